What follows belongs to an exercise in optimizing a design on an open flow for small area; a production flow would make more cautious choices.
RTL that was checked went through simulation tests only; none was proved equivalent to the original.
The runs stand in the order in which they began. Some may have run side by side, so a run need not build on the results above it, and the first need not be the original design.
Not every run is shown, and edits may drop behaviour that the tests do not exercise.
Only the layout flow was run in runs 3 and 4; the RTL was not checked for function there.

===== flow/design.v =====
module fifo
#(
    parameter DATA_WIDTH = 20,
    parameter FIFO_DEPTH = 16,
    parameter ADDR_WIDTH = 4
)
(
    input  wire                  clk,
    input  wire                  rst,
    input  wire                  wr_en,
    input  wire                  rd_en,
    input  wire [DATA_WIDTH-1:0] wr_data,
    output wire [DATA_WIDTH-1:0] rd_data,
    output wire                  full,
    output wire                  empty
);
    reg [DATA_WIDTH-1:0] fifo_mem [0:FIFO_DEPTH-1];
    reg [ADDR_WIDTH:0]   wr_ptr;
    reg [ADDR_WIDTH:0]   rd_ptr;
    wire push = wr_en && !full;
    wire pop  = rd_en && !empty;
    always @(posedge clk) begin
        if (push)
            fifo_mem[wr_ptr[ADDR_WIDTH-1:0]] <= wr_data;
    end
    always @(posedge clk or posedge rst) begin
        if (rst) begin
            wr_ptr <= 0;
            rd_ptr <= 0;
        end else begin
            if (push) wr_ptr <= wr_ptr + 1'b1;
            if (pop)  rd_ptr <= rd_ptr + 1'b1;
        end
    end
    reg [DATA_WIDTH-1:0] rd_mux;
    integer k;
    always @(*) begin
        rd_mux = {DATA_WIDTH{1'b0}};
        for (k = 0; k < FIFO_DEPTH; k = k + 1)
            rd_mux = rd_mux | (fifo_mem[k] & {DATA_WIDTH{rd_ptr[ADDR_WIDTH-1:0] == k}});
    end
    assign rd_data = rd_mux;
    assign empty = (wr_ptr == rd_ptr);
    assign full  = (wr_ptr == {~rd_ptr[ADDR_WIDTH], rd_ptr[ADDR_WIDTH-1:0]});
endmodule
module LIF_neuron
(
    input  wire       clk,
    input  wire       rst,
    input  wire       fire,       
    input  wire       load,       
    input  wire [6:0] load_val,
    output wire       ge_thr,     
    output reg  [6:0] pot_lo
);
    assign ge_thr = (pot_lo >= 7'd100);
    always @(posedge clk or posedge rst) begin
        if (rst)
            pot_lo <= 7'd0;
        else if (fire)
            pot_lo <= 7'd0;
        else if (load)
            pot_lo <= load_val;
        else if (pot_lo != 7'd0)
            pot_lo <= pot_lo - 7'd1;
    end
endmodule
module snn_core
#(
    parameter N_NEURONS  = 16,
    parameter ID_WIDTH   = 4,
    parameter DATA_WIDTH = 16,
    parameter FIFO_DEPTH = 16,
    parameter FIFO_AW    = 4
)
(
    input  wire                               clk,
    input  wire                               rst,
    input  wire                               ev_valid,
    input  wire [ID_WIDTH+DATA_WIDTH-1:0]     ev_data,
    input  wire                               run,
    output wire                               full,
    output wire                               empty,
    output wire [N_NEURONS-1:0]               spike_out,
    output wire [N_NEURONS*DATA_WIDTH-1:0]    potential
);
    wire [ID_WIDTH+DATA_WIDTH-1:0] head;
    fifo #(
        .DATA_WIDTH (ID_WIDTH+DATA_WIDTH),
        .FIFO_DEPTH (FIFO_DEPTH),
        .ADDR_WIDTH (FIFO_AW)
    ) u_queue (
        .clk     (clk),
        .rst     (rst),
        .wr_en   (ev_valid),
        .rd_en   (run),
        .wr_data (ev_data),
        .rd_data (head),
        .full    (full),
        .empty   (empty)
    );
    wire                  deliver = run && !empty;
    wire [ID_WIDTH-1:0]   head_id = head[ID_WIDTH+DATA_WIDTH-1:DATA_WIDTH];
    wire [DATA_WIDTH-1:0] head_w  = head[DATA_WIDTH-1:0];
    reg  [ID_WIDTH-1:0]   last_id;
    reg  [8:0]            hi;
    reg  [ID_WIDTH-1:0]   spk_id;
    reg                   spk_v;
    wire                  hi_nz = |hi;
    wire [6:0]            lo     [0:N_NEURONS-1];
    wire [N_NEURONS-1:0]  ge_thr;
    wire [N_NEURONS-1:0]  fire;
    wire [N_NEURONS-1:0]  addr;
    reg  [6:0]            sel_lo;
    integer k;
    always @(*) begin
        sel_lo = 7'd0;
        for (k = 0; k < N_NEURONS; k = k + 1)
            sel_lo = sel_lo | (lo[k] & {7{addr[k]}});
    end
    wire [DATA_WIDTH-1:0] y_raw = {9'd0, sel_lo} + head_w - 1'b1;
    wire [DATA_WIDTH-1:0] y     = (&y_raw) ? {DATA_WIDTH{1'b0}} : y_raw;
    wire fire_tgt = |(addr & fire);
    wire load_hi  = deliver && !fire_tgt;
    genvar i;
    generate
        for (i = 0; i < N_NEURONS; i = i + 1) begin : g_neuron
            assign addr[i] = deliver && (head_id == i);
            assign fire[i] = ge_thr[i] || (hi_nz && (last_id == i));
            LIF_neuron u_neuron (
                .clk      (clk),
                .rst      (rst),
                .fire     (fire[i]),
                .load     (addr[i]),
                .load_val (y[6:0]),
                .ge_thr   (ge_thr[i]),
                .pot_lo   (lo[i])
            );
            assign potential[i*DATA_WIDTH +: 7] = lo[i];
            assign potential[i*DATA_WIDTH+7 +: 9] = (last_id == i) ? hi : 9'd0;
            assign spike_out[i] = spk_v && (spk_id == i);
        end
    endgenerate
    always @(posedge clk or posedge rst) begin
        if (rst) begin
            last_id <= 0;
            hi      <= 9'd0;
            spk_id  <= 0;
            spk_v   <= 1'b0;
        end else begin
            if (deliver) last_id <= head_id;
            hi     <= load_hi ? y[15:7] : 9'd0;
            spk_id <= last_id;
            spk_v  <= |fire;
        end
    end
endmodule

===== flow/run.sh =====
#!/bin/bash
# synth_recipe.tcl (not shown) runs the flow's synth.tcl, then flattens the netlist and writes it again
# the make line also repeats each setting of config.mk as NAME=value (left out here)
make -C /OpenROAD-flow-scripts/flow DESIGN_CONFIG=/design/flow/config.mk WORK_HOME=/design/flow/orfs CLKGATE_MAP_FILE= SYNTH_SCRIPT=/design/flow/synth_recipe.tcl finish

===== flow/config.mk =====
export PLATFORM = sky130hd
export DESIGN_NAME = snn_core
export DESIGN_NICKNAME = snn_core
export VERILOG_FILES = /design/flow/design.v
export SDC_FILE = /design/flow/constraint.sdc
export NUM_CORES = 4
export LEC_CHECK = 0
export CAP_MARGIN = 20
export CORE_MARGIN = 2
export CORE_UTILIZATION = 40
export PLACE_DENSITY = 0.6
export SLEW_MARGIN = 20

===== flow/constraint.sdc =====
create_clock -name core_clock -period 10.0 [get_ports {clk}]
set_input_delay 2.0000 -clock core_clock [delete_from_list [all_inputs] [get_ports {clk}]]
set_output_delay 2.0000 -clock core_clock [all_outputs]
set_load 0.01 [all_outputs]

==> summary.md, run 1 <==
| Metric | Value |
|---|---|
| Cell Count, Final, Fillers Out | 3085 |
| Clock skew | 35.0 ps |
| Most common cell in the netlist | edfxtp_1 |
| Routed len/inst | 26.7 um |
| TNS Setup | 0 ps |
| Chip height | 245 um |
| Ratio of cells with drive above 1 in the final layout | between 8 and 9% |
| Setup CP Type | reg2reg |
| Clk slew on worst S/H paths | 60 ps |
| Clk Latency, worst-skew pair | slightly above 600 ps |
| Max Cap Viol | 0 |
| I/O Buffers | 297 |
| Drt via density | 6.02 |
| Final wirelength | 82400 um |
| Top post-synthesis cells by count | edfxtp_1 (320), nand2_1 (168), and2_1 (148) |
| Hold Buf Count CTS | 0 |
| Full die area | 0.0600 mm^2 |
| Yosys warnings | 3 |
| HP Start | u_queue.wr_ptr[4] |
| Die Wd | roughly 240 um |
| Design area | 0.0289 mm^2 |
| Gate Count Post-Synth | 2000 |
| Post-synth top area share | 41.4% |
| Overflow after GRT | 0 |
| Final min period | 7960 ps |
| CTS tree | built |
| Core area | 0.0576 mm^2 |
| Setup crit end kind | register |
| Yosys cell types | 82 |
| Starting DRT DRC Count | 2128 |
| Crit path DAT | 8410 ps |
| Post-DP HPWL | 54500 um |
| CTS H-Tree Depth | 2 |
| Final Cycle Share | 79.6% |
| Number of global-route vias before repair | roughly 18000 |
| Mapped cell area | between 0.02 and 0.025 mm^2 |
| Post-route DRC | 0 |
| Slew margin rel. | between 20% and 30% |
| Synthesis-stage register bit count | 460 |
| First-pass GRT wire length | 120000 um |
| # rows | 88 |
| Detail Route Antenna Nets | 0 |
| Synth-to-Final Area Change | 24.3% |
| Vias post-DR | 18600 |
| PostCTS Resize Cnt | 0 |
| Critical Path Source Type | register |
| Seq/Total Area, Yosys | 56.5% |
| Fraction of registers with async set/reset | 30.4% |
| Area contributors post-synth | edfxtp_1 (41%), dfrtp_1 (15%), a22oi_1 (4.2%), and2_1 (4.0%), ha_1 (3.3%) |
| Root Buffer | clkbuf_16 |
| Area occupied by multi-input gates | 0.00949 mm^2 |
| Final hold violation count | 0 |
| Routability cong. | just under 1 |
| Syn_area_per_cell | 11.6 um^2 |
| Hold Path Class | reg2reg |
| Drt first pass iters | 7 |
| Crit Path Max Fanout | 72 |
| Antenna violations before repair | 1 |
| Area after DPL | 0.0272 mm^2 |
| Initial core utilization | around 40% |
| Slew Viols, Final | 0 |
| Register Area | 0.0131 mm^2 |
| Post-CTS setup buffers | 0 |
| Worst reg2reg path startpoint | u_queue.rd_ptr[0] |
| Layout fillers | roughly 5000 |
| Cts bufs inserted | 48 |
| WP data required | approximately 10000 ps |
| DP Cell Count | 2994 |
| Post-synth EDFFs | 320 |
| Yosys top cell by area | edfxtp_1 |
| Fmax achieved | approximately 130 MHz |
| RSZ-0062 raised after global routing | no |
| Sink Count | 460 |
| Largest net degree at the start of global routing | 73 |
| Least-Margin Pin Slew | 1140 ps |
| Clock Path Buffers | 3 |
| I/O pins | 298 |
| Status | no timing/DRC/antenna violations |
| Worst Setup SP | u_queue.rd_ptr[0] |
| # nets final | 2365 |
| Main synth FF type | edfxtp_1 |
| Final setup fails | 0 |
| Syn Nets | about 2100 |
| GR Util All Layers | between 20% and 30% |
==> cell usage in the layout, fill, tap and decap left out, drive strengths merged, types with 64 or more instances in the layout <==
cell           netlist  routed
edfxtp             320     320
clkdlybuf4s50        0     297
nand2              168     168
and2               154     154
dfrtp              140     140
a22oi              131     131
nor2               115     115
inv                 76      77
xnor2               70      70
nor3                64      64
==> area by class of cell <==
type	instances	share of cell area, %
antenna	2	0.0173
clock buffer	55	4.32
clock inverter	34	1.45
inverter	77	1.02
multi-input combinational	1346	32.9
sequential	460	45.4
tap	765	3.32
timing repair buffer	346	11.6
==> sequential cells by signal, summed over array words and instances (netlist names) <==
register / flops
u_queue.wr_ptr: 5
hi: 9
spk_id: 4
u_queue.fifo_mem: 320
g_neuron.u_neuron.pot_lo: 112
last_id: 4
u_queue.rd_ptr: 5
spk_v: 1
==> worst paths after layout <==
check / end / slack [ps] / cells past startpoint
max in group asynchronous: g_neuron[5].u_neuron.pot_lo[5] / 6750 / 3
setup / recovery: g_neuron[15].u_neuron.pot_lo[2] / 2040 / 22
hold / removal: u_queue.wr_ptr[4] / 490 / 1
min in group asynchronous: g_neuron[12].u_neuron.pot_lo[1] / 1860 / 2
setup reg to reg: g_neuron[15].u_neuron.pot_lo[2] / 2040 / 22
hold reg to reg: u_queue.wr_ptr[4] / 490 / 1
==> kinds of logic (layout without fill, tap and decap cells) <==
family	Yosys count	after routing	share of synthesized area [%]
simple gates	699	699	15.8
buf+inv	194	512	3.56
other cells	0	2	0
compound gates	453	453	15.5
xor+xnor	108	108	4.07
flops	460	460	56.5
fa+ha+maj	62	62	3.37
mux	24	24	1.22
==> stage by stage <==
stage / hold slack [ps] / setup slack (ps) / util, %
4_1_cts: 499 / 2060 / 50.1
2_1_floorplan: 460 / 3670 / -
3_5_place_dp: 484 / 1840 / 47.2
6_report: 491 / 2040 / 50.1
3_3_place_gp: 478 / 1900 / 47.2
5_1_grt: 508 / 1540 / 50.1
==> routing by layer <==
metal	wire [um]	part of all wire [%]	track usage (%)
met2	39100	47	44.6
met3	6230	7.6	4.18
met1	33500	41	34.9
met4	3530	4.3	11.8
met5	0	0	0
==> critical path, stage by stage (launching register included) <==
cell       delay (ps)
dfrtp_1           440
inv_1             150
ha_1              760
and2_1            230
buf_4             320
nand2_1           200
nand3_1           710
nor3_1            340
buf_4             260
a222oi_1          520
nand3_1           150
nor4_1            350
ha_1              330
fa_1              430
xor2_2            160
or4_1             420
nor4bb_1          270
o21ai_0           130
nor4_1            290
o2111ai_1         230
nor2_4            140
buf_4             630
o32ai_1           210
Power of run 1 is not shown: default switching activity piles up to over one toggle a cycle in this logic, so the estimate is an artifact.
==> run 2: changes to the inputs <==
==> flow/flow/run.sh (new file) <==
#!/bin/bash
set -euo pipefail
echo 'export BUFFER_PORTS_ARGS = -buffer_cell sky130_fd_sc_hd__buf_1' >> config.mk
bash standard.sh > standard_flow.log 2>&1
==> flow/standard.sh (new file) <==
#!/bin/bash
# synth_recipe.tcl (not shown) runs the flow's synth.tcl, then flattens the netlist and writes it again
# the make line also repeats each setting of config.mk as NAME=value (left out here)
make -C /OpenROAD-flow-scripts/flow DESIGN_CONFIG=/design/flow/config.mk WORK_HOME=/design/flow/orfs CLKGATE_MAP_FILE= SYNTH_SCRIPT=/design/flow/synth_recipe.tcl "${@:-finish}"
--- a/flow/config.mk
+++ b/flow/config.mk
@@ -8,5 +8,7 @@
 export CAP_MARGIN = 20
 export CORE_MARGIN = 2
 export CORE_UTILIZATION = 40
+export CTS_BUF_LIST = sky130_fd_sc_hd__clkbuf_8
 export PLACE_DENSITY = 0.6
 export SLEW_MARGIN = 20
+export BUFFER_PORTS_ARGS = -buffer_cell sky130_fd_sc_hd__buf_1
removed: flow/run.sh
==> summary.md, run 2 <==
| Metric | Value |
|---|---|
| Status | no timing/DRC/antenna violations |
| Synthesis-stage register bit count | 460 (unchanged) |
| Post-layout util | 46.6% (-3.6 points) |
| Routability cong. | 0.990 (+0.35%) |
| Max Cap Viol | 0 (unchanged) |
| CTS H-Tree Depth | 3 (+1) |
| Tightest hold margin | 483 ps (-8.17 ps) |
| Slew margin rel. | 19.2% (-4.8 points) |
| Full die area | 0.0600 mm^2 (unchanged) |
| Number of global-route vias before repair | 17900 (+1.7%) |
| Post-synth top area share | 41.4% (unchanged) |
| Hold Buf Count CTS | 0 (unchanged) |
| TNS Setup | 0 ps (unchanged) |
| Ratio of cells with drive above 1 in the final layout | 9.21% (+0.89 points) |
| I/O pins | 298 (unchanged) |
| Register Area | 0.0131 mm^2 (unchanged) |
| RSZ-0062 raised after global routing | no |
| Crit Path Max Fanout | 74 (+2.8%) |
| First-pass GRT wire length | 120000 um (+0.35%) |
| GR Util All Layers | 27.1% (+0.24 points) |
| Post-synth EDFFs | 320 (unchanged) |
| Final wirelength | 82400 um (about the same) |
| Initial core utilization | 40.3% (unchanged) |
| Crit path DAT | 8820 ps (+410 ps) |
| Main synth FF type | edfxtp_1 |
| # rows | 88 (unchanged) |
| Top post-synthesis cells by count | edfxtp_1 (320), nand2_1 (168), and2_1 (148) |
| Starting DRT DRC Count | 2099 (-1.4%) |
| Setup CP Type | reg2reg |
| Cell Count, Final, Fillers Out | 3134 (+1.6%) |
| Post-synthesis mux area share | 1.22% (unchanged) |
| Clk Latency, worst-skew pair | 710 ps (+90 ps) |
| Slew Viols, Final | 0 (unchanged) |
| Clk slew on worst S/H paths | 60 ps (about the same) |
| Synth-to-Final Area Change | 15.5% |
| Yosys top cell by area | edfxtp_1 |
| Routed len/inst | 26.3 um (-1.5%) |
| Hold Path Class | reg2reg |
| WP data required | 10500 ps (+60 ps) |
| Drt via density | 5.95 (-1.1%) |
| Yosys cell types | 82 (unchanged) |
| Final min period | 8320 ps (+354 ps) |
| Clock skew | 45.3 ps (+10.3 ps) |
| Vias post-DR | 18700 (+0.45%) |
| Sink Count | 460 (unchanged) |
| Synth Area in Simple Gates | 15.8% (unchanged) |
| Largest family of logic cells by synthesized area | simple AND/OR/NAND/NOR gates |
| Cts bufs inserted | 78 (+63%) |
| Overflow after GRT | 0 (unchanged) |
| Adder-Cell Fraction of Synth Area | 3.37% (unchanged) |
| Chip height | 245 um (unchanged) |
| Drt first pass iters | 6 (-1) |
| Post-Synth XOR/XNOR Area | 4.07% (unchanged) |
| Post-route DRC | 0 (unchanged) |
| Syn Nets | 2086 (unchanged) |
| Final Cycle Share | 83.2% (+3.5 points) |
| PostCTS Resize Cnt | 0 (unchanged) |
| Commonest non-fill, non-tap cells in the layout | edfxtp_1 (320), buf_1 (297), nand2_1 (168), and2_1 (148), dfrtp_1 (140) |
| Antenna violations before repair | 4 (+3) |
| Least-Margin Pin Slew | 1210 ps (+73.7 ps) |
| Leading cell type in the layout, fill and taps excluded | edfxtp_1 |
| Setup crit end kind | register |
| Final hold violation count | 0 (unchanged) |
| Post-DP HPWL | 54700 um (+0.44%) |
| Fraction of registers with async set/reset | 30.4% (unchanged) |
| Critical Path Source Type | register |
| Layout fillers | 5383 (+7.9%) |
| Fmax achieved | 120 MHz (-4.3%) |
| Largest net degree at the start of global routing | 77 (+5.5%) |
| Mapped cell area | 0.0232 mm^2 (unchanged) |
| Syn_area_per_cell | 11.6 um^2 (unchanged) |
| Yosys warnings | 3 (unchanged) |
| CTS tree | built |
| Area contributors post-synth | edfxtp_1 (41%), dfrtp_1 (15%), a22oi_1 (4.2%), and2_1 (4.0%), ha_1 (3.3%) |
| Clock Path Buffers | 3 (unchanged) |
| Compound-Gate Fraction of Synth Area | 15.5% (unchanged) |
| Core area | 0.0576 mm^2 (unchanged) |
| Gate Count Post-Synth | 2000 (unchanged) |
| Die Wd | 245 um (unchanged) |
| Detail Route Antenna Nets | 0 (unchanged) |
| I/O Buffers | 297 (unchanged) |
| Most common cell in the netlist | edfxtp_1 |
| Seq/Total Area, Yosys | 56.5% (unchanged) |
| Post-CTS setup buffers | 0 (unchanged) |
| Root Buffer | clkbuf_8 |
| DP Cell Count | 3001 (+0.23%) |
| Area occupied by multi-input gates | 0.00946 mm^2 (-0.32%) |
| # nets final | 2402 (+1.6%) |
| Max FFs per register | 320 (unchanged) |
| Final setup fails | 0 (unchanged) |
## run 2: cell types whose count changed in the layout (fill, tap and decap cells not counted), moves of 4 or more
cell	delta
buf_1	+297
buf_4	+9
bufinv_16	-5
clkbuf_1	-5
clkbuf_16	-48
clkbuf_8	+78
clkdlybuf4s50_1	-297
clkinv_4	-4
inv_1	+24
## run 2: kinds of logic after synthesis
kind of cell	count (synthesis)
and+or+nand+nor	699
DFF	460
AOI/OAI and AO/OA	453
buffers and inverters	194
xor gates and xnor gates	108
adders and majority gates	62
muxes	24
## run 2: path summary, 6_finish.rpt
path | startpoint | end | slack, ps | cells after the start
max | u_queue.rd_ptr[0] | g_neuron[11].u_neuron.pot_lo[4] | 1680 | 24
min | u_queue.wr_ptr[4] | u_queue.wr_ptr[4] | 480 | 1
max reg2reg | u_queue.rd_ptr[0] | g_neuron[11].u_neuron.pot_lo[4] | 1680 | 24
min reg2reg | u_queue.wr_ptr[4] | u_queue.wr_ptr[4] | 480 | 1
max in group asynchronous | rst | g_neuron[7].u_neuron.pot_lo[1] | 7170 | 3
min in group asynchronous | rst | u_queue.rd_ptr[4] | 1450 | 2
## run 2: metrics by stage
step	instance area (um^2)	worst slack (ps)
finish	26800	1680
global route	26800	1130
CTS	26800	1850
detailed placement	25400	1780
global placement	25400	1870
floorplan	23200	3670
## run 2: area by class of cell
class                   instances  area share, %
well taps                     765           3.57
repair buffers                353           5.73
clock buffers                  80           4.11
multi-input cells            1346           35.3
flip-flops and latches        460           48.9
inverters                      77           1.10
diodes                          3         0.0280
clock inverters                50           1.30
## run 2: critical path, cell delays in order, from the launching register on
cell       delay [ps]
dfrtp_1           430
inv_1             120
ha_1              440
buf_4             300
a222oi_1          320
o21ai_1           110
a21oi_2           250
nand3_1           650
and3_1            610
a22oi_1           250
nand3_1           130
a211oi_1          370
ha_1              290
inv_1              50
ha_1              170
inv_1              70
fa_1              960
or4_1             690
nor4bb_1          260
o21ai_0           120
nor4_1            240
o2111ai_1         220
nor2_4            130
buf_4             680
o32ai_1           200
## run 2: routing by layer
metal	up-vias	routed length, um	track usage (%)
li1	8255	-	-
met1	9323	33200	35.3
met3	171	6170	4.31
met4	0	3270	11.2
met5	-	0	0
met2	911	39700	45.1
Power of run 2 is left out for the same reason.
==> run 3: changes to the inputs <==
--- a/flow/design.v
+++ b/flow/design.v
@@ -15,33 +15,34 @@
     output wire                  empty
 );
     reg [DATA_WIDTH-1:0] fifo_mem [0:FIFO_DEPTH-1];
-    reg [ADDR_WIDTH:0]   wr_ptr;
-    reg [ADDR_WIDTH:0]   rd_ptr;
+    reg [FIFO_DEPTH:0]   occ;
+    assign empty = occ[0];
+    assign full  = occ[FIFO_DEPTH];
     wire push = wr_en && !full;
     wire pop  = rd_en && !empty;
+    integer k;
     always @(posedge clk) begin
-        if (push)
-            fifo_mem[wr_ptr[ADDR_WIDTH-1:0]] <= wr_data;
+        if (push) begin
+            fifo_mem[0] <= wr_data;
+            for (k = 1; k < FIFO_DEPTH; k = k + 1)
+                fifo_mem[k] <= fifo_mem[k-1];
+        end
     end
     always @(posedge clk or posedge rst) begin
-        if (rst) begin
-            wr_ptr <= 0;
-            rd_ptr <= 0;
-        end else begin
-            if (push) wr_ptr <= wr_ptr + 1'b1;
-            if (pop)  rd_ptr <= rd_ptr + 1'b1;
-        end
+        if (rst)
+            occ <= 1;
+        else if (push && !pop)
+            occ <= {occ[FIFO_DEPTH-1:0], 1'b0};
+        else if (pop && !push)
+            occ <= {1'b0, occ[FIFO_DEPTH:1]};
     end
     reg [DATA_WIDTH-1:0] rd_mux;
-    integer k;
     always @(*) begin
         rd_mux = {DATA_WIDTH{1'b0}};
         for (k = 0; k < FIFO_DEPTH; k = k + 1)
-            rd_mux = rd_mux | (fifo_mem[k] & {DATA_WIDTH{rd_ptr[ADDR_WIDTH-1:0] == k}});
+            rd_mux = rd_mux | (fifo_mem[k] & {DATA_WIDTH{occ[k+1]}});
     end
     assign rd_data = rd_mux;
-    assign empty = (wr_ptr == rd_ptr);
-    assign full  = (wr_ptr == {~rd_ptr[ADDR_WIDTH], rd_ptr[ADDR_WIDTH-1:0]});
 endmodule
 module LIF_neuron
 (
@@ -49,20 +50,25 @@
     input  wire       rst,
     input  wire       fire,       
     input  wire       load,       
-    input  wire [6:0] load_val,
+    input  wire [6:0] load_val,   
     output wire       ge_thr,     
     output reg  [6:0] pot_lo
 );
-    assign ge_thr = (pot_lo >= 7'd100);
+    assign ge_thr = pot_lo[6] & pot_lo[5] & (pot_lo[4] | pot_lo[3] | pot_lo[2]);
+    wire [7:0] zero_below;
+    assign zero_below[0] = 1'b1;
+    genvar k;
+    generate
+        for (k = 1; k < 8; k = k + 1) begin : g_z
+            assign zero_below[k] = zero_below[k-1] & ~pot_lo[k-1];
+        end
+    endgenerate
+    wire keep = ~fire & ~load & ~zero_below[7];
     always @(posedge clk or posedge rst) begin
         if (rst)
             pot_lo <= 7'd0;
-        else if (fire)
-            pot_lo <= 7'd0;
-        else if (load)
-            pot_lo <= load_val;
-        else if (pot_lo != 7'd0)
-            pot_lo <= pot_lo - 7'd1;
+        else
+            pot_lo <= ({7{keep}} & (pot_lo ^ zero_below[6:0])) | ({7{load}} & load_val);
     end
 endmodule
 module snn_core
@@ -103,10 +109,10 @@
     wire [ID_WIDTH-1:0]   head_id = head[ID_WIDTH+DATA_WIDTH-1:DATA_WIDTH];
     wire [DATA_WIDTH-1:0] head_w  = head[DATA_WIDTH-1:0];
     reg  [ID_WIDTH-1:0]   last_id;
-    reg  [8:0]            hi;
+    reg  [8:0]            hi_n;     
     reg  [ID_WIDTH-1:0]   spk_id;
     reg                   spk_v;
-    wire                  hi_nz = |hi;
+    wire                  hi_nz = ~&hi_n;
     wire [6:0]            lo     [0:N_NEURONS-1];
     wire [N_NEURONS-1:0]  ge_thr;
     wire [N_NEURONS-1:0]  fire;
@@ -119,9 +125,9 @@
             sel_lo = sel_lo | (lo[k] & {7{addr[k]}});
     end
     wire [DATA_WIDTH-1:0] y_raw = {9'd0, sel_lo} + head_w - 1'b1;
-    wire [DATA_WIDTH-1:0] y     = (&y_raw) ? {DATA_WIDTH{1'b0}} : y_raw;
     wire fire_tgt = |(addr & fire);
-    wire load_hi  = deliver && !fire_tgt;
+    wire y_ok     = deliver & ~fire_tgt & ~(&y_raw);
+    wire [DATA_WIDTH-1:0] y = y_raw & {DATA_WIDTH{y_ok}};
     genvar i;
     generate
         for (i = 0; i < N_NEURONS; i = i + 1) begin : g_neuron
@@ -137,19 +143,19 @@
                 .pot_lo   (lo[i])
             );
             assign potential[i*DATA_WIDTH +: 7] = lo[i];
-            assign potential[i*DATA_WIDTH+7 +: 9] = (last_id == i) ? hi : 9'd0;
+            assign potential[i*DATA_WIDTH+7 +: 9] = (last_id == i) ? ~hi_n : 9'd0;
             assign spike_out[i] = spk_v && (spk_id == i);
         end
     endgenerate
     always @(posedge clk or posedge rst) begin
         if (rst) begin
             last_id <= 0;
-            hi      <= 9'd0;
+            hi_n    <= 9'h1ff;
             spk_id  <= 0;
             spk_v   <= 1'b0;
         end else begin
             if (deliver) last_id <= head_id;
-            hi     <= load_hi ? y[15:7] : 9'd0;
+            hi_n   <= ~y[15:7];
             spk_id <= last_id;
             spk_v  <= |fire;
         end
--- a/flow/config.mk
+++ b/flow/config.mk
@@ -7,8 +7,10 @@
 export LEC_CHECK = 0
 export CAP_MARGIN = 20
 export CORE_MARGIN = 2
-export CORE_UTILIZATION = 40
+export CORE_UTILIZATION = 60
 export CTS_BUF_LIST = sky130_fd_sc_hd__clkbuf_8
-export PLACE_DENSITY = 0.6
+export CTS_CLUSTER_DIAMETER = 60
+export CTS_CLUSTER_SIZE = 16
+export PLACE_DENSITY = 0.75
 export SLEW_MARGIN = 20
 export BUFFER_PORTS_ARGS = -buffer_cell sky130_fd_sc_hd__buf_1
==> summary.md, run 3 <==
| Metric | Value |
|---|---|
| Fraction of registers with async set/reset | 31.5% (+1.0 points) |
| Compound-Gate Fraction of Synth Area | 14.8% (-0.67 points) |
| Detail Route Antenna Nets | 0 (unchanged) |
| Slew margin rel. | 28.2% (+9.0 points) |
| Die Wd | 196 um (-20%) |
| Full die area | 0.0385 mm^2 (-36%) |
| Routed len/inst | 26.4 um (+0.45%) |
| Yosys warnings | 4 (+1) |
| Met3 wire length | 7250 um (+18%) |
| WHS Endpoint | u_queue.fifo_mem[2][14] |
| Post-synthesis mux area share | 1.05% (-0.17 points) |
| Max FFs per register | 320 (unchanged) |
| Adder-Cell Fraction of Synth Area | 6.74% (+3.4 points) |
| Crit Path Max Fanout | 29 (-61%) |
| Largest net degree at the start of global routing | 164 (+110%) |
| # nets final | 2284 (-4.9%) |
| Leading cell type in the layout, fill and taps excluded | edfxtp_1 |
| R2r setup slk | 2320 ps (+630 ps) |
| Max Cap Viol | 0 (unchanged) |
| Drt via density | 6.64 (+12%) |
| Commonest non-fill, non-tap cells in the layout | edfxtp_1 (320), buf_1 (297), nor2_1 (244), inv_1 (157), a22oi_1 (153) |
| RSZ-0062 raised after global routing | no |
| Final wirelength | 69700 um (-15%) |
| I/O Buffers | 297 (unchanged) |
| Core area | 0.0365 mm^2 (-37%) |
| Overflow after GRT | 0 (unchanged) |
| Syn Nets | 2036 (-2.4%) |
| Syn_area_per_cell | 11.7 um^2 (+0.94%) |
| Synthesis-stage register bit count | 467 (+1.5%) |
| Final hold violation count | 0 (unchanged) |
| Area contributors post-synth | edfxtp_1 (43%), dfrtp_1 (15%), ha_1 (6.7%), a22oi_1 (5.2%), nor2_1 (4.1%) |
| Status | no timing/DRC/antenna violations |
| TNS Setup | 0 ps (unchanged) |
| Clock skew | 29.8 ps (-15.5 ps) |
| Clock Path Buffers | 3 (unchanged) |
| GR Util All Layers | 35.8% (+8.7 points) |
| Post-CTS setup buffers | 0 (unchanged) |
| Most common cell in the netlist | edfxtp_1 |
| Antenna violations before repair | 1 (-3) |
| Root Buffer | clkbuf_8 |
| Critical Path Source Type | register |
| Top post-synthesis cells by count | edfxtp_1 (320), nor2_1 (245), a22oi_1 (153) |
| Clk Latency, worst-skew pair | 620 ps (-90 ps) |
| I/O pins | 298 (unchanged) |
| Routability cong. | 1.02 (+2.8%) |
| Post-route DRC | 0 (unchanged) |
| Post-synth EDFFs | 320 (unchanged) |
| Starting DRT DRC Count | 2215 (+5.5%) |
| Yosys top cell by area | edfxtp_1 |
| Post-synth top area share | 43.3% (+1.9 points) |
| Final Cycle Share | 76.8% (-6.3 points) |
| Final min period | 7680 ps (-633 ps) |
| Crit path DAT | 8160 ps (-660 ps) |
| Uppermost routed layer | met5 |
| Met2 wire length | 32100 um (-19%) |
| Sink Count | 467 (+1.5%) |
| Post-Synth XOR/XNOR Area | 0.355% (-3.7 points) |
| Worst hold path depth | 0 (-1) |
| Hold Buf Count CTS | 0 (unchanged) |
| Least-Margin Pin Slew | 1070 ps (-138 ps) |
| Mapped cell area | 0.0222 mm^2 (-4.5%) |
| Setup CP Type | reg2reg |
| Setup crit end kind | register |
| Final setup fails | 0 (unchanged) |
| Number of global-route vias before repair | 16200 (-9.7%) |
| PostCTS Resize Cnt | 0 (unchanged) |
| CTS tree | built |
| Seq/Total Area, Yosys | 59.9% (+3.5 points) |
| Initial core utilization | 60.7% (+20 points) |
| Largest family of logic cells by synthesized area | compound AO/OA/AOI/OAI gates |
| Post-DP HPWL | 48800 um (-11%) |
| Drt first pass iters | 6 (unchanged) |
| Diode count | 0 (-3) |
| Yosys cell types | 74 (-9.8%) |
| Main synth FF type | edfxtp_1 |
| WP data required | 10480 ps (-20 ps) |
| Hold Path Class | reg2reg |
| Clk slew on worst S/H paths | 110 ps (+50 ps) |
| Reg2Reg Depth | 23 (-4.2%) |
| Slew Viols, Final | 0 (unchanged) |
| R2R Path End | g_neuron[11].u_neuron.pot_lo[5] |
| First-pass GRT wire length | 102000 um (-15%) |
| Cts bufs inserted | 39 (-50%) |
| Worst reg2reg path startpoint | u_queue.occ[4] |
| Met1 WL | 26600 um (-20%) |
| # rows | 70 (-20%) |
| Chip height | 196 um (-20%) |
| Vias post-DR | 17500 (-6.0%) |
| CTS H-Tree Depth | 2 (-1) |
| Synth Area in Simple Gates | 12.1% (-3.7 points) |
| HP Start | u_queue.fifo_mem[1][14] |
| Synth-to-Final Area Change | 10.6% |
| Ratio of cells with drive above 1 in the final layout | 6.26% (-3.0 points) |
| Gate Count Post-Synth | 1893 (-5.4%) |
| Fmax achieved | 130 MHz (+8.2%) |
[run 3: how the worst max path moves through the flow]
stage | from | to | slack [ps] | cells past startpoint
after CTS | u_queue.occ[4] | g_neuron[11].u_neuron.pot_lo[5] | 2510 | 23
after floorplan | ev_valid | u_queue.occ[7] | 1470 | 6
after detailed placement | run | g_neuron[11].u_neuron.pot_lo[5] | 2240 | 23
after global routing | u_queue.occ[4] | g_neuron[11].u_neuron.pot_lo[5] | 1720 | 23
final | u_queue.occ[4] | g_neuron[11].u_neuron.pot_lo[5] | 2320 | 23
after global placement | run | g_neuron[11].u_neuron.pot_lo[4] | 2370 | 22
[run 3: stage by stage]
step	util, %	hold slack (ps)	std cells	setup slack, ps	instance area (um^2)
floorplan	-	349	1893	1470	22200
global placement	64.9	428	2568	2370	23700
detailed placement	64.9	434	2568	2240	23700
CTS	67.2	439	2640	2510	24500
global route	67.2	444	2640	1720	24500
finish	67.2	435	2640	2320	24500
[run 3: area by class of cell]
class,instances,area (um^2)
Sequential cell,467,13300
Tap cell,468,586
Clock buffer,42,578
Multi-Input combinational cell,1149,7810
Fill cell,2792,12000
Timing Repair Buffer,344,1480
Clock inverter,30,244
Inverter,140,531
[run 3: per-layer routing]
layer	track usage, %	up-vias
met1	47.6	8536
li1	-	7630
met4	18.3	2
met3	6.70	234
met2	56.7	1133
met5	0	-
[run 3: kinds of logic after synthesis]
group | Yosys count
XOR/XNOR | 9
flip-flops | 467
AO/OA/AOI/OAI | 432
AND/OR/NAND/NOR | 567
buffers and inverters | 277
adder cells (fa/ha/maj) | 119
multiplexers | 22
[run 3: worst max-delay path, cell delays in order (launching register included)]
cell and delay, ps:
dfrtp_1 620, buf_4 340, a22oi_1 200, nand2_1 130, nor4_4 690, nand2_1 370, nor2_1 820, a22oi_1 270
nand4_1 160, nor2_1 90, ha_1 290, inv_1 60, ha_1 200, inv_1 80, fa_1 500, inv_1 680
nand4_1 160, nor2_1 130, nand4_1 120, nor4_1 290, nand4_1 200, nor2_4 600, buf_4 420, o22ai_1 130
Power of run 3 is not shown: the default activity estimate is doubtful for this run.
==> run 4: changes to the inputs <==
--- a/flow/config.mk
+++ b/flow/config.mk
@@ -8,9 +8,9 @@
 export CAP_MARGIN = 20
 export CORE_MARGIN = 2
 export CORE_UTILIZATION = 60
-export CTS_BUF_LIST = sky130_fd_sc_hd__clkbuf_8
-export CTS_CLUSTER_DIAMETER = 60
-export CTS_CLUSTER_SIZE = 16
+export CTS_BUF_LIST = sky130_fd_sc_hd__clkbuf_16
+export CTS_CLUSTER_DIAMETER = 80
+export CTS_CLUSTER_SIZE = 30
 export PLACE_DENSITY = 0.75
 export SLEW_MARGIN = 20
 export BUFFER_PORTS_ARGS = -buffer_cell sky130_fd_sc_hd__buf_1
==> summary.md, run 4 <==
| Metric | Value |
|---|---|
| CTS tree | built |
| Mapped cell area | 0.0222 mm^2 (unchanged) |
| Status | no timing/DRC/antenna violations |
| I/O Buffers | 297 (unchanged) |
| Max Cap Viol | 0 (unchanged) |
| Antenna violations before repair | 1 (unchanged) |
| Largest net degree at the start of global routing | 164 (unchanged) |
| Drt via density | 6.67 (+0.45%) |
| Area contributors post-synth | edfxtp_1 (43%), dfrtp_1 (15%), ha_1 (6.7%), a22oi_1 (5.2%), nor2_1 (4.1%) |
| Max FFs per register | 320 (unchanged) |
| Post-synth top area share | 43.3% (unchanged) |
| Chip height | 196 um (unchanged) |
| Fmax achieved | 130 MHz (+0.18%) |
| Yosys cell types | 74 (unchanged) |
| # rows | 70 (unchanged) |
| Number of global-route vias before repair | 16100 (-0.61%) |
| Syn Nets | 2036 (unchanged) |
| Synth-to-Final Area Change | 10.6% (about the same) |
| Hold Path Class | reg2reg |
| Least-Margin Pin Slew | 1070 ps (-6.83 ps) |
| Layout fillers | 2768 (-0.86%) |
| WP data required | 10440 ps (-40 ps) |
| Critical Path Source Type | register |
| Slew margin rel. | 28.9% (+0.72 points) |
| Commonest non-fill, non-tap cells in the layout | edfxtp_1 (320), buf_1 (297), nor2_1 (244), a22oi_1 (153), inv_1 (142) |
| Diode count | 0 (unchanged) |
| Main synth FF type | edfxtp_1 |
| Setup crit end kind | register |
| Initial core utilization | 60.7% (unchanged) |
| Fraction of registers with async set/reset | 31.5% (unchanged) |
| Routability cong. | 1.02 (unchanged) |
| Post-synth EDFFs | 320 (unchanged) |
| I/O pins | 298 (unchanged) |
| Final wirelength | 69700 um (-0.10%) |
| Sink Count | 467 (unchanged) |
| Final setup fails | 0 (unchanged) |
| Max stage delay on crit path | 830 ps (about the same) |
| Gate Count Post-Synth | 1893 (unchanged) |
| Cts bufs inserted | 23 (-41%) |
| Post-route DRC | 0 (unchanged) |
| Routed len/inst | 26.7 um (+1.0%) |
| First-pass GRT wire length | 102000 um (-0.30%) |
| Post-CTS setup buffers | 0 (unchanged) |
| TNS Setup | 0 ps (unchanged) |
| Most common cell on crit path | nand4_1 |
| Leading cell type in the layout, fill and taps excluded | edfxtp_1 |
| Vias post-DR | 17400 (-0.69%) |
| Final hold violation count | 0 (unchanged) |
| Slew Viols, Final | 0 (unchanged) |
| Top post-synthesis cells by count | edfxtp_1 (320), nor2_1 (245), a22oi_1 (153) |
| Critical-path cell list | buf_4 > a22oi_1 > nand2_1 > nor4_4 > nand2_1 > nor2_1 > a22oi_1 > nand4_1 > nor2_1 > ha_1 > inv_1 > ha_1 > inv_1 > fa_1 > inv_1 > nand4_1 > nor2_1 > nand4_1 > nor4_1 > nand4_1 > nor2_4 > buf_4 > o22ai_1 |
| Yosys top cell by area | edfxtp_1 |
| Post-DP HPWL | 48800 um (unchanged) |
| Synthesis-stage register bit count | 467 (unchanged) |
| CTS H-Tree Depth | 1 (-1) |
| PostCTS Resize Cnt | 0 (unchanged) |
| Clock skew | 34.8 ps (+5.04 ps) |
| Hold Buf Count CTS | 0 (unchanged) |
| DP Cell Count | 2568 (unchanged) |
| Core area | 0.0365 mm^2 (unchanged) |
| CP bufs+invs | 5 (unchanged) |
| Starting DRT DRC Count | 2092 (-5.6%) |
| Post-layout util | 67.2% (about the same) |
| GR Util All Layers | 35.5% (-0.30 points) |
| Clk slew on worst S/H paths | 110 ps (about the same) |
| Critical-path top delay cell | nor2_1 |
| Syn_area_per_cell | 11.7 um^2 (unchanged) |
| Crit Path Max Fanout | 29 (unchanged) |
| Most common cell in the netlist | edfxtp_1 |
| Yosys warnings | 4 (unchanged) |
| Setup CP Type | reg2reg |
| Crit-path leading delay family | simple AND/OR/NAND/NOR gates |
| # nets final | 2269 (-0.66%) |
| Detail Route Antenna Nets | 0 (unchanged) |
| Crit path DAT | 8120 ps (-40 ps) |
| Seq/Total Area, Yosys | 59.9% (unchanged) |
| Final Cycle Share | 76.7% (-0.14 points) |
| Overflow after GRT | 0 (unchanged) |
| Cell Count, Final, Fillers Out | 2610 (-1.1%) |
| Ratio of cells with drive above 1 in the final layout | 5.65% (-0.61 points) |
| Clock Path Buffers | 3 (unchanged) |
| Clk Latency, worst-skew pair | 580 ps (-40 ps) |
| Tightest hold margin | 451 ps (+16.5 ps) |
| Drt first pass iters | 5 (-1) |
| Die Wd | 196 um (unchanged) |
| Root Buffer | clkbuf_16 |
| Final min period | 7670 ps (-13.6 ps) |
| Full die area | 0.0385 mm^2 (unchanged) |
| RSZ-0062 raised after global routing | no |
[run 4: cell type report]
type                    count  area [um^2]  share of cell area, %
repair buffers            345         1510                   6.14
flip-flops and latches    467        13300                   54.2
well taps                 468          586                   2.39
clock inverters            17          198                  0.806
multi-input cells        1149         7810                   31.8
clock buffers              24          601                   2.45
inverters                 140          531                   2.16
[run 4: logic make-up (layout without fill, tap and decap cells)]
group                      count (synthesis)  after routing  share of synthesized area, %
muxes                                     22             22                          1.05
adders and majority gates                119            119                          6.74
AOI/OAI and AO/OA                        432            432                          14.8
xor gates and xnor gates                   9              9                         0.355
and+or+nand+nor                          567            567                          12.1
buffers and inverters                    277            526                          5.00
DFF                                      467            467                          59.9
[run 4: final timing paths]
path | endpoint | slack (ps) | cells after the start | start
min in group asynchronous | spk_v | 1530 | 2 | rst
hold reg to reg | u_queue.fifo_mem[4][17] | 450 | 0 | u_queue.fifo_mem[3][17]
hold / removal | u_queue.fifo_mem[4][17] | 450 | 0 | u_queue.fifo_mem[3][17]
setup reg to reg | g_neuron[11].u_neuron.pot_lo[5] | 2330 | 23 | u_queue.occ[15]
max in group asynchronous | hi_n[1] | 7270 | 4 | rst
setup / recovery | g_neuron[11].u_neuron.pot_lo[5] | 2330 | 23 | u_queue.occ[15]
[run 4: metrics by stage]
step,worst slack (ps),area [um^2]
2_1_floorplan,1470,22200
3_3_place_gp,2370,23700
3_5_place_dp,2240,23700
4_1_cts,2570,24500
5_1_grt,1780,24500
6_report,2330,24500
[run 4: layer usage]
| metal | share of wire, % | vias to the layer above | global-route usage (%) |
|---|---|---|---|
| met3 | 10 | 218 | 6.17 |
| met2 | 46 | 1075 | 56.6 |
| li1 | - | 7589 | - |
| met5 | 0 | - | 0 |
| met4 | 5.1 | 0 | 16.8 |
| met1 | 38 | 8532 | 47.7 |
Power of run 4 is not shown: the default activity estimate is doubtful for this run.
==> run 5: changes to the inputs <==
--- a/flow/design.v
+++ b/flow/design.v
@@ -51,10 +51,8 @@
     input  wire       fire,       
     input  wire       load,       
     input  wire [6:0] load_val,   
-    output wire       ge_thr,     
     output reg  [6:0] pot_lo
 );
-    assign ge_thr = pot_lo[6] & pot_lo[5] & (pot_lo[4] | pot_lo[3] | pot_lo[2]);
     wire [7:0] zero_below;
     assign zero_below[0] = 1'b1;
     genvar k;
@@ -90,6 +88,7 @@
     output wire [N_NEURONS-1:0]               spike_out,
     output wire [N_NEURONS*DATA_WIDTH-1:0]    potential
 );
+    localparam THRESHOLD = 100;
     wire [ID_WIDTH+DATA_WIDTH-1:0] head;
     fifo #(
         .DATA_WIDTH (ID_WIDTH+DATA_WIDTH),
@@ -109,12 +108,11 @@
     wire [ID_WIDTH-1:0]   head_id = head[ID_WIDTH+DATA_WIDTH-1:DATA_WIDTH];
     wire [DATA_WIDTH-1:0] head_w  = head[DATA_WIDTH-1:0];
     reg  [ID_WIDTH-1:0]   last_id;
-    reg  [8:0]            hi_n;     
+    reg  [8:0]            hi_n;
+    reg                   at_thr;
     reg  [ID_WIDTH-1:0]   spk_id;
     reg                   spk_v;
-    wire                  hi_nz = ~&hi_n;
     wire [6:0]            lo     [0:N_NEURONS-1];
-    wire [N_NEURONS-1:0]  ge_thr;
     wire [N_NEURONS-1:0]  fire;
     wire [N_NEURONS-1:0]  addr;
     reg  [6:0]            sel_lo;
@@ -132,14 +130,13 @@
     generate
         for (i = 0; i < N_NEURONS; i = i + 1) begin : g_neuron
             assign addr[i] = deliver && (head_id == i);
-            assign fire[i] = ge_thr[i] || (hi_nz && (last_id == i));
+            assign fire[i] = at_thr && (last_id == i);
             LIF_neuron u_neuron (
                 .clk      (clk),
                 .rst      (rst),
                 .fire     (fire[i]),
                 .load     (addr[i]),
                 .load_val (y[6:0]),
-                .ge_thr   (ge_thr[i]),
                 .pot_lo   (lo[i])
             );
             assign potential[i*DATA_WIDTH +: 7] = lo[i];
@@ -151,13 +148,15 @@
         if (rst) begin
             last_id <= 0;
             hi_n    <= 9'h1ff;
+            at_thr  <= 1'b0;
             spk_id  <= 0;
             spk_v   <= 1'b0;
         end else begin
             if (deliver) last_id <= head_id;
             hi_n   <= ~y[15:7];
+            at_thr <= (y >= THRESHOLD);
             spk_id <= last_id;
-            spk_v  <= |fire;
+            spk_v  <= at_thr;
         end
     end
 endmodule
--- a/flow/config.mk
+++ b/flow/config.mk
@@ -8,9 +8,10 @@
 export CAP_MARGIN = 20
 export CORE_MARGIN = 2
 export CORE_UTILIZATION = 60
-export CTS_BUF_LIST = sky130_fd_sc_hd__clkbuf_16
-export CTS_CLUSTER_DIAMETER = 80
-export CTS_CLUSTER_SIZE = 30
+export CTS_BUF_LIST = sky130_fd_sc_hd__clkbuf_8
+export CTS_CLUSTER_DIAMETER = 60
+export CTS_CLUSTER_SIZE = 16
 export PLACE_DENSITY = 0.75
 export SLEW_MARGIN = 20
+export SYNTH_HIERARCHICAL = 1
 export BUFFER_PORTS_ARGS = -buffer_cell sky130_fd_sc_hd__buf_1
==> summary.md, run 5 <==
| Metric | Value |
|---|---|
| Largest net degree at the start of global routing | 202 (+23%) |
| Worst Setup SP | u_queue.occ[1] |
| Diode count | 0 (unchanged) |
| Sink Count | 468 (+0.21%) |
| Final hold violation count | 0 (unchanged) |
| Post-Synth XOR/XNOR Area | 0.359% (+0.0040 points) |
| Adder-Cell Fraction of Synth Area | 6.82% (+0.077 points) |
| Detail Route Antenna Nets | 0 (unchanged) |
| I/O pins | 298 (unchanged) |
| Met3 usage | 6.18% (+0.012 points) |
| Area after DPL | 0.0234 mm^2 (-1.5%) |
| Clock skew | 41.4 ps (+6.61 ps) |
| Clock Path Buffers | 3 (unchanged) |
| Post-synth top area share | 43.8% (+0.49 points) |
| Antenna violations before repair | 1 (unchanged) |
| Largest family of logic cells by synthesized area | compound AO/OA/AOI/OAI gates |
| Reg2Reg Depth | 22 (-4.3%) |
| Setup CP Type | reg2reg |
| Post-CTS setup buffers | 0 (unchanged) |
| Syn_area_per_cell | 12.1 um^2 (+2.9%) |
| Slew Viols, Final | 0 (unchanged) |
| Clk slew on worst S/H paths | 110 ps (about the same) |
| Post-synth EDFFs | 320 (unchanged) |
| Cell Count, Final, Fillers Out | 2575 (-1.3%) |
| Core area | 0.0363 mm^2 (-0.48%) |
| # rows | 70 (unchanged) |
| Top post-synthesis cells by count | edfxtp_1 (320), nor2_1 (202), inv_1 (162) |
| Vias post-DR | 16500 (-5.4%) |
| Design area | 0.0241 mm^2 (-1.8%) |
| # nets final | 2222 (-2.1%) |
| Drt via density | 6.39 (-4.2%) |
| GR Util All Layers | 33.5% (-2.0 points) |
| Routed len/inst | 25.1 um (-5.9%) |
| Post-DP HPWL | 44500 um (-8.8%) |
| Chip height | 195 um (-0.55%) |
| Critical Path Stages | 22 (-4.3%) |
| First-pass GRT wire length | 95300 um (-6.4%) |
| Root Buffer | clkbuf_8 |
| Post-synthesis mux area share | 0.730% (-0.32 points) |
| Mapped cell area | 0.0219 mm^2 (-1.1%) |
| Synth Area in Simple Gates | 10.3% (-1.8 points) |
| Overflow after GRT | 0 (unchanged) |
| Syn Nets | 1962 (-3.6%) |
| Status | no timing/DRC/antenna violations |
| Die Wd | 195 um (-0.55%) |
| Met1 Use GR | 44.6% (-3.1 points) |
| Hold Path Class | reg2reg |
| Final Cycle Share | 79.0% (+2.3 points) |
| Final min period | 7900 ps (+226 ps) |
| Max Cap Viol | 0 (unchanged) |
| R2R Path End | g_neuron[11].u_neuron.pot_lo[5] |
| Busiest layer in global routing | met2 |
| Critical Path Source Type | register |
| M2 GR Usage | 54.1% (-2.5 points) |
| Yosys top cell by area | edfxtp_1 |
| Hold Buf Count CTS | 0 (unchanged) |
| Gate Count Post-Synth | 1819 (-3.9%) |
| Most common cell in the netlist | edfxtp_1 |
| Clk Latency, worst-skew pair | 620 ps (+40 ps) |
| Final setup fails | 0 (unchanged) |
| Fraction of registers with async set/reset | 31.6% (+0.15 points) |
| Slew margin rel. | 22.5% (-6.4 points) |
| Max FFs per register | 320 (unchanged) |
| Seq/Total Area, Yosys | 60.7% (+0.79 points) |
| Cts bufs inserted | 38 (+65%) |
| Synthesis-stage register bit count | 468 (+0.21%) |
| Critical Path End | g_neuron[11].u_neuron.pot_lo[5] |
| Fmax achieved | 127 MHz (-2.9%) |
| Main synth FF type | edfxtp_1 |
| CTS tree | built |
| Critical-path cell list | buf_4 > a22o_1 > a221oi_1 > nand4_1 > or4b_2 > nor2_2 > a22oi_1 > nand4_1 > nor2_1 > ha_1 > inv_1 > ha_1 > fa_1 > a21o_1 > a311oi_2 > a211oi_1 > o211ai_1 > nor4b_2 > and4_2 > a211oi_4 > nand2_1 > o31ai_1 |
| Least-Margin Pin Slew | 1160 ps (+91.9 ps) |
| Post-route DRC | 0 (unchanged) |
| I/O Buffers | 297 (unchanged) |
| Ratio of cells with drive above 1 in the final layout | 6.03% (+0.38 points) |
| Starting DRT DRC Count | 1937 (-7.4%) |
| Setup crit end kind | register |
| Area contributors post-synth | edfxtp_1 (44%), dfrtp_1 (16%), ha_1 (6.7%), o31ai_1 (3.9%), a221oi_1 (3.5%) |
| R2r setup slk | 2100 ps (-230 ps) |
| CP bufs+invs | 2 (-3) |
| Number of global-route vias before repair | 15500 (-3.7%) |
| PostCTS Resize Cnt | 0 (unchanged) |
| Leading cell type in the layout, fill and taps excluded | edfxtp_1 |
| Critical-path top delay cell | a211oi_4 |
| Layout fillers | 2766 (-0.072%) |
| Initial core utilization | 60.4% (-0.39 points) |
| Yosys warnings | 10 (+6) |
| Crit Path Max Fanout | 22 (-24%) |
| DP Cell Count | 2507 (-2.4%) |
| Full die area | 0.0381 mm^2 (-1.1%) |
| Compound-Gate Fraction of Synth Area | 15.4% (+0.58 points) |
| Worst reg2reg path startpoint | u_queue.occ[1] |
| CTS H-Tree Depth | 2 (+1) |
| Crit-path leading delay family | simple AND/OR/NAND/NOR gates |
| Synth-to-Final Area Change | 9.86% |
| Final wirelength | 64700 um (-7.2%) |
| Min setup slack post-route | 2100 ps (-226 ps) |
| Max stage delay on crit path | 990 ps (+160 ps) |
| RSZ-0062 raised after global routing | no |
| Routability cong. | 0.943 (-7.3%) |
| DP Worst Slack | 2000 ps (-234 ps) |
| Crit path DAT | 8420 ps (+300 ps) |
| TNS Setup | 0 ps (unchanged) |
| Drt first pass iters | 6 (+1) |
| Commonest non-fill, non-tap cells in the layout | edfxtp_1 (320), buf_1 (297), nor2_1 (202), inv_1 (181), nand2_1 (159) |
| WP data required | 10520 ps (+80 ps) |
| Yosys cell types | 68 (-8.1%) |
-- run 5: worst min-delay path by stage --
stage	startpoint	end	slack (ps)	cells past startpoint
after floorplan	last_id[1]	spk_id[1]	360	0
after global placement	u_queue.fifo_mem[6][1]	u_queue.fifo_mem[7][1]	430	0
after detailed placement	u_queue.fifo_mem[11][12]	u_queue.fifo_mem[12][12]	430	0
after CTS	u_queue.fifo_mem[2][15]	u_queue.fifo_mem[3][15]	450	0
after global routing	u_queue.fifo_mem[2][11]	u_queue.fifo_mem[3][11]	450	0
final	u_queue.fifo_mem[7][9]	u_queue.fifo_mem[8][9]	450	0
-- run 5: per-layer routing --
metal / share of wire (%) / wire (um) / vias to the layer above
met2: 47 / 30400 / 966
met5: 0.020 / 13 / -
met1: 39 / 25300 / 8059
met4: 4.6 / 3010 / 2
met3: 9.1 / 5880 / 167
li1: - / - / 7272
-- run 5: metrics by stage --
step | utilization (%) | hold slack [ps]
2_1_floorplan | - | 362
3_3_place_gp | 64.3 | 429
3_5_place_dp | 64.3 | 435
4_1_cts | 66.3 | 454
5_1_grt | 66.3 | 455
6_report | 66.3 | 452
-- run 5: layout make-up --
cell class / instances / area (um^2) / area share (%)
multi-input cells: 1072 / 7420 / 30.8
repair buffers: 337 / 1430 / 5.92
flip-flops and latches: 468 / 13300 / 55.3
inverters: 162 / 608 / 2.52
clock inverters: 29 / 200 / 0.831
well taps: 468 / 586 / 2.43
clock buffers: 39 / 537 / 2.23
-- run 5: worst register-to-register path: stages, from the launching register on --
cell and delay, ps:
dfrtp_1 640, buf_4 350, a22o_1 230, a221oi_1 260, nand4_1 430, or4b_2 910
nor2_2 720, a22oi_1 190, nand4_1 160, nor2_1 80, ha_1 270, inv_1 50
ha_1 230, fa_1 480, a21o_1 250, a311oi_2 390, a211oi_1 160, o211ai_1 300
nor4b_2 100, and4_2 340, a211oi_4 990, nand2_1 160, o31ai_1 120
-- run 5: cells by family after synthesis --
family / Yosys count
simple gates: 501
mux: 16
xor+xnor: 9
compound gates: 427
buf+inv: 279
flops: 468
fa+ha+maj: 119
-- run 5: per-module statistics from Yosys, one instance, submodules excluded, excerpt --
module | cells inside | cell area (um^2) | flops+latches | copies in the design
LIF_neuron | 38 | 375 | 7 | 16
snn_core | 602 | 3750 | 19 | 1
Power of run 5 is not shown: the default activity estimate is doubtful for this run.
==> run 6: changes to the inputs <==
==> flow/flow/run.sh (replaced) <==
#!/bin/bash
# The standard layout with two changes:
#  - synthesis maps with an area-oriented ABC script (flow/abc_area.script:
#    delay relaxed, no buffering or upsizing in ABC; the resizer buffers
#    later as needed) in place of ORFS's abc_speed.script;
#  - the port buffers are the smallest buffer (buf_1).
# Everything else, the synthesis script included, is the standard flow's own.
set -euo pipefail
W=$(pwd)
echo 'export BUFFER_PORTS_ARGS = -buffer_cell sky130_fd_sc_hd__buf_1' >> config.mk
rm -rf "$W/synth_scripts"
cp -r "$FLOW_HOME/scripts" "$W/synth_scripts"
cp "$W/flow/abc_area.script" "$W/synth_scripts/abc_speed.script"
SCRIPTS_DIR="$W/synth_scripts" bash standard.sh synth > synth_flow.log 2>&1
bash standard.sh > standard_flow.log 2>&1
==> flow/flow/abc_area.script (new file) <==
&get -n
&st
&dch
&nf -R 1000 -C 32
&put
--- a/flow/config.mk
+++ b/flow/config.mk
@@ -13,5 +13,4 @@
 export CTS_CLUSTER_SIZE = 16
 export PLACE_DENSITY = 0.75
 export SLEW_MARGIN = 20
-export SYNTH_HIERARCHICAL = 1
 export BUFFER_PORTS_ARGS = -buffer_cell sky130_fd_sc_hd__buf_1
==> summary.md, run 6 <==
| Metric | Value |
|---|---|
| Status | no timing/DRC/antenna violations |
| Final wirelength | 54400 um (-16%) |
| Full die area | 0.0349 mm^2 (-8.5%) |
| CP bufs+invs | 4 (+2) |
| Area contributors post-synth | edfxtp_1 (48%), dfrtp_1 (17%), ha_1 (7.4%), a222oi_1 (4.1%), nor2_1 (4.0%) |
| Max FFs per register | 320 (unchanged) |
| Gate Count Post-Synth | 1534 (-16%) |
| Sink Count | 468 (unchanged) |
| Critical Path Source Type | primary input |
| Critical-path top delay cell | nand2_1 |
| Synth-to-Final Area Change | 12.8% |
| First-pass GRT wire length | 82400 um (-14%) |
| Layout fillers | 2396 (-13%) |
| Fmax achieved | 117 MHz (-7.3%) |
| Commonest non-fill, non-tap cells in the layout | edfxtp_1 (320), buf_1 (297), nor2_1 (213), dfrtp_1 (138), clkinv_1 (137) |
| Final hold violation count | 0 (unchanged) |
| I/O pins | 298 (unchanged) |
| Setup CP Type | in2reg |
| Chip height | 187 um (-4.4%) |
| R2r setup slk | 1690 ps (-410 ps) |
| Least-Margin Pin Slew | 998 ps (-160 ps) |
| Crit-path leading delay family | simple AND/OR/NAND/NOR gates |
| Clock skew | 45.2 ps (+3.76 ps) |
| Number of global-route vias before repair | 14000 (-9.9%) |
| Hold Path Class | reg2reg |
| Syn Nets | 1677 (-15%) |
| Antenna violations before repair | 0 (-1) |
| Final min period | 8520 ps (+625 ps) |
| Vias post-DR | 15000 (-9.1%) |
| Yosys cell types | 41 (-40%) |
| Cts bufs inserted | 37 (-2.6%) |
| Final setup fails | 0 (unchanged) |
| Max stage delay on crit path | 800 ps (-190 ps) |
| Starting DRT DRC Count | 2069 (+6.8%) |
| Setup crit end kind | register |
| Initial core utilization | 61.3% (+0.90 points) |
| GR Util All Layers | 30.4% (-3.0 points) |
| Clk slew on worst S/H paths | 100 ps (about the same) |
| Yosys top cell by area | edfxtp_1 |
| Final Cycle Share | 85.2% (+6.3 points) |
| Die Wd | 187 um (-4.4%) |
| Post-DP HPWL | 37200 um (-16%) |
| TNS Setup | 0 ps (unchanged) |
| WP data required | 10490 ps (-30 ps) |
| Routed len/inst | 23.1 um (-8.1%) |
| # rows | 66 (-5.7%) |
| Post-synth top area share | 48.0% (+4.2 points) |
| Mapped cell area | 0.0200 mm^2 (-8.7%) |
| Largest net degree at the start of global routing | 225 (+11%) |
| Most common cell in the netlist | edfxtp_1 |
| CTS tree | built |
| Main synth FF type | edfxtp_1 |
| Fraction of registers with async set/reset | 31.6% (unchanged) |
| RSZ-0062 raised after global routing | no |
| Overflow after GRT | 0 (unchanged) |
| I/O Buffers | 297 (unchanged) |
| Diode count | 0 (unchanged) |
| Max Cap Viol | 0 (unchanged) |
| Crit Path Max Fanout | 20 (-9.1%) |
| Seq/Total Area, Yosys | 66.5% (+5.8 points) |
| Detail Route Antenna Nets | 0 (unchanged) |
| Drt first pass iters | 9 (+3) |
| Hold Buf Count CTS | 0 (unchanged) |
| Clock Path Buffers | 3 (unchanged) |
| Post-synth EDFFs | 320 (unchanged) |
| Slew margin rel. | 33.5% (+11 points) |
| Synthesis-stage register bit count | 468 (unchanged) |
| Drt via density | 6.35 (-0.68%) |
| Core area | 0.0327 mm^2 (-10%) |
| CTS H-Tree Depth | 2 (unchanged) |
| Post-route DRC | 0 (unchanged) |
| Ratio of cells with drive above 1 in the final layout | 4.18% (-1.8 points) |
| PostCTS Resize Cnt | 0 (unchanged) |
| Post-CTS setup buffers | 0 (unchanged) |
| Leading cell type in the layout, fill and taps excluded | edfxtp_1 |
| Yosys warnings | 4 (-6) |
| Slew Viols, Final | 0 (unchanged) |
| Clk Latency, worst-skew pair | 580 ps (-40 ps) |
| # nets final | 2036 (-8.4%) |
| Top post-synthesis cells by count | edfxtp_1 (320), nor2_1 (213), dfrtp_1 (138) |
| Routability cong. | 0.965 (+2.3%) |
| Root Buffer | clkbuf_8 |
| Crit path DAT | 9010 ps (+590 ps) |
| Syn_area_per_cell | 13.1 um^2 (+8.3%) |
run 6: cell type report:
| type | count | area (um^2) | area share [%] |
|---|---|---|---|
| Sequential cell | 468 | 13300 | 59.0 |
| Multi-Input combinational cell | 929 | 6200 | 27.4 |
| Clock inverter | 23 | 155 | 0.687 |
| Tap cell | 442 | 553 | 2.45 |
| Inverter | 137 | 519 | 2.30 |
| Timing Repair Buffer | 320 | 1320 | 5.84 |
| Clock buffer | 38 | 523 | 2.31 |
run 6: routing by layer:
| layer | track usage [%] | up-vias | share of wire (%) |
|---|---|---|---|
| li1 | - | 6659 | - |
| met1 | 42.0 | 7347 | 40 |
| met2 | 50.3 | 858 | 48 |
| met3 | 4.02 | 105 | 8.7 |
| met4 | 10.9 | 0 | 3.3 |
| met5 | 0 | - | 0 |
run 6: worst paths after layout:
check                                    startpoint                               to  cells after the start
max                                             run                           at_thr                     32
max reg2reg                          u_queue.occ[2]                           at_thr                     31
max in group asynchronous                       rst   g_neuron[7].u_neuron.pot_lo[4]                      3
min                        u_queue.fifo_mem[11][13]         u_queue.fifo_mem[12][13]                      0
min reg2reg                u_queue.fifo_mem[11][13]         u_queue.fifo_mem[12][13]                      0
min in group asynchronous                       rst  g_neuron[14].u_neuron.pot_lo[2]                      2
run 6: kinds of logic (layout without fill, tap and decap cells):
| logic type | Yosys count | in the layout | synth area share, % |
|---|---|---|---|
| flip-flops | 468 | 468 | 66.5 |
| multiplexers | 15 | 15 | 0.750 |
| XOR/XNOR | 14 | 14 | 0.612 |
| AO/OA/AOI/OAI | 320 | 320 | 12.2 |
| adder cells (fa/ha/maj) | 119 | 119 | 7.47 |
| AND/OR/NAND/NOR | 461 | 461 | 9.91 |
| buffers and inverters | 137 | 518 | 2.57 |
run 6: stage by stage:
stage          setup WS [ps]  hold slack (ps)  area [um^2]  instances  utilization, %
5_1_grt                 1020              460        22600       2357            69.1
4_1_cts                 1610              448        22600       2356            69.0
2_1_floorplan           1660              426        20000       1534               -
6_report                1480              448        22600       2357            69.1
3_5_place_dp            1040              433        21900       2295            66.9
3_3_place_gp            1420              428        21900       2295            66.9
Power of run 6 is not shown: the default activity estimate is doubtful for this run.
==> run 7: changes to the inputs <==
--- a/flow/design.v
+++ b/flow/design.v
@@ -15,9 +15,9 @@
     output wire                  empty
 );
     reg [DATA_WIDTH-1:0] fifo_mem [0:FIFO_DEPTH-1];
-    reg [FIFO_DEPTH:0]   occ;
-    assign empty = occ[0];
-    assign full  = occ[FIFO_DEPTH];
+    reg [ADDR_WIDTH:0]   head_idx;
+    assign empty = head_idx[ADDR_WIDTH];
+    assign full  = (head_idx == FIFO_DEPTH - 1);
     wire push = wr_en && !full;
     wire pop  = rd_en && !empty;
     integer k;
@@ -30,17 +30,17 @@
     end
     always @(posedge clk or posedge rst) begin
         if (rst)
-            occ <= 1;
+            head_idx <= {(ADDR_WIDTH+1){1'b1}};
         else if (push && !pop)
-            occ <= {occ[FIFO_DEPTH-1:0], 1'b0};
+            head_idx <= head_idx + 1'b1;
         else if (pop && !push)
-            occ <= {1'b0, occ[FIFO_DEPTH:1]};
+            head_idx <= head_idx - 1'b1;
     end
     reg [DATA_WIDTH-1:0] rd_mux;
     always @(*) begin
         rd_mux = {DATA_WIDTH{1'b0}};
         for (k = 0; k < FIFO_DEPTH; k = k + 1)
-            rd_mux = rd_mux | (fifo_mem[k] & {DATA_WIDTH{occ[k+1]}});
+            rd_mux = rd_mux | (fifo_mem[k] & {DATA_WIDTH{head_idx[ADDR_WIDTH-1:0] == k}});
     end
     assign rd_data = rd_mux;
 endmodule
@@ -51,7 +51,9 @@
     input  wire       fire,       
     input  wire       load,       
     input  wire [6:0] load_val,   
-    output reg  [6:0] pot_lo
+    output reg  [6:0] pot_lo,
+    output wire [6:0] pot_dec,    
+    output wire       pot_zero    
 );
     wire [7:0] zero_below;
     assign zero_below[0] = 1'b1;
@@ -61,12 +63,14 @@
             assign zero_below[k] = zero_below[k-1] & ~pot_lo[k-1];
         end
     endgenerate
-    wire keep = ~fire & ~load & ~zero_below[7];
+    assign pot_dec  = pot_lo ^ zero_below[6:0];
+    assign pot_zero = zero_below[7];
+    wire keep = ~fire & ~load & ~pot_zero;
     always @(posedge clk or posedge rst) begin
         if (rst)
             pot_lo <= 7'd0;
         else
-            pot_lo <= ({7{keep}} & (pot_lo ^ zero_below[6:0])) | ({7{load}} & load_val);
+            pot_lo <= ({7{keep}} & pot_dec) | ({7{load}} & load_val);
     end
 endmodule
 module snn_core
@@ -113,16 +117,22 @@
     reg  [ID_WIDTH-1:0]   spk_id;
     reg                   spk_v;
     wire [6:0]            lo     [0:N_NEURONS-1];
+    wire [6:0]            dec    [0:N_NEURONS-1];
+    wire [N_NEURONS-1:0]  zero;
     wire [N_NEURONS-1:0]  fire;
     wire [N_NEURONS-1:0]  addr;
-    reg  [6:0]            sel_lo;
+    reg  [6:0]            sel_dec;
+    reg                   sel_zero;
     integer k;
     always @(*) begin
-        sel_lo = 7'd0;
-        for (k = 0; k < N_NEURONS; k = k + 1)
-            sel_lo = sel_lo | (lo[k] & {7{addr[k]}});
+        sel_dec  = 7'd0;
+        sel_zero = 1'b0;
+        for (k = 0; k < N_NEURONS; k = k + 1) begin
+            sel_dec  = sel_dec  | (dec[k] & {7{addr[k]}});
+            sel_zero = sel_zero | (zero[k] & addr[k]);
+        end
     end
-    wire [DATA_WIDTH-1:0] y_raw = {9'd0, sel_lo} + head_w - 1'b1;
+    wire [DATA_WIDTH-1:0] y_raw = head_w + {{9{sel_zero}}, sel_dec};
     wire fire_tgt = |(addr & fire);
     wire y_ok     = deliver & ~fire_tgt & ~(&y_raw);
     wire [DATA_WIDTH-1:0] y = y_raw & {DATA_WIDTH{y_ok}};
@@ -137,7 +147,9 @@
                 .fire     (fire[i]),
                 .load     (addr[i]),
                 .load_val (y[6:0]),
-                .pot_lo   (lo[i])
+                .pot_lo   (lo[i]),
+                .pot_dec  (dec[i]),
+                .pot_zero (zero[i])
             );
             assign potential[i*DATA_WIDTH +: 7] = lo[i];
             assign potential[i*DATA_WIDTH+7 +: 9] = (last_id == i) ? ~hi_n : 9'd0;
==> flow/flow/run.sh (replaced) <==
#!/bin/bash
# The standard layout with three changes:
#  - synthesis maps with an area-oriented ABC script (flow/abc_area.script:
#    delay relaxed, then an area remap; no buffering or upsizing in ABC, the
#    resizer buffers later as needed) in place of ORFS's abc_speed.script;
#  - synthesis leaves adders to ABC (no ADDER_MAP_FILE half/full adder cells);
#  - the port buffers are the smallest buffer (buf_1).
# Everything else, the synthesis script included, is the standard flow's own.
set -euo pipefail
W=$(pwd)
cat >> config.mk <<'MK'
export BUFFER_PORTS_ARGS = -buffer_cell sky130_fd_sc_hd__buf_1
export ADDER_MAP_FILE =
MK
rm -rf "$W/synth_scripts"
cp -r "$FLOW_HOME/scripts" "$W/synth_scripts"
cp "$W/flow/abc_area.script" "$W/synth_scripts/abc_speed.script"
SCRIPTS_DIR="$W/synth_scripts" bash standard.sh synth > synth_flow.log 2>&1
bash standard.sh > standard_flow.log 2>&1
==> flow/flow/abc_area.script (replaced) <==
&get -n
&st
&dch
&nf -R 1000 -C 32
&put
strash
dc2
dch
amap
--- a/flow/config.mk
+++ b/flow/config.mk
@@ -14,3 +14,4 @@
 export PLACE_DENSITY = 0.75
 export SLEW_MARGIN = 20
 export BUFFER_PORTS_ARGS = -buffer_cell sky130_fd_sc_hd__buf_1
+export ADDER_MAP_FILE =
==> summary.md, run 7 <==
| Metric | Value |
|---|---|
| Final setup fails | 0 (unchanged) |
| Setup CP Type | reg2reg |
| # rows | 65 (-1.5%) |
| Critical Path End | at_thr |
| Leading cell type in the layout, fill and taps excluded | nor2_1 |
| Largest net degree at the start of global routing | 142 (-37%) |
| DP Worst Slack | 769 ps (-268 ps) |
| Overflow after GRT | 0 (unchanged) |
| # nets final | 2036 (unchanged) |
| Post-route DRC | 0 (unchanged) |
| Sink Count | 456 (-2.6%) |
| Gate Count Post-Synth | 1618 (+5.5%) |
| Most common cell in the netlist | nor2_1 |
| Clk slew on worst S/H paths | 100 ps (about the same) |
| Root Buffer | clkbuf_8 |
| Least-Margin Pin Slew | 1080 ps (+82.9 ps) |
| Top post-synthesis cells by count | nor2_1 (343), edfxtp_1 (320), o22ai_1 (160) |
| Tightest hold margin | 442 ps (-5.58 ps) |
| Hold Path Class | reg2reg |
| Drt via density | 6.56 (+3.3%) |
| Fmax achieved | 111 MHz (-5.5%) |
| Chip height | 182 um (-2.3%) |
| Post-synth EDFFs | 320 (unchanged) |
| Max FFs per register | 320 (unchanged) |
| R2r setup slk | 980 ps (-710 ps) |
| Diode count | 0 (unchanged) |
| Design area | 0.0219 mm^2 (-3.0%) |
| Yosys cell types | 40 (-2.4%) |
| Yosys warnings | 4 (unchanged) |
| Reg2Reg Depth | 44 (+42%) |
| TNS Setup | 0 ps (unchanged) |
| Final Cycle Share | 90.2% (+4.9 points) |
| Commonest non-fill, non-tap cells in the layout | nor2_1 (341), edfxtp_1 (320), buf_1 (297), o22ai_1 (160), dfrtp_1 (122) |
| Core area | 0.0315 mm^2 (-3.8%) |
| Routed len/inst | 23.2 um (+0.53%) |
| WP data required | 10430 ps (-60 ps) |
| Final hold violation count | 0 (unchanged) |
| Final min period | 9020 ps (+495 ps) |
| Drt first pass iters | 6 (-3) |
| CTS H-Tree Depth | 2 (unchanged) |
| I/O pins | 298 (unchanged) |
| Worst reg2reg path startpoint | u_queue.head_idx[2] |
| Clock skew | 34.0 ps (-11.2 ps) |
| Slew Viols, Final | 0 (unchanged) |
| Crit path DAT | 9450 ps (+440 ps) |
| Routability cong. | 0.975 (+1.1%) |
| Cts bufs inserted | 37 (unchanged) |
| Initial core utilization | 60.7% (-0.56 points) |
| Slew margin rel. | 27.9% (-5.5 points) |
| Max Cap Viol | 0 (unchanged) |
| Setup crit end kind | register |
| I/O Buffers | 297 (unchanged) |
| Starting DRT DRC Count | 2260 (+9.2%) |
| Post-synth top area share | 50.3% (+2.3 points) |
| Worst hold path depth | 0 (unchanged) |
| RSZ-0062 raised after global routing | no |
| Critical-path top delay cell | nor3_2 |
| Syn_area_per_cell | 11.8 um^2 (-9.6%) |
| Ratio of cells with drive above 1 in the final layout | 6.50% (+2.3 points) |
| Mapped cell area | 0.0191 mm^2 (-4.6%) |
| Min setup slack post-route | 983 ps (-495 ps) |
| Yosys top cell by area | edfxtp_1 |
| Clk Latency, worst-skew pair | 590 ps (about the same) |
| Hold Buf Count CTS | 0 (unchanged) |
| Post-DP HPWL | 39400 um (+5.9%) |
| Clock Path Buffers | 3 (unchanged) |
| Syn Nets | 1642 (-2.1%) |
| Number of global-route vias before repair | 14700 (+5.3%) |
| Seq/Total Area, Yosys | 68.2% (+1.7 points) |
| Area after DPL | 0.0212 mm^2 (-3.2%) |
| First-pass GRT wire length | 84200 um (+2.2%) |
| Max stage delay on crit path | 580 ps (-220 ps) |
| Critical Path Source Type | register |
| Detail Route Antenna Nets | 0 (unchanged) |
| Crit Path Max Fanout | 17 (-15%) |
| Synth-to-Final Area Change | 14.7% |
| Die Wd | 182 um (-2.3%) |
| Worst Setup SP | u_queue.head_idx[2] |
| R2R Path End | at_thr |
| Antenna violations before repair | 0 (unchanged) |
| Final wirelength | 56500 um (+3.8%) |
| CTS tree | built |
| Full die area | 0.0333 mm^2 (-4.5%) |
| Status | no timing/DRC/antenna violations |
| Most common cell on crit path | nor2_1 |
| GR Util All Layers | 33.2% (+2.7 points) |
| Vias post-DR | 16000 (+6.7%) |
| Fraction of registers with async set/reset | 29.8% (-1.8 points) |
| Synthesis-stage register bit count | 456 (-2.6%) |
| Area contributors post-synth | edfxtp_1 (50%), dfrtp_1 (16%), nor2_1 (6.7%), o22ai_1 (5.2%), a222oi_1 (3.0%) |
| Main synth FF type | edfxtp_1 |
## run 7: final cells by class
| type | count | area [um^2] |
|---|---|---|
| tap | 402 | 503 |
| clock inverter | 21 | 173 |
| fill | 2353 | 9560 |
| clock buffer | 38 | 523 |
| multi-input combinational | 1043 | 5660 |
| sequential | 456 | 13000 |
| timing repair buffer | 355 | 1550 |
| inverter | 119 | 464 |
## run 7: per-layer routing
| layer | vias up | share of wire (%) | GRT usage [%] |
|---|---|---|---|
| met5 | - | 0 | 0 |
| met4 | 0 | 4.5 | 13.6 |
| met3 | 182 | 10 | 4.81 |
| met2 | 1154 | 47 | 54.1 |
| met1 | 7620 | 38 | 45.5 |
| li1 | 7009 | - | - |
## run 7: cells by family after synthesis
group                     after synthesis  synth area share [%]
and+or+nand+nor                       589                  13.3
DFF                                   456                  68.2
AOI/OAI and AO/OA                     453                  16.1
buffers and inverters                 119                  2.34
xor gates and xnor gates                1                0.0459
## run 7: worst max-delay path: cells and delay by family, from the launching register on
kind | cells | cell delay (ps)
compound gates | 12 | 2070
flops | 1 | 400
buf+inv | 6 | 1470
simple gates | 26 | 4930
## run 7: repair_timing
item | in CTS | in global routing
gates resized for setup | 0 | 6
setup buffers | 0 | 2
setup endpoints to repair | 0 | 17
## run 7: worst min path at each step
| stage | slack [ps] | start | end |
|---|---|---|---|
| 2_1_floorplan | 400 | at_thr | spk_v |
| 6_report | 440 | u_queue.fifo_mem[10][12] | u_queue.fifo_mem[11][12] |
| 5_1_grt | 460 | u_queue.fifo_mem[6][19] | u_queue.fifo_mem[7][19] |
| 3_3_place_gp | 430 | u_queue.fifo_mem[2][6] | u_queue.fifo_mem[3][6] |
| 4_1_cts | 440 | at_thr | spk_v |
| 3_5_place_dp | 430 | at_thr | spk_v |
## run 7: through the flow
stage,utilization (%),cells
2_1_floorplan,-,1618
3_3_place_gp,67.3,2373
3_5_place_dp,67.3,2373
4_1_cts,69.5,2432
5_1_grt,69.6,2434
6_report,69.6,2434
Power of run 7 is not shown: the default activity estimate is doubtful for this run.
==> run 8: changes to the inputs <==
--- a/flow/config.mk
+++ b/flow/config.mk
@@ -5,13 +5,13 @@
 export SDC_FILE = /design/flow/constraint.sdc
 export NUM_CORES = 4
 export LEC_CHECK = 0
-export CAP_MARGIN = 20
+export CAP_MARGIN = 0
 export CORE_MARGIN = 2
 export CORE_UTILIZATION = 60
 export CTS_BUF_LIST = sky130_fd_sc_hd__clkbuf_8
 export CTS_CLUSTER_DIAMETER = 60
 export CTS_CLUSTER_SIZE = 16
 export PLACE_DENSITY = 0.75
-export SLEW_MARGIN = 20
+export SLEW_MARGIN = 0
 export BUFFER_PORTS_ARGS = -buffer_cell sky130_fd_sc_hd__buf_1
 export ADDER_MAP_FILE =
==> summary.md, run 8 <==
| Metric | Value |
|---|---|
| Crit Path Max Fanout | 17 (unchanged) |
| Routability cong. | 0.975 (unchanged) |
| Met3 wire length | 5740 um (-3.2%) |
| Max Cap Viol | 0 (unchanged) |
| Final min period | 9060 ps (+45.5 ps) |
| Most common cell in the netlist | nor2_1 |
| I/O Buffers | 297 (unchanged) |
| Syn_area_per_cell | 11.8 um^2 (unchanged) |
| Overflow after GRT | 0 (unchanged) |
| Min setup slack post-route | 938 ps (-45.5 ps) |
| Post-layout util | 69.6% (about the same) |
| Syn Nets | 1642 (unchanged) |
| Met1 WL | 21400 um (+0.26%) |
| Yosys cell types | 40 (unchanged) |
| RSZ-0062 raised after global routing | no |
| # nets final | 2036 (unchanged) |
| Max FFs per register | 320 (unchanged) |
| DP Worst Slack | 769 ps (unchanged) |
| Clk slew on worst S/H paths | 100 ps (about the same) |
| Hold Path Class | reg2reg |
| Routed len/inst | 23.1 um (-0.39%) |
| Synth-to-Final Area Change | 14.7% (about the same) |
| Synthesis-stage register bit count | 456 (unchanged) |
| Critical Path Source Type | register |
| Final Cycle Share | 90.6% (+0.46 points) |
| Layout fillers | 2352 (-0.042%) |
| Clock Path Buffers | 3 (unchanged) |
| Root Buffer | clkbuf_8 |
| Critical-path top delay cell | dfstp_2 |
| Yosys top cell by area | edfxtp_1 |
| CTS H-Tree Depth | 2 (unchanged) |
| Core area | 0.0315 mm^2 (unchanged) |
| Vias post-DR | 15800 (-0.90%) |
| Tightest hold margin | 441 ps (-0.917 ps) |
| Uppermost routed layer | met4 |
| # rows | 65 (unchanged) |
| Slew Viols, Final | 0 (unchanged) |
| Area occupied by multi-input gates | 0.00566 mm^2 (about the same) |
| Status | no timing/DRC/antenna violations |
| Cts bufs inserted | 37 (unchanged) |
| Post-DP HPWL | 39400 um (unchanged) |
| Met2 wire length | 26500 um (-0.65%) |
| Final hold violation count | 0 (unchanged) |
| Reg2Reg Depth | 42 (-4.5%) |
| Main synth FF type | edfxtp_1 |
| Top post-synthesis cells by count | nor2_1 (343), edfxtp_1 (320), o22ai_1 (160) |
| Post-synth top area share | 50.3% (unchanged) |
| Number of global-route vias before repair | 14700 (unchanged) |
| Most common cell on crit path | nor2_1 |
| Least-Margin Pin Slew | 1140 ps (+56.9 ps) |
| Detail Route Antenna Nets | 0 (unchanged) |
| WHS Endpoint | spk_v |
| R2r setup slk | 940 ps (-50 ps) |
| Largest net degree at the start of global routing | 142 (unchanged) |
| Fmax achieved | 110 MHz (-0.50%) |
| Starting DRT DRC Count | 2302 (+1.9%) |
| CTS tree | built |
| Post-route DRC | 0 (unchanged) |
| Ratio of cells with drive above 1 in the final layout | 6.50% (unchanged) |
| GR Util All Layers | 33.2% (unchanged) |
| First-pass GRT wire length | 84200 um (unchanged) |
| Fraction of registers with async set/reset | 29.8% (unchanged) |
| Setup crit end kind | register |
| Drt via density | 6.50 (-0.90%) |
| Max stage delay on crit path | 650 ps (+70 ps) |
| Worst hold path depth | 0 (unchanged) |
| Diode count | 0 (unchanged) |
| Mapped cell area | 0.0191 mm^2 (unchanged) |
| WP data required | 10430 ps (about the same) |
| Antenna violations before repair | 0 (unchanged) |
| Gate Count Post-Synth | 1618 (unchanged) |
| Leading cell type in the layout, fill and taps excluded | nor2_1 |
| Final wirelength | 56300 um (-0.39%) |
| Yosys warnings | 4 (unchanged) |
| Crit path DAT | 9490 ps (+40 ps) |
| HP Start | at_thr |
| Final setup fails | 0 (unchanged) |
| Chip height | 182 um (unchanged) |
| Sink Count | 456 (unchanged) |
| Clk Latency, worst-skew pair | 590 ps (about the same) |
| Seq/Total Area, Yosys | 68.2% (unchanged) |
| Setup CP Type | reg2reg |
| Register Area | 0.0130 mm^2 (unchanged) |
| Commonest non-fill, non-tap cells in the layout | nor2_1 (341), edfxtp_1 (320), buf_1 (297), o22ai_1 (160), dfrtp_1 (122) |
| Clock skew | 29.3 ps (-4.72 ps) |
| R2R Path End | at_thr |
| TNS Setup | 0 ps (unchanged) |
| Initial core utilization | 60.7% (unchanged) |
| Drt first pass iters | 8 (+2) |
| I/O pins | 298 (unchanged) |
| Area contributors post-synth | edfxtp_1 (50%), dfrtp_1 (16%), nor2_1 (6.7%), o22ai_1 (5.2%), a222oi_1 (3.0%) |
| Worst reg2reg path startpoint | u_queue.head_idx[1] |
| Full die area | 0.0333 mm^2 (unchanged) |
| Post-synth EDFFs | 320 (unchanged) |
| Die Wd | 182 um (unchanged) |
| Slew margin rel. | 22.2% (-5.8 points) |
run 8: final cells by class:
type | count | share of cell area [%]
Multi-Input combinational cell | 1043 | 25.8
Clock buffer | 38 | 2.39
Timing Repair Buffer | 355 | 7.08
Sequential cell | 456 | 59.5
Inverter | 119 | 2.11
Tap cell | 402 | 2.30
Clock inverter | 21 | 0.788
run 8: worst max path at each step:
stage	end	slack (ps)	startpoint
after global routing	at_thr	50	u_queue.head_idx[2]
final	at_thr	940	u_queue.head_idx[1]
after global placement	at_thr	1010	run
after CTS	at_thr	880	u_queue.head_idx[2]
after detailed placement	at_thr	770	run
after floorplan	at_thr	900	run
run 8: through the flow:
stage                     std cells  cell area (um^2)
after CTS                      2432             21900
final                          2434             21900
after detailed placement       2373             21200
after floorplan                1618             19100
after global routing           2434             21900
after global placement         2373             21200
run 8: what timing repair did:
action                                  in CTS  in global routing
hold buffers                                 0                  0
endpoints found under the setup margin       0                 17
gates resized for setup                      0                  6
buffers inserted                             0                  2
run 8: critical path, delay by kind of cell (launching register included):
| kind | cells | cell delay [ps] |
|---|---|---|
| buffers and inverters | 5 | 1310 |
| AOI/OAI and AO/OA | 11 | 1980 |
| DFF | 1 | 650 |
| and+or+nand+nor | 26 | 4950 |
run 8: kinds of logic after synthesis:
kind of cell	after synthesis	synth area share, %
DFF	456	68.2
buffers and inverters	119	2.34
AOI/OAI and AO/OA	453	16.1
and+or+nand+nor	589	13.3
xor gates and xnor gates	1	0.0459
run 8: metal layers:
metal / global-route usage (%) / up-vias
met4: 13.6 / 0
met1: 45.5 / 7536
met3: 4.81 / 196
li1: - / 7012
met5: 0 / -
met2: 54.1 / 1077
Power of run 8 is not shown: the default activity estimate is doubtful for this run.
==> run 9: changes to the inputs <==
--- a/flow/config.mk
+++ b/flow/config.mk
@@ -5,13 +5,14 @@
 export SDC_FILE = /design/flow/constraint.sdc
 export NUM_CORES = 4
 export LEC_CHECK = 0
-export CAP_MARGIN = 0
+export CAP_MARGIN = 20
 export CORE_MARGIN = 2
 export CORE_UTILIZATION = 60
 export CTS_BUF_LIST = sky130_fd_sc_hd__clkbuf_8
 export CTS_CLUSTER_DIAMETER = 60
 export CTS_CLUSTER_SIZE = 16
+export GPL_TIMING_DRIVEN = 0
 export PLACE_DENSITY = 0.75
-export SLEW_MARGIN = 0
+export SLEW_MARGIN = 20
 export BUFFER_PORTS_ARGS = -buffer_cell sky130_fd_sc_hd__buf_1
 export ADDER_MAP_FILE =
==> summary.md, run 9 <==
| Metric | Value |
|---|---|
| Status | no timing/DRC/antenna violations |
| Yosys top cell by area | edfxtp_1 |
| Crit path DAT | 10000 ps (+510 ps) |
| Final hold violation count | 0 (unchanged) |
| Worst hold path depth | 0 (unchanged) |
| Sink Count | 456 (unchanged) |
| Syn Nets | 1642 (unchanged) |
| Antenna violations before repair | 0 (unchanged) |
| Gate Count Post-Synth | 1618 (unchanged) |
| RSZ-0062 raised after global routing | yes |
| Drt first pass iters | 8 (unchanged) |
| Vias post-DR | 15600 (-1.1%) |
| Core area | 0.0315 mm^2 (unchanged) |
| Crit Path Max Fanout | 17 (unchanged) |
| Ratio of cells with drive above 1 in the final layout | 6.77% (+0.27 points) |
| CP bufs+invs | 3 (-2) |
| Least-Margin Pin Slew | 1000 ps (-137 ps) |
| Seq/Total Area, Yosys | 68.2% (unchanged) |
| Cts bufs inserted | 35 (-5.4%) |
| Critical Path Source Type | register |
| Fmax achieved | 105 MHz (-5.3%) |
| Area contributors post-synth | edfxtp_1 (50%), dfrtp_1 (16%), nor2_1 (6.7%), o22ai_1 (5.2%), a222oi_1 (3.0%) |
| Slew Viols, Final | 0 (unchanged) |
| Overflow after GRT | 0 (unchanged) |
| Yosys cell types | 40 (unchanged) |
| Final min period | 9560 ps (+503 ps) |
| Hold Path Class | reg2reg |
| I/O Buffers | 297 (unchanged) |
| Leading cell type in the layout, fill and taps excluded | nor2_1 |
| Hold Buf Count CTS | 0 (unchanged) |
| Final setup fails | 0 (unchanged) |
| Critical-path top delay cell | nor4b_1 |
| Syn_area_per_cell | 11.8 um^2 (unchanged) |
| Routed len/inst | 23.0 um (-0.55%) |
| Chip height | 182 um (unchanged) |
| Layout fillers | 2238 (-4.8%) |
| Slew margin rel. | 31.6% (+9.4 points) |
| Starting DRT DRC Count | 2247 (-2.4%) |
| Detail Route Antenna Nets | 0 (unchanged) |
| Design area | 0.0219 mm^2 (about the same) |
| Setup CP Type | reg2reg |
| Clk Latency, worst-skew pair | 570 ps (-20 ps) |
| I/O pins | 298 (unchanged) |
| Max Cap Viol | 0 (unchanged) |
| Number of global-route vias before repair | 14300 (-3.1%) |
| Crit-path leading delay family | simple AND/OR/NAND/NOR gates |
| Post-route DRC | 0 (unchanged) |
| # nets final | 2006 (-1.5%) |
| Register Area | 0.0130 mm^2 (unchanged) |
| Area after DPL | 0.0211 mm^2 (-0.30%) |
| Post-DP HPWL | 36800 um (-6.7%) |
| Top post-synthesis cells by count | nor2_1 (343), edfxtp_1 (320), o22ai_1 (160) |
| Most common cell in the netlist | nor2_1 |
| Setup crit end kind | register |
| Final wirelength | 55100 um (-2.1%) |
| Max FFs per register | 320 (unchanged) |
| Mapped cell area | 0.0191 mm^2 (unchanged) |
| CTS H-Tree Depth | 2 (unchanged) |
| WP data required | 10440 ps (about the same) |
| Routability cong. | 0.900 (-7.8%) |
| DP Worst Slack | -1190 ps (-1960 ps) |
| Drt via density | 6.53 (+0.48%) |
| Max stage delay on crit path | 630 ps (-20 ps) |
| CTS tree | built |
| # rows | 65 (unchanged) |
| Root Buffer | clkbuf_8 |
| Full die area | 0.0333 mm^2 (unchanged) |
| Largest net degree at the start of global routing | 148 (+4.2%) |
| Final Cycle Share | 95.6% (+5.0 points) |
| Die Wd | 182 um (unchanged) |
| Cell Count, Final, Fillers Out | 2396 (-1.6%) |
| Main synth FF type | edfxtp_1 |
| Post-synth top area share | 50.3% (unchanged) |
| DP Cell Count | 2335 (-1.6%) |
| Clock skew | 24.0 ps (-5.27 ps) |
| Critical Path Stages | 38 (-9.5%) |
| Reg2Reg Depth | 38 (-9.5%) |
| GR Util All Layers | 31.7% (-1.5 points) |
| Post-synth EDFFs | 320 (unchanged) |
| Area occupied by multi-input gates | 0.00590 mm^2 (+4.2%) |
| Most common cell on crit path | nor2_1 |
| Yosys warnings | 4 (unchanged) |
| Synth-to-Final Area Change | 14.7% (about the same) |
| Clk slew on worst S/H paths | 100 ps (about the same) |
| Min setup slack post-route | 435 ps (-503 ps) |
| Diode count | 0 (unchanged) |
| Commonest non-fill, non-tap cells in the layout | nor2_1 (328), edfxtp_1 (320), buf_1 (297), o22ai_1 (160), dfrtp_1 (122) |
| Fraction of registers with async set/reset | 29.8% (unchanged) |
| First-pass GRT wire length | 80200 um (-4.7%) |
| Clock Path Buffers | 3 (unchanged) |
| Initial core utilization | 60.7% (unchanged) |
| Synthesis-stage register bit count | 456 (unchanged) |
==> run 9: cell types whose count changed in the layout (fill, tap and decap cells not counted), sizes merged <==
cell,change
bufinv,-1
inv,-9
clkbuf,-1
nor2,+8
buf,-36
clkinvlp,+2
clkinv,-1
==> run 9: per-stage QoR <==
| stage | hold slack, ps | util, % | setup TNS [ps] |
|---|---|---|---|
| after floorplan | 402 | - | 0 |
| after global placement | 426 | 65.8 | -266840 |
| after detailed placement | 425 | 67.1 | -39270 |
| after CTS | 446 | 69.0 | 0 |
| after global routing | 455 | 69.6 | -304 |
| final | 444 | 69.6 | 0 |
==> run 9: path summary, 6_finish.rpt <==
| kind | endpoint | startpoint | slack, ps |
|---|---|---|---|
| max | at_thr | u_queue.head_idx[2] | 440 |
| min | spk_v | at_thr | 440 |
| max reg2reg | at_thr | u_queue.head_idx[2] | 440 |
| min reg2reg | spk_v | at_thr | 440 |
| max in group asynchronous | g_neuron[8].u_neuron.pot_lo[2] | rst | 7710 |
| min in group asynchronous | g_neuron[2].u_neuron.pot_lo[6] | rst | 1510 |
==> run 9: cells by family after synthesis <==
group,synth area share (%)
buffers and inverters,2.34
AO/OA/AOI/OAI,16.1
XOR/XNOR,0.0459
flip-flops,68.2
AND/OR/NAND/NOR,13.3
==> run 9: what timing repair did <==
action                     CTS  global route
setup buffers                0             4
resized for setup           10            34
gates cloned                 0             8
setup endpoints to repair    1           113
pin swaps                    1             8
==> run 9: routing by layer <==
layer	vias up	global-route usage [%]	routed length, um
met5	-	0	0
met4	0	16.0	2670
met3	170	7.72	6430
met2	1019	48.5	25300
met1	7498	42.9	20700
li1	6962	-	-
==> run 9: area by class of cell <==
| type | count | share of cell area, % |
|---|---|---|
| inverter | 119 | 2.23 |
| clock inverter | 12 | 0.297 |
| multi-input combinational | 1051 | 26.9 |
| tap | 402 | 2.30 |
| clock buffer | 37 | 2.33 |
| timing repair buffer | 319 | 6.40 |
| sequential | 456 | 59.5 |
Power of run 9 is not shown: the default activity estimate is doubtful for this run.
==> run 10: changes to the inputs <==
--- a/flow/config.mk
+++ b/flow/config.mk
@@ -7,12 +7,12 @@
 export LEC_CHECK = 0
 export CAP_MARGIN = 20
 export CORE_MARGIN = 2
-export CORE_UTILIZATION = 60
+export CORE_UTILIZATION = 75
 export CTS_BUF_LIST = sky130_fd_sc_hd__clkbuf_8
 export CTS_CLUSTER_DIAMETER = 60
 export CTS_CLUSTER_SIZE = 16
 export GPL_TIMING_DRIVEN = 0
-export PLACE_DENSITY = 0.75
+export PLACE_DENSITY = 0.88
 export SLEW_MARGIN = 20
 export BUFFER_PORTS_ARGS = -buffer_cell sky130_fd_sc_hd__buf_1
 export ADDER_MAP_FILE =
==> summary.md, run 10 <==
| Metric | Value |
|---|---|
| Status | no timing/DRC/antenna violations |
| Max FFs per register | 320 (unchanged) |
| Max Cap Viol | 0 (unchanged) |
| CTS H-Tree Depth | 2 (unchanged) |
| Post-route DRC | 0 (unchanged) |
| Syn Nets | 1642 (unchanged) |
| Least-Margin Pin Slew | 1100 ps (+95.7 ps) |
| Crit Path Max Fanout | 17 (unchanged) |
| RSZ-0062 raised after global routing | yes |
| Design area | 0.0218 mm^2 (-0.32%) |
| Synth-to-Final Area Change | 14.3% |
| Critical-path top delay cell | dfstp_2 |
| CTS tree | built |
| Fmax achieved | 103 MHz (-1.1%) |
| Slew margin rel. | 26.7% (-4.8 points) |
| Clk Latency, worst-skew pair | 580 ps (about the same) |
| Overflow after GRT | 0 (unchanged) |
| Synthesis-stage register bit count | 456 (unchanged) |
| Critical Path Source Type | register |
| Max stage delay on crit path | 750 ps (+120 ps) |
| DP Cell Count | 2262 (-3.1%) |
| Initial core utilization | 76.1% (+15 points) |
| Diode count | 0 (unchanged) |
| Post-synth top area share | 50.3% (unchanged) |
| Gate Count Post-Synth | 1618 (unchanged) |
| First-pass GRT wire length | 82800 um (+3.2%) |
| Drt first pass iters | 10 (+2) |
| Final Cycle Share | 96.8% (+1.1 points) |
| WP data required | 10430 ps (about the same) |
| Sink Count | 456 (unchanged) |
| # nets final | 2012 (+0.30%) |
| Area after DPL | 0.0210 mm^2 (-0.62%) |
| Syn_area_per_cell | 11.8 um^2 (unchanged) |
| Die Wd | 164 um (-10%) |
| Final hold violation count | 0 (unchanged) |
| Commonest non-fill, non-tap cells in the layout | nor2_1 (329), edfxtp_1 (320), buf_1 (297), o22ai_1 (160), dfrtp_1 (122) |
| # rows | 58 (-11%) |
| Full die area | 0.0268 mm^2 (-20%) |
| Mapped cell area | 0.0191 mm^2 (unchanged) |
| I/O pins | 298 (unchanged) |
| Most common cell on crit path | nor2_1 |
| Yosys cell types | 40 (unchanged) |
| Vias post-DR | 16700 (+6.6%) |
| Crit-path leading delay family | simple AND/OR/NAND/NOR gates |
| Post-DP HPWL | 37300 um (+1.4%) |
| Detail Route Antenna Nets | 0 (unchanged) |
| Top post-synthesis cells by count | nor2_1 (343), edfxtp_1 (320), o22ai_1 (160) |
| Chip height | 164 um (-10%) |
| Final wirelength | 58900 um (+6.9%) |
| Crit path DAT | 10100 ps (+100 ps) |
| Clock skew | 32.4 ps (+8.34 ps) |
| Area contributors post-synth | edfxtp_1 (50%), dfrtp_1 (16%), nor2_1 (6.7%), o22ai_1 (5.2%), a222oi_1 (3.0%) |
| Seq/Total Area, Yosys | 68.2% (unchanged) |
| GR Util All Layers | 41.2% (+9.5 points) |
| Setup crit end kind | register |
| Yosys warnings | 4 (unchanged) |
| Clock Path Buffers | 3 (unchanged) |
| Fraction of registers with async set/reset | 29.8% (unchanged) |
| I/O Buffers | 297 (unchanged) |
| Hold Path Class | reg2reg |
| Starting DRT DRC Count | 3503 (+56%) |
| Number of global-route vias before repair | 14800 (+3.8%) |
| Drt via density | 7.15 (+9.5%) |
| Antenna violations before repair | 0 (unchanged) |
| Routability cong. | 0.957 (+6.4%) |
| Largest net degree at the start of global routing | 152 (+2.7%) |
| Layout fillers | 1283 (-43%) |
| Post-layout util | 86.9% (+17 points) |
| Clk slew on worst S/H paths | 110 ps (about the same) |
| Cts bufs inserted | 34 (-2.9%) |
| Main synth FF type | edfxtp_1 |
| Final min period | 9680 ps (+111 ps) |
| Root Buffer | clkbuf_8 |
| Post-synth EDFFs | 320 (unchanged) |
| Ratio of cells with drive above 1 in the final layout | 6.74% (-0.034 points) |
| Setup CP Type | reg2reg |
| Yosys top cell by area | edfxtp_1 |
| Leading cell type in the layout, fill and taps excluded | nor2_1 |
| Cell Count, Final, Fillers Out | 2334 (-2.6%) |
| CP bufs+invs | 3 (unchanged) |
| Slew Viols, Final | 0 (unchanged) |
| Most common cell in the netlist | nor2_1 |
| Routed len/inst | 25.2 um (+9.8%) |
| Final setup fails | 0 (unchanged) |
| Core area | 0.0251 mm^2 (-20%) |
## run 10: routing by layer
metal,global-route usage (%),part of all wire [%]
met1,55.7,33
met2,65.1,47
met3,7.69,14
met4,21.4,6.4
met5,0,0
## run 10: worst paths after layout
check                                            start                              end  slack, ps  cells past startpoint
worst max-delay path               u_queue.head_idx[1]                           at_thr        320                     41
worst min-delay path            u_queue.fifo_mem[6][1]           u_queue.fifo_mem[7][1]        440                      0
worst max register to register     u_queue.head_idx[1]                           at_thr        320                     41
worst min register to register  u_queue.fifo_mem[6][1]           u_queue.fifo_mem[7][1]        440                      0
max in group asynchronous                          rst                          hi_n[4]       7670                      3
min in group asynchronous                          rst  g_neuron[10].u_neuron.pot_lo[2]       1490                      2
## run 10: cells by family (layout without fill, tap and decap cells)
logic type / Yosys count / count (layout) / share of synthesized area (%)
AND/OR/NAND/NOR: 589 / 600 / 13.3
AO/OA/AOI/OAI: 453 / 453 / 16.1
buffers and inverters: 119 / 494 / 2.34
flip-flops: 456 / 456 / 68.2
XOR/XNOR: 1 / 1 / 0.0459
## run 10: worst reg2reg max path, delay by kind of cell (launching register included)
kind                   cells  cell delay (ps)
DFF                        1              750
and+or+nand+nor           26             5280
AOI/OAI and AO/OA         12             2650
buffers and inverters      3              860
## run 10: layout make-up
cell class                 instances  area [um^2]  area share, %
sequential                       456        13000           59.7
clock inverter                    15         93.8          0.430
multi-input combinational       1054         5910           27.1
tap                              330          413           1.89
clock buffer                      37          509           2.33
inverter                         119          479           2.20
timing repair buffer             323         1400           6.40
## run 10: timing repair
item                                    CTS  global route
buffers inserted                          0             9
endpoints found under the setup margin   32           113
hold buffers                              0             0
gates resized for setup                   8            29
pin swaps                                 1            12
cloned                                    0            11
## run 10: metrics by stage
step           setup TNS [ps]  hold slack (ps)  setup WS (ps)
3_3_place_gp          -218190              425          -2660
2_1_floorplan               0              402            900
6_report                    0              439            324
5_1_grt                  -315              458           -315
4_1_cts                     0              434            114
3_5_place_dp           -31420              432           -989
Power of run 10 is not shown: the default activity estimate is doubtful for this run.
==> run 11: changes to the inputs <==
--- a/flow/design.v
+++ b/flow/design.v
@@ -134,7 +134,8 @@
     end
     wire [DATA_WIDTH-1:0] y_raw = head_w + {{9{sel_zero}}, sel_dec};
     wire fire_tgt = |(addr & fire);
-    wire y_ok     = deliver & ~fire_tgt & ~(&y_raw);
+    wire y_neg    = (head_w == ~{{9{sel_zero}}, sel_dec});
+    wire y_ok     = deliver & ~fire_tgt & ~y_neg;
     wire [DATA_WIDTH-1:0] y = y_raw & {DATA_WIDTH{y_ok}};
     genvar i;
     generate
--- a/flow/config.mk
+++ b/flow/config.mk
@@ -7,12 +7,11 @@
 export LEC_CHECK = 0
 export CAP_MARGIN = 20
 export CORE_MARGIN = 2
-export CORE_UTILIZATION = 75
+export CORE_UTILIZATION = 60
 export CTS_BUF_LIST = sky130_fd_sc_hd__clkbuf_8
 export CTS_CLUSTER_DIAMETER = 60
 export CTS_CLUSTER_SIZE = 16
-export GPL_TIMING_DRIVEN = 0
-export PLACE_DENSITY = 0.88
+export PLACE_DENSITY = 0.75
 export SLEW_MARGIN = 20
 export BUFFER_PORTS_ARGS = -buffer_cell sky130_fd_sc_hd__buf_1
 export ADDER_MAP_FILE =
==> summary.md, run 11 <==
| Metric | Value |
|---|---|
| Crit-path leading delay family | compound AO/OA/AOI/OAI gates |
| Clock skew | 36.9 ps (+4.52 ps) |
| Reg2Reg Depth | 29 (-29%) |
| Yosys top cell by area | edfxtp_1 |
| Layout fillers | 2380 (+86%) |
| Met3 wire length | 6770 um (-20%) |
| Fmax achieved | 120 MHz (+16%) |
| Detail Route Antenna Nets | 0 (unchanged) |
| Routability cong. | 1.01 (+5.0%) |
| I/O pins | 298 (unchanged) |
| Post-route DRC | 0 (unchanged) |
| Final wirelength | 60500 um (+2.7%) |
| Most common cell in the netlist | nor2_1 |
| Vias post-DR | 16200 (-3.0%) |
| Critical Path Source Type | register |
| Max FFs per register | 320 (unchanged) |
| TNS Setup | 0 ps (unchanged) |
| R2R Path End | at_thr |
| I/O Buffers | 297 (unchanged) |
| Met1 WL | 22900 um (+19%) |
| Final setup fails | 0 (unchanged) |
| Critical-path top delay cell | a211oi_1 |
| Post-synth top area share | 50.0% (-0.27 points) |
| Max stage delay on crit path | 850 ps (+100 ps) |
| Core area | 0.0316 mm^2 (+26%) |
| RSZ-0062 raised after global routing | no |
| Syn_area_per_cell | 11.8 um^2 (about the same) |
| Largest family of logic cells by synthesized area | compound AO/OA/AOI/OAI gates |
| Setup crit end kind | register |
| Crit Path Max Fanout | 20 (+3) |
| Diode count | 0 (unchanged) |
| Largest net degree at the start of global routing | 142 (-6.6%) |
| Most common cell on crit path | nor2_1 |
| Post-DP HPWL | 41100 um (+10%) |
| Hold Path Class | reg2reg |
| Top post-synthesis cells by count | nor2_1 (365), edfxtp_1 (320), o22ai_1 (151) |
| GR Util All Layers | 35.4% (-5.8 points) |
| Chip height | 183 um (+12%) |
| # rows | 65 (+12%) |
| Syn Nets | 1652 (+0.61%) |
| Drt first pass iters | 8 (-2) |
| Uppermost routed layer | met5 |
| WP data required | 10450 ps (+20 ps) |
| CTS tree | built |
| Post-CTS setup buffers | 0 (unchanged) |
| Area contributors post-synth | edfxtp_1 (50%), dfrtp_1 (16%), nor2_1 (7.1%), o22ai_1 (4.9%), a222oi_1 (3.0%) |
| Worst reg2reg path startpoint | u_queue.head_idx[2] |
| Critical Path End | at_thr |
| Slew margin rel. | 18.0% (-8.7 points) |
| CP bufs+invs | 4 (+1) |
| Number of global-route vias before repair | 14900 (+0.86%) |
| Synthesis-stage register bit count | 456 (unchanged) |
| Final min period | 8350 ps (-1320 ps) |
| Synth-to-Final Area Change | 13.8% |
| Crit path DAT | 8800 ps (-1300 ps) |
| Status | no timing/DRC/antenna violations |
| Overflow after GRT | 0 (unchanged) |
| Cts bufs inserted | 39 (+15%) |
| Yosys warnings | 4 (unchanged) |
| Ratio of cells with drive above 1 in the final layout | 4.91% (-1.8 points) |
| Post-synth EDFFs | 320 (unchanged) |
| Slew Viols, Final | 0 (unchanged) |
| R2r setup slk | 1650 ps (+1320 ps) |
| Initial core utilization | 60.9% (-15 points) |
| Fraction of registers with async set/reset | 29.8% (unchanged) |
| Full die area | 0.0335 mm^2 (+25%) |
| Yosys cell types | 43 (+7.5%) |
| Compound-Gate Fraction of Synth Area | 15.9% (-0.20 points) |
| # nets final | 2019 (+0.35%) |
| Clk Latency, worst-skew pair | 600 ps (+20 ps) |
| Setup CP Type | reg2reg |
| Hold Buf Count CTS | 0 (unchanged) |
| Post-Synth XOR/XNOR Area | 0% (-0.046 points) |
| Die Wd | 183 um (+12%) |
| Sink Count | 456 (unchanged) |
| Final Cycle Share | 83.5% (-13 points) |
| Seq/Total Area, Yosys | 67.8% (-0.36 points) |
| Drt via density | 6.69 (-6.5%) |
| Met2 wire length | 28100 um (+2.6%) |
| Gate Count Post-Synth | 1628 (+0.62%) |
| Routed len/inst | 25.0 um (-0.93%) |
| Max Cap Viol | 0 (unchanged) |
| Critical Path Stages | 29 (-29%) |
| Commonest non-fill, non-tap cells in the layout | nor2_1 (365), edfxtp_1 (320), buf_1 (297), o22ai_1 (151), dfrtp_1 (122) |
| First-pass GRT wire length | 89000 um (+7.4%) |
| Clk slew on worst S/H paths | 90 ps (-20 ps) |
| Root Buffer | clkbuf_8 |
| Mapped cell area | 0.0192 mm^2 (+0.54%) |
| Final hold violation count | 0 (unchanged) |
| Clock Path Buffers | 3 (unchanged) |
| Least-Margin Pin Slew | 1200 ps (+103 ps) |
| CTS H-Tree Depth | 2 (unchanged) |
| Starting DRT DRC Count | 2429 (-31%) |
| Worst Setup SP | u_queue.head_idx[2] |
| PostCTS Resize Cnt | 0 (-8) |
| Synth Area in Simple Gates | 14.0% (+0.68 points) |
| Antenna violations before repair | 2 (+2) |
| Adder-Cell Fraction of Synth Area | 0% (unchanged) |
| Post-synthesis mux area share | 0% (unchanged) |
| Leading cell type in the layout, fill and taps excluded | nor2_1 |
| Main synth FF type | edfxtp_1 |
==> run 11: how the worst min path moves through the flow <==
stage | end | depth (start not counted) | from | slack [ps]
floorplan | spk_v | 0 | at_thr | 360
global route | spk_v | 0 | at_thr | 410
global placement | spk_v | 0 | at_thr | 370
finish | spk_v | 0 | at_thr | 400
detailed placement | spk_v | 0 | at_thr | 380
CTS | spk_v | 0 | at_thr | 400
==> run 11: cell type report <==
| class | instances | area [um^2] | share of cell area [%] |
|---|---|---|---|
| clock inverter | 23 | 185 | 0.848 |
| timing repair buffer | 326 | 1370 | 6.28 |
| clock buffer | 41 | 564 | 2.58 |
| multi-input combinational | 1056 | 5740 | 26.3 |
| sequential | 456 | 13000 | 59.6 |
| tap | 402 | 503 | 2.30 |
| inverter | 116 | 453 | 2.07 |
==> run 11: worst reg2reg max path: cells and delay by family (launching register included) <==
kind	cells	cell delay, ps
buf+inv	4	870
simple gates	14	3080
flops	1	550
compound gates	11	3690
==> run 11: cell families after synthesis <==
| kind of cell | after synthesis |
|---|---|
| compound gates | 451 |
| simple gates | 605 |
| buf+inv | 116 |
| flops | 456 |
==> run 11: per-layer routing <==
metal,vias up,GRT usage (%)
met3,194,5.84
met4,2,16.3
met2,1184,55.2
li1,7045,-
met5,-,0
met1,7761,49.7
==> run 11: stage by stage <==
step | hold WS (ps) | cell area (um^2) | cells | setup slack, ps | utilization [%]
after CTS | 401 | 21800 | 2418 | 1940 | 69.1
after detailed placement | 379 | 21000 | 2354 | 2010 | 66.7
after global placement | 374 | 21000 | 2354 | 2100 | 66.7
after global routing | 412 | 21800 | 2420 | 952 | 69.2
final | 395 | 21800 | 2420 | 1650 | 69.2
after floorplan | 361 | 19200 | 1628 | 2290 | -
Power of run 11 is not shown: the default activity estimate is doubtful for this run.
==> run 12: changes to the inputs <==
--- a/flow/config.mk
+++ b/flow/config.mk
@@ -8,9 +8,9 @@
 export CAP_MARGIN = 20
 export CORE_MARGIN = 2
 export CORE_UTILIZATION = 60
-export CTS_BUF_LIST = sky130_fd_sc_hd__clkbuf_8
-export CTS_CLUSTER_DIAMETER = 60
-export CTS_CLUSTER_SIZE = 16
+export CTS_BUF_LIST = sky130_fd_sc_hd__clkbuf_16
+export CTS_CLUSTER_DIAMETER = 70
+export CTS_CLUSTER_SIZE = 28
 export PLACE_DENSITY = 0.75
 export SLEW_MARGIN = 20
 export BUFFER_PORTS_ARGS = -buffer_cell sky130_fd_sc_hd__buf_1
==> summary.md, run 12 <==
| Metric | Value |
|---|---|
| Critical Path Source Type | register |
| Slew Viols, Final | 0 (unchanged) |
| Gate Count Post-Synth | 1628 (unchanged) |
| Number of global-route vias before repair | 14900 (-0.14%) |
| Final Cycle Share | 84.3% (+0.77 points) |
| Layout fillers | 2337 (-1.8%) |
| Starting DRT DRC Count | 2510 (+3.3%) |
| Root Buffer | clkbuf_16 |
| Adder-Cell Fraction of Synth Area | 0% (unchanged) |
| Worst Setup SP | u_queue.head_idx[2] |
| Clk slew on worst S/H paths | 100 ps (about the same) |
| Detail Route Antenna Nets | 0 (unchanged) |
| Setup CP Type | reg2reg |
| Synthesis-stage register bit count | 456 (unchanged) |
| Fmax achieved | 119 MHz (-0.91%) |
| Ratio of cells with drive above 1 in the final layout | 4.31% (-0.60 points) |
| Reg2Reg Depth | 29 (unchanged) |
| Drt first pass iters | 9 (+1) |
| Final setup fails | 0 (unchanged) |
| R2R Path End | at_thr |
| Drt via density | 6.76 (+1.0%) |
| Post-CTS setup buffers | 0 (unchanged) |
| Hold Path Class | reg2reg |
| CTS tree | built |
| Chip height | 183 um (unchanged) |
| CP bufs+invs | 4 (unchanged) |
| Core area | 0.0316 mm^2 (unchanged) |
| Diode count | 0 (unchanged) |
| Max stage delay on crit path | 900 ps (+50 ps) |
| R2r setup slk | 1570 ps (-80 ps) |
| Overflow after GRT | 0 (unchanged) |
| Clock skew | 41.9 ps (+5.03 ps) |
| I/O Buffers | 297 (unchanged) |
| Most common cell in the netlist | nor2_1 |
| Post-synth top area share | 50.0% (unchanged) |
| Crit-path leading delay family | compound AO/OA/AOI/OAI gates |
| Yosys warnings | 4 (unchanged) |
| Fraction of registers with async set/reset | 29.8% (unchanged) |
| # nets final | 2004 (-0.74%) |
| Syn_area_per_cell | 11.8 um^2 (unchanged) |
| Most common cell on crit path | nor2_1 |
| TNS Setup | 0 ps (unchanged) |
| Setup crit end kind | register |
| Hold Buf Count CTS | 0 (unchanged) |
| First-pass GRT wire length | 89000 um (about the same) |
| Worst reg2reg path startpoint | u_queue.head_idx[2] |
| Yosys cell types | 43 (unchanged) |
| Slew margin rel. | 28.2% (+10 points) |
| Sink Count | 456 (unchanged) |
| Synth Area in Simple Gates | 14.0% (unchanged) |
| Clock Path Buffers | 3 (unchanged) |
| Crit Path Max Fanout | 20 (unchanged) |
| Critical Path End | at_thr |
| RSZ-0062 raised after global routing | no |
| Routed len/inst | 25.1 um (+0.53%) |
| Syn Nets | 1652 (unchanged) |
| PostCTS Resize Cnt | 0 (unchanged) |
| GR Util All Layers | 35.3% (-0.070 points) |
| Leading cell type in the layout, fill and taps excluded | nor2_1 |
| Post-DP HPWL | 41100 um (unchanged) |
| Mapped cell area | 0.0192 mm^2 (unchanged) |
| Least-Margin Pin Slew | 1050 ps (-150 ps) |
| Commonest non-fill, non-tap cells in the layout | nor2_1 (365), edfxtp_1 (320), buf_1 (297), o22ai_1 (151), dfrtp_1 (122) |
| Post-route DRC | 0 (unchanged) |
| Final min period | 8430 ps (+77.1 ps) |
| Post-synth EDFFs | 320 (unchanged) |
| Critical Path Stages | 29 (unchanged) |
| Post-synthesis mux area share | 0% (unchanged) |
| Top post-synthesis cells by count | nor2_1 (365), edfxtp_1 (320), o22ai_1 (151) |
| Full die area | 0.0335 mm^2 (unchanged) |
| Routability cong. | 1.01 (unchanged) |
| Critical-path top delay cell | nor4b_1 |
| Max Cap Viol | 0 (unchanged) |
| Yosys top cell by area | edfxtp_1 |
| Register Area | 0.0130 mm^2 (unchanged) |
| Crit path DAT | 8860 ps (+60 ps) |
| Die Wd | 183 um (unchanged) |
| Area occupied by multi-input gates | 0.00574 mm^2 (unchanged) |
| # rows | 65 (unchanged) |
| Largest family of logic cells by synthesized area | compound AO/OA/AOI/OAI gates |
| WP data required | 10430 ps (-20 ps) |
| Synth-to-Final Area Change | 14.4% |
| Status | no timing/DRC/antenna violations |
| Post-Synth XOR/XNOR Area | 0% (unchanged) |
| Largest net degree at the start of global routing | 142 (unchanged) |
| Area contributors post-synth | edfxtp_1 (50%), dfrtp_1 (16%), nor2_1 (7.1%), o22ai_1 (4.9%), a222oi_1 (3.0%) |
| Cts bufs inserted | 26 (-33%) |
| Antenna violations before repair | 2 (unchanged) |
| Compound-Gate Fraction of Synth Area | 15.9% (unchanged) |
| Clk Latency, worst-skew pair | 600 ps (about the same) |
| Seq/Total Area, Yosys | 67.8% (unchanged) |
| Final wirelength | 60300 um (-0.34%) |
| Worst hold path depth | 0 (unchanged) |
| Max FFs per register | 320 (unchanged) |
| Final hold violation count | 0 (unchanged) |
| Vias post-DR | 16200 (+0.12%) |
| CTS H-Tree Depth | 1 (-1) |
| Initial core utilization | 60.9% (unchanged) |
| Main synth FF type | edfxtp_1 |
| I/O pins | 298 (unchanged) |
## run 12: cell counts after synthesis
Identical to the previous run, type by type.
## run 12: how the worst min path moves through the flow
stage,startpoint,end,slack (ps)
final,at_thr,spk_v,400
after detailed placement,at_thr,spk_v,380
after CTS,at_thr,spk_v,400
after global routing,at_thr,spk_v,410
after global placement,at_thr,spk_v,370
after floorplan,at_thr,spk_v,360
## run 12: metal layers
layer	up-vias	share of wire, %	GRT usage (%)
met5	-	0.043	0
met4	4	4.5	17.0
met3	196	11	5.90
met2	1178	46	55.1
met1	7815	38	49.2
li1	7013	-	-
## run 12: logic make-up after synthesis
| logic type | count (synthesis) |
|---|---|
| AOI/OAI and AO/OA | 451 |
| DFF | 456 |
| and+or+nand+nor | 605 |
| buffers and inverters | 116 |
## run 12: worst register-to-register path: cells and delay by family, from the launching register on
kind	cells	cell delay, ps
AOI/OAI and AO/OA	11	3640
buffers and inverters	4	880
DFF	1	560
and+or+nand+nor	14	3160
## run 12: stage by stage
| step | hold WS, ps | instance area [um^2] | setup WS [ps] | cells | util, % |
|---|---|---|---|---|---|
| final | 397 | 22000 | 1570 | 2399 | 69.7 |
| after global routing | 408 | 22000 | 928 | 2399 | 69.7 |
| after CTS | 401 | 22000 | 1890 | 2399 | 69.6 |
| after detailed placement | 379 | 21000 | 2010 | 2354 | 66.7 |
| after global placement | 374 | 21000 | 2100 | 2354 | 66.7 |
| after floorplan | 361 | 19200 | 2290 | 1628 | - |
## run 12: cell type report
class | count | share of cell area (%)
Sequential cell | 456 | 59.3
Timing Repair Buffer | 324 | 6.01
Multi-Input combinational cell | 1056 | 26.1
Clock inverter | 19 | 1.28
Inverter | 116 | 2.06
Tap cell | 402 | 2.29
Clock buffer | 26 | 2.96
Power of run 12 is not shown: the default activity estimate is doubtful for this run.
==> run 13: changes to the inputs <==
--- a/flow/flow/run.sh
+++ b/flow/flow/run.sh
@@ -1,7 +1,7 @@
 #!/bin/bash
 # The standard layout with three changes:
 #  - synthesis maps with an area-oriented ABC script (flow/abc_area.script:
-#    delay relaxed, then an area remap; no buffering or upsizing in ABC, the
+#    an AIG clean-up and then area mapping with amap; no buffering or upsizing in ABC, the
 #    resizer buffers later as needed) in place of ORFS's abc_speed.script;
 #  - synthesis leaves adders to ABC (no ADDER_MAP_FILE half/full adder cells);
 #  - the port buffers are the smallest buffer (buf_1).
==> flow/flow/abc_area.script (replaced) <==
strash
ifraig
dc2
dch
amap
--- a/flow/config.mk
+++ b/flow/config.mk
@@ -8,9 +8,9 @@
 export CAP_MARGIN = 20
 export CORE_MARGIN = 2
 export CORE_UTILIZATION = 60
-export CTS_BUF_LIST = sky130_fd_sc_hd__clkbuf_16
-export CTS_CLUSTER_DIAMETER = 70
-export CTS_CLUSTER_SIZE = 28
+export CTS_BUF_LIST = sky130_fd_sc_hd__clkbuf_8
+export CTS_CLUSTER_DIAMETER = 60
+export CTS_CLUSTER_SIZE = 16
 export PLACE_DENSITY = 0.75
 export SLEW_MARGIN = 20
 export BUFFER_PORTS_ARGS = -buffer_cell sky130_fd_sc_hd__buf_1
==> summary.md, run 13 <==
| Metric | Value |
|---|---|
| Synth-to-Final Area Change | 13.2% |
| Sink Count | 456 (unchanged) |
| Min setup slack post-route | 2170 ps (+593 ps) |
| First-pass GRT wire length | 85000 um (-4.4%) |
| # rows | 65 (unchanged) |
| Number of global-route vias before repair | 14400 (-3.7%) |
| Slew margin rel. | 27.9% (-0.30 points) |
| WP data required | 10500 ps (+70 ps) |
| Drt first pass iters | 8 (-1) |
| TNS Setup | 0 ps (unchanged) |
| Slew Viols, Final | 0 (unchanged) |
| Chip height | 182 um (-0.38%) |
| Synthesis-stage register bit count | 456 (unchanged) |
| Most common cell in the netlist | edfxtp_1 |
| Post-synth EDFFs | 320 (unchanged) |
| CTS H-Tree Depth | 2 (+1) |
| Clk slew on worst S/H paths | 100 ps (about the same) |
| Crit path DAT | 8340 ps (-520 ps) |
| Top post-synthesis cells by count | edfxtp_1 (320), nor2_1 (319), o22ai_1 (158) |
| Syn_area_per_cell | 12.0 um^2 (+2.1%) |
| Fmax achieved | 128 MHz (+7.6%) |
| Final min period | 7830 ps (-593 ps) |
| RSZ-0062 raised after global routing | no |
| Vias post-DR | 15800 (-2.4%) |
| I/O pins | 298 (unchanged) |
| Critical-path top delay cell | nor4b_2 |
| CTS tree | built |
| Post-Synth XOR/XNOR Area | 0.0460% (+0.046 points) |
| Post-route DRC | 0 (unchanged) |
| Ratio of cells with drive above 1 in the final layout | 4.86% (+0.55 points) |
| Setup crit end kind | register |
| Mapped cell area | 0.0191 mm^2 (-0.78%) |
| Setup CP Type | reg2reg |
| Most common cell on crit path | nor2_1 |
| Die Wd | 182 um (-0.38%) |
| Final hold violation count | 0 (unchanged) |
| Post-DP HPWL | 38700 um (-5.9%) |
| Drt via density | 6.71 (-0.71%) |
| Fraction of registers with async set/reset | 29.8% (unchanged) |
| Final wirelength | 57500 um (-4.7%) |
| Leading cell type in the layout, fill and taps excluded | edfxtp_1 |
| Status | no timing/DRC/antenna violations |
| # nets final | 1969 (-1.7%) |
| Yosys cell types | 43 (unchanged) |
| Critical Path Source Type | register |
| Routability cong. | 0.952 (-5.3%) |
| Hold Buf Count CTS | 0 (unchanged) |
| Initial core utilization | 60.7% (-0.16 points) |
| Detail Route Antenna Nets | 0 (unchanged) |
| Yosys warnings | 4 (unchanged) |
| Seq/Total Area, Yosys | 68.4% (+0.53 points) |
| Post-synth top area share | 50.4% (+0.39 points) |
| Diode count | 0 (unchanged) |
| GR Util All Layers | 33.9% (-1.5 points) |
| Yosys top cell by area | edfxtp_1 |
| Crit Path Max Fanout | 18 (-10%) |
| Cts bufs inserted | 36 (+38%) |
| Synth Area in Simple Gates | 12.8% (-1.2 points) |
| Clock Path Buffers | 3 (unchanged) |
| Syn Nets | 1606 (-2.8%) |
| Adder-Cell Fraction of Synth Area | 0% (unchanged) |
| Final Cycle Share | 78.3% (-5.9 points) |
| Full die area | 0.0332 mm^2 (-0.76%) |
| Final setup fails | 0 (unchanged) |
| Gate Count Post-Synth | 1582 (-2.8%) |
| Largest net degree at the start of global routing | 164 (+15%) |
| Commonest non-fill, non-tap cells in the layout | edfxtp_1 (320), nor2_1 (319), buf_1 (297), o22ai_1 (158), dfrtp_1 (122) |
| Clock skew | 31.1 ps (-10.8 ps) |
| Max Cap Viol | 0 (unchanged) |
| Post-synthesis mux area share | 0% (unchanged) |
| Least-Margin Pin Slew | 1080 ps (+31.7 ps) |
| Hold Path Class | reg2reg |
| PostCTS Resize Cnt | 0 (unchanged) |
| Core area | 0.0314 mm^2 (-0.52%) |
| Overflow after GRT | 0 (unchanged) |
| Main synth FF type | edfxtp_1 |
| Post-CTS setup buffers | 0 (unchanged) |
| Root Buffer | clkbuf_8 |
| Max FFs per register | 320 (unchanged) |
| I/O Buffers | 297 (unchanged) |
| Max stage delay on crit path | 860 ps (-40 ps) |
| DP Worst Slack | 2100 ps (+91.6 ps) |
| Area contributors post-synth | edfxtp_1 (50%), dfrtp_1 (16%), nor2_1 (6.3%), o22ai_1 (5.2%), a222oi_1 (3.0%) |
| Routed len/inst | 24.4 um (-3.1%) |
| Largest family of logic cells by synthesized area | compound AO/OA/AOI/OAI gates |
| Compound-Gate Fraction of Synth Area | 16.7% (+0.75 points) |
| Clk Latency, worst-skew pair | 580 ps (-20 ps) |
| Antenna violations before repair | 0 (-2) |
| Starting DRT DRC Count | 2257 (-10%) |
-- run 13: final timing paths --
check | from | end | slack, ps | depth (start not counted)
max in group asynchronous | rst | g_neuron[5].u_neuron.pot_lo[1] | 7260 | 3
hold / removal | u_queue.fifo_mem[8][5] | u_queue.fifo_mem[9][5] | 430 | 0
hold reg to reg | u_queue.fifo_mem[8][5] | u_queue.fifo_mem[9][5] | 430 | 0
setup / recovery | u_queue.head_idx[2] | at_thr | 2170 | 28
setup reg to reg | u_queue.head_idx[2] | at_thr | 2170 | 28
min in group asynchronous | rst | last_id[0] | 1580 | 2
-- run 13: cell type report --
class	count	area, um^2
Sequential cell	456	13000
Fill cell	2357	9820
Multi-Input combinational cell	1018	5650
Timing Repair Buffer	325	1330
Clock buffer	37	509
Tap cell	402	503
Inverter	108	423
Clock inverter	12	130
-- run 13: per-stage QoR --
step / instances / hold WS (ps) / instance area (um^2) / utilization [%]
2_1_floorplan: 1582 / 361 / 19100 / -
3_3_place_gp: 2309 / 427 / 20900 / 66.7
3_5_place_dp: 2309 / 433 / 20900 / 66.7
4_1_cts: 2358 / 443 / 21600 / 68.7
5_1_grt: 2358 / 449 / 21600 / 68.7
6_report: 2358 / 432 / 21600 / 68.7
-- run 13: per-layer routing --
metal,global-route usage (%),up-vias,share of wire [%]
li1,-,6926,-
met1,44.1,7610,37
met2,53.3,1096,46
met3,7.74,184,11
met4,18.8,0,5.7
met5,0,-,0
-- run 13: critical path, delay by kind of cell (launching register included) --
kind / cells / cell delay (ps)
DFF: 1 / 560
buffers and inverters: 4 / 1140
AOI/OAI and AO/OA: 4 / 1270
and+or+nand+nor: 20 / 4770
-- run 13: logic make-up after synthesis --
family,after synthesis
compound gates,467
xor+xnor,1
simple gates,550
flops,456
buf+inv,108
Power of run 13 is not shown: the default activity estimate is doubtful for this run.
==> run 14: changes to the inputs <==
--- a/flow/config.mk
+++ b/flow/config.mk
@@ -9,8 +9,8 @@
 export CORE_MARGIN = 2
 export CORE_UTILIZATION = 60
 export CTS_BUF_LIST = sky130_fd_sc_hd__clkbuf_8
-export CTS_CLUSTER_DIAMETER = 60
-export CTS_CLUSTER_SIZE = 16
+export CTS_CLUSTER_DIAMETER = 50
+export CTS_CLUSTER_SIZE = 20
 export PLACE_DENSITY = 0.75
 export SLEW_MARGIN = 20
 export BUFFER_PORTS_ARGS = -buffer_cell sky130_fd_sc_hd__buf_1
==> summary.md, run 14 <==
| Metric | Value |
|---|---|
| Synth-to-Final Area Change | 13.4% |
| Crit Path Max Fanout | 18 (unchanged) |
| PostCTS Resize Cnt | 0 (unchanged) |
| Diode count | 0 (unchanged) |
| Met1 WL | 21200 um (about the same) |
| I/O pins | 298 (unchanged) |
| Slew Viols, Final | 0 (unchanged) |
| Max FFs per register | 320 (unchanged) |
| Crit path DAT | 8310 ps (-30 ps) |
| Least-Margin Pin Slew | 1110 ps (+26.1 ps) |
| Yosys top cell by area | edfxtp_1 |
| Post-CTS setup buffers | 0 (unchanged) |
| Commonest non-fill, non-tap cells in the layout | edfxtp_1 (320), nor2_1 (319), buf_1 (297), o22ai_1 (158), dfrtp_1 (122) |
| Antenna violations before repair | 0 (unchanged) |
| Clk Latency, worst-skew pair | 580 ps (about the same) |
| GR Util All Layers | 33.9% (about the same) |
| # nets final | 1968 (-0.051%) |
| Critical Path Source Type | register |
| Ratio of cells with drive above 1 in the final layout | 5.14% (+0.29 points) |
| Final setup fails | 0 (unchanged) |
| Max Cap Viol | 0 (unchanged) |
| Routability cong. | 0.952 (unchanged) |
| CTS tree | built |
| Final wirelength | 57300 um (-0.31%) |
| HP Start | u_queue.fifo_mem[0][11] |
| Area contributors post-synth | edfxtp_1 (50%), dfrtp_1 (16%), nor2_1 (6.3%), o22ai_1 (5.2%), a222oi_1 (3.0%) |
| Full die area | 0.0332 mm^2 (unchanged) |
| TNS Setup | 0 ps (unchanged) |
| Number of global-route vias before repair | 14500 (+0.56%) |
| Met3 wire length | 6250 um (-1.6%) |
| Setup crit end kind | register |
| CTS H-Tree Depth | 2 (unchanged) |
| Critical-path top delay cell | nor4b_2 |
| First-pass GRT wire length | 85100 um (about the same) |
| Initial core utilization | 60.7% (unchanged) |
| Most common cell in the netlist | edfxtp_1 |
| Largest net degree at the start of global routing | 164 (unchanged) |
| Slew margin rel. | 26.2% (-1.7 points) |
| I/O Buffers | 297 (unchanged) |
| Syn Nets | 1606 (unchanged) |
| Chip height | 182 um (unchanged) |
| Critical Path Stages | 26 (-7.1%) |
| Crit-path leading delay family | simple AND/OR/NAND/NOR gates |
| Post-DP HPWL | 38700 um (unchanged) |
| Routed len/inst | 24.2 um (-0.65%) |
| Top post-synthesis cells by count | edfxtp_1 (320), nor2_1 (319), o22ai_1 (158) |
| Mapped cell area | 0.0191 mm^2 (unchanged) |
| Worst reg2reg path startpoint | u_queue.head_idx[2] |
| Hold Buf Count CTS | 0 (unchanged) |
| Yosys cell types | 43 (unchanged) |
| Root Buffer | clkbuf_8 |
| Setup CP Type | reg2reg |
| Die Wd | 182 um (unchanged) |
| Synthesis-stage register bit count | 456 (unchanged) |
| Met2 wire length | 26500 um (-0.44%) |
| Post-synth top area share | 50.4% (unchanged) |
| Final min period | 7830 ps (-7.20 ps) |
| Drt via density | 6.66 (-0.66%) |
| Final Cycle Share | 78.3% (about the same) |
| Reg2Reg Depth | 26 (-7.1%) |
| Leading cell type in the layout, fill and taps excluded | edfxtp_1 |
| Post-route DRC | 0 (unchanged) |
| Uppermost routed layer | met5 |
| Core area | 0.0314 mm^2 (unchanged) |
| Gate Count Post-Synth | 1582 (unchanged) |
| R2R Path End | at_thr |
| Seq/Total Area, Yosys | 68.4% (unchanged) |
| WHS Endpoint | u_queue.fifo_mem[1][11] |
| Layout fillers | 2355 (-0.085%) |
| Yosys warnings | 4 (unchanged) |
| Sink Count | 456 (unchanged) |
| Main synth FF type | edfxtp_1 |
| Clock skew | 32.6 ps (+1.54 ps) |
| Most common cell on crit path | clkinv_1 |
| Worst hold path depth | 0 (unchanged) |
| RSZ-0062 raised after global routing | no |
| Status | no timing/DRC/antenna violations |
| Fmax achieved | 128 MHz (about the same) |
| Drt first pass iters | 7 (-1) |
| # rows | 65 (unchanged) |
| R2r setup slk | 2170 ps (about the same) |
| CP bufs+invs | 6 (+2) |
| Syn_area_per_cell | 12.0 um^2 (unchanged) |
| Max stage delay on crit path | 840 ps (-20 ps) |
| Cts bufs inserted | 35 (-2.8%) |
| Final hold violation count | 0 (unchanged) |
| Hold Path Class | reg2reg |
| Vias post-DR | 15800 (-0.32%) |
| Starting DRT DRC Count | 2181 (-3.4%) |
| Clock Path Buffers | 3 (unchanged) |
| Fraction of registers with async set/reset | 29.8% (unchanged) |
| Post-synth EDFFs | 320 (unchanged) |
| WP data required | 10480 ps (-20 ps) |
| Overflow after GRT | 0 (unchanged) |
| Detail Route Antenna Nets | 0 (unchanged) |
| Clk slew on worst S/H paths | 110 ps (about the same) |
==> run 14: worst max-delay path by stage <==
stage	from	endpoint
final	u_queue.head_idx[2]	at_thr
after global routing	u_queue.head_idx[2]	at_thr
after CTS	u_queue.head_idx[2]	at_thr
after detailed placement	run	at_thr
after global placement	run	at_thr
after floorplan	u_queue.head_idx[2]	at_thr
==> run 14: cell type report <==
class                   instances  area [um^2]  share of cell area (%)
clock inverters                21          176                   0.816
well taps                     402          503                    2.33
clock buffers                  36          495                    2.29
flip-flops and latches        456        13000                    60.3
inverters                     108          423                    1.96
repair buffers                325         1330                    6.13
multi-input cells            1018         5650                    26.2
==> run 14: logic make-up (layout without fill, tap and decap cells) <==
kind of cell / count (synthesis) / in the layout / synth area share (%)
AND/OR/NAND/NOR: 550 / 550 / 12.8
AO/OA/AOI/OAI: 467 / 467 / 16.7
flip-flops: 456 / 456 / 68.4
buffers and inverters: 108 / 490 / 2.13
XOR/XNOR: 1 / 1 / 0.0460
==> run 14: per-layer routing <==
layer	track usage [%]	vias up
li1	-	6952
met1	44.4	7559
met2	53.7	1065
met3	7.14	187
met4	18.1	2
met5	1.19	-
==> run 14: metrics by stage <==
stage | util (%) | worst slack, ps | hold WS, ps | instances | cell area (um^2)
floorplan | - | 2210 | 361 | 1582 | 19100
global placement | 66.7 | 2260 | 427 | 2309 | 20900
detailed placement | 66.7 | 2100 | 433 | 2309 | 20900
CTS | 68.8 | 2380 | 445 | 2366 | 21600
global route | 68.8 | 1360 | 455 | 2366 | 21600
finish | 68.8 | 2170 | 441 | 2366 | 21600
Power of run 14 is not shown: the default activity estimate is doubtful for this run.

==> separate check: timing with driven ports <==
Ports are ideal in the flow. The routed layouts listed here were re-timed in OpenROAD.
Step 1 assumes that a clkbuf_16 drives the clock port and a buf_2 every other input.
Step 2 moves the port delays by t, midway between the first and last clock arrival at a register: inputs arrive t later, outputs are due t later. That takes back most of the time a late clock gives input paths.
a / b / c = no drivers / after step 1 / after step 2; a / b = the first two.
| run | t, ns | setup slack, ns | cell pins on the clock port's net |
|---|---|---|---|
| run 1 | 0.659 | 2.037 / 2.037 / 1.740 | 1 |
| run 2 | 0.744 | 1.683 / 1.683 / 1.567 | 1 |
| run 3 | 0.653 | 2.316 / 2.316 / 1.969 | 1 |
| run 4 | 0.615 | 2.329 / 2.329 / 1.991 | 1 |
| run 5 | 0.645 | 2.103 / 2.103 / 1.810 | 1 |
| run 6 | 0.605 | 1.478 / 1.503 / 0.899 | 1 |
| run 7 | 0.617 | 0.983 / 0.983 / 0.732 | 1 |
| run 8 | 0.619 | 0.938 / 0.938 / 0.720 | 1 |
| run 9 | 0.606 | 0.435 / 0.435 / 0.211 | 1 |
| run 10 | 0.611 | 0.324 / 0.324 / 0.006 | 1 |
| run 11 | 0.631 | 1.649 / 1.649 / 1.649 | 1 |
| run 12 | 0.633 | 1.572 / 1.572 / 1.572 | 1 |
| run 13 | 0.611 | 2.165 / 2.165 / 1.923 | 1 |
| run 14 | 0.611 | 2.172 / 2.172 / 1.926 | 1 |
After both steps every run listed still meets setup and hold. For run 6, which loses most, drivers alone change the setup slack by +0.025 ns; drivers and shift together by -0.579 ns.
